This design comes from an exercise in tuning for small area on the open sky130 flow, not from production work.
In this exercise RTL edits were held to simulation tests only and were not proved equivalent to the original.
The runs stand in the order in which they began. Some may have run side by side, so a run need not build on the results above it, and the first need not be the original design.
Not every run is shown, and edits may drop behaviour that the tests do not exercise.
No driver is modelled on the clock port, so clocking that relies on it looks cheaper here than on a real chip.
Power and IR drop assume default switching activity.

==> flow/constraint.sdc <==
create_clock -name core_clock -period 20.0 [get_ports {clk50mhz}]
set_input_delay 4.0000 -clock core_clock [delete_from_list [all_inputs] [get_ports {clk50mhz}]]
set_output_delay 4.0000 -clock core_clock [all_outputs]
set_load 0.01 [all_outputs]
==> flow/config.mk <==
export PLATFORM = sky130hd
export DESIGN_NAME = missile_predictor_fpga
export DESIGN_NICKNAME = missile_predictor_fpga
export VERILOG_FILES = /design/flow/design.v
export SDC_FILE = /design/flow/constraint.sdc
export NUM_CORES = 4
export LEC_CHECK = 0
export CAP_MARGIN = 20
export CORE_MARGIN = 2
export CORE_UTILIZATION = 40
export SLEW_MARGIN = 20
==> flow/design.v <==
module missile_predictor_fpga(
    input clk50mhz,
    input rst,
    input uart_rx,
    output reg servo_pwm_out_x,
    output reg servo_pwm_out_y,
    output uart_tx
);
    reg [10:0] rx_sh;
    reg [12:0] rx_baud;
    reg        rx_dv;
    wire       rx_idle = rx_sh[0];
    wire       rx_tick = (rx_baud == 13'd0);
    always @(posedge clk50mhz) begin
        if (rst) begin
            rx_sh[0] <= 1'b1;
            rx_dv <= 1'b0;
        end else begin
            rx_dv <= 1'b0;
            if (rx_idle) begin
                if (!uart_rx) begin
                    rx_sh <= 11'b100_0000_0000;
                    rx_baud <= 13'd2604;
                end
            end else if (rx_tick) begin
                rx_sh <= {uart_rx, rx_sh[10:1]};
                rx_baud <= 13'd5207;
                rx_dv <= rx_sh[1];
            end else begin
                rx_baud <= rx_baud - 13'd1;
            end
        end
    end
    wire [7:0] rx_byte = rx_sh[8:1];
    reg        byte_state;
    reg [7:0]  ux, uy, lx, ly, hx, hy, xpos, ypos;
    reg [4:0]  cnt;
    wire       window = (cnt == 5'd20);
    wire       differs = (ux != lx) || (uy != ly);
    wire [8:0] dx = {1'b0, lx} - {1'b0, hx};
    wire [8:0] dy = {1'b0, ly} - {1'b0, hy};
    wire [8:0] px = {1'b0, lx} + {dx[8], dx[8:2], 1'b0};
    wire [8:0] py = {1'b0, ly} + {dy[8], dy[8:2], 1'b0};
    wire [7:0] fx = px[8] ? 8'd0 : px[7:0];
    wire [7:0] fy = py[8] ? 8'd0 : py[7:0];
    wire [7:0] fvx = dx[8] ? 8'd0 : {2'b00, dx[7:2]};
    wire [7:0] fvy = dy[8] ? 8'd0 : {2'b00, dy[7:2]};
    always @(posedge clk50mhz) begin
        if (rst) begin
            byte_state <= 1'b0;
            uy <= 8'd128;
            lx <= 8'd128;
            ly <= 8'd128;
            xpos <= 8'd128;
            ypos <= 8'd128;
            cnt <= 5'd0;
        end else if (rx_dv) begin
            byte_state <= ~byte_state;
            if (!byte_state) begin
                ux <= rx_byte;
            end else begin
                uy <= rx_byte;
                if (differs) begin
                    lx <= ux;
                    ly <= uy;
                    if (cnt == 5'd14) begin
                        hx <= ux;
                        hy <= uy;
                    end
                    if (!window)
                        cnt <= cnt + 5'd1;
                end
                if (window) begin
                    xpos <= fx;
                    ypos <= fy;
                    cnt <= 5'd0;
                end
            end
        end
    end
    reg [8:0]  pr;
    reg [12:0] pq;
    wire       pr_wrap = (pr == 9'd293);
    wire       p_end = (pq == 13'd3316) && (pr == 9'd95);
    wire       pq_low = (pq[12:8] == 5'd0);
    wire       lt_x = pq[12] | (pq_low & (pq[7:0] < xpos));
    wire       lt_y = pq[12] | (pq_low & (pq[7:0] < ypos));
    always @(posedge clk50mhz) begin
        if (rst || p_end) begin
            pr <= 9'd284;
            pq <= -13'sd86;
        end else if (pr_wrap) begin
            pr <= 9'd0;
            pq <= pq + 13'd1;
        end else begin
            pr <= pr + 9'd1;
        end
    end
    always @(posedge clk50mhz) begin
        if (rst) begin
            servo_pwm_out_x <= 1'b0;
            servo_pwm_out_y <= 1'b0;
        end else begin
            servo_pwm_out_x <= window & lt_x;
            servo_pwm_out_y <= window & lt_y;
        end
    end
    reg [2:0]  tx_state;
    reg [10:0] tx_sh;
    reg [12:0] tx_baud;
    wire       tx_busy = |tx_sh[10:1];
    wire       tx_tick = (tx_baud == 13'd0);
    reg [7:0]  tx_byte;
    always @(*) begin
        case (tx_state[1:0])
            2'd0: tx_byte = fy;
            2'd1: tx_byte = fx;
            2'd2: tx_byte = fvy;
            default: tx_byte = fvx;
        endcase
    end
    assign uart_tx = tx_sh[0];
    always @(posedge clk50mhz) begin
        if (rst) begin
            tx_state <= 3'd0;
            tx_sh <= 11'd1;
        end else if (tx_busy) begin
            if (tx_tick) begin
                tx_sh <= {1'b0, tx_sh[10:1]};
                tx_baud <= 13'd5207;
            end else begin
                tx_baud <= tx_baud - 13'd1;
            end
        end else if (window) begin
            if (tx_state[2]) begin
                tx_state <= 3'd0;
            end else begin
                tx_sh <= {1'b1, tx_byte, 1'b0, 1'b1};
                tx_baud <= 13'd5208;
                tx_state <= tx_state + 3'd1;
            end
        end
    end
endmodule
==> flow/run.sh <==
#!/bin/bash
# synth_recipe.tcl (not shown) runs the flow's synth.tcl, then flattens the netlist and writes it again
# the make line also repeats each setting of config.mk as NAME=value (left out here)
make -C /OpenROAD-flow-scripts/flow DESIGN_CONFIG=/design/flow/config.mk WORK_HOME=/design/flow/orfs CLKGATE_MAP_FILE= SYNTH_SCRIPT=/design/flow/synth_recipe.tcl finish
==> results.sh, run 1 <==
export IMPL_outcome="no timing/DRC/antenna violations"
export IMPL_setup_viol=0
export IMPL_die_area_sq_um=20900
export IMPL_hold_buffers=0
export IMPL_maxCapViolCount=0
export IMPL_grt_pass1_wl_um=26400
export IMPL_cts_tree="done"
export IMPL_muxShareOfSynthArea_pct=2.15
export IMPL_clock_sinks=146
export IMPL_p_total_uw=652
export IMPL_worst_endpoint_required_ns=20.32
export IMPL_viasPerCell=5.13
export IMPL_h_tree_depth=4
export IMPL_io_buffers=5
export IMPL_synth_cells=814
export IMPL_place_ws_ns=14.12
export IMPL_synth_edff_count=60
export IMPL_finalCriticalPeriod_ns=5.38
export IMPL_synth_adder_area_share_pct=9.69
export IMPL_worstSetupPathType="in2reg"
export IMPL_core_area_sq_um=19400
export IMPL_hold_slack_ns=0.452
export IMPL_yosysSeqAreaShare_pct=44.6
export IMPL_clk_latency_ns=0.43
export IMPL_avgRoutedWirePerCell_um=14.3
export IMPL_synth_top_family_by_area="simple AND/OR/NAND/NOR gates"
export IMPL_finalWorstSetupSlack_ns=14.62
export IMPL_max_freq_ghz=0.186
export IMPL_cp_max_fo=53
export IMPL_area_delta_synth_final_pct=11.6
export IMPL_numCtsBuffers=17
export IMPL_drive_gt1_share_pct=7.11
export IMPL_worst_pin_slew_ns=1.07
export IMPL_cp_end_kind="flip-flop"
export IMPL_hpwl_um=11300
export IMPL_gp_congestion=0.805
export IMPL_drt_total_wl_um=15700
export IMPL_firstDrtPassIters=5
export IMPL_slew_violations=0
export IMPL_grt_max_degree=54
export IMPL_arrival_ns=5.70
export IMPL_p_leak_uw=0.00322
export IMPL_start_util_pct=40.7
export IMPL_fin_nets=880
export IMPL_root_buffer="clkbuf_16"
export IMPL_crit_path_start_kind="input port"
export IMPL_diodes=0
export IMPL_die_y_um=145
export IMPL_synth_compound_area_share_pct=12.7
export IMPL_ys_flop_type="dfxtp_1"
export IMPL_fp_row_count=51
export IMPL_relSlewSlack_pct=28.6
export IMPL_ys_async_sr_fraction_pct=0
export IMPL_clk_path_buf_depth=2
export IMPL_die_x_um=145
export IMPL_yosys_area_share_simple_pct=17.8
export IMPL_overflow=0
export IMPL_skew_ns=0.00676
export IMPL_fin_tns_setup_ns=0
export IMPL_drt_iter0_drc=297
export IMPL_path_clk_slew_ns=0.06
export IMPL_cts_setup_buffers=0
export IMPL_synth_area_sq_um=7900
export IMPL_synth_cell_type_count=71
export IMPL_rsz0062_at_grt="no"
export IMPL_io_pins=6
export IMPL_vias=5613
export IMPL_grt_pass1_vias=5404
export IMPL_syn_area_per_cell_sq_um=9.71
export IMPL_detail_route_antenna_nets=0
export IMPL_grt_use_total_pct=16.1
export IMPL_cts_resized=0
export IMPL_synth_xor_area_share_pct=8.53
export IMPL_ys_ff_latch=146
export IMPL_antenna_found_initial=0
export IMPL_n_fill_cell=1896
export IMPL_syn_nets=877
export IMPL_period_share_pct=26.9
export IMPL_drc_errors=0
export IMPL_fin_area_sq_um=8820
export IMPL_hold_violations=0
export IMPL_power_density_nw_per_um2=73.9
export IMPL_place_area_sq_um=8210
export IMPL_worst_ir_drop_vdd_v=0.0000592
export IMPL_hp_class="reg2reg"
export IMPL_ys_warn_count=1
-- through the flow --
stage / util (%) / std cells
after floorplan: - / 814
after global placement: 42.3 / 1063
after detailed placement: 42.3 / 1063
after CTS: 45.5 / 1095
after global routing: 45.5 / 1095
final: 45.5 / 1095
-- registers in the layout, indices dropped and copies added (netlist names) --
| register | cells |
|---|---|
| tx_sh | 11 |
| uy | 8 |
| ly | 8 |
| byte_state | 1 |
| tx_state | 3 |
| rx_sh | 11 |
| pr | 9 |
| ypos | 8 |
| pq | 13 |
| servo_pwm_out_y | 1 |
| rx_baud | 13 |
| tx_baud | 13 |
| hy | 8 |
| lx | 8 |
| cnt | 5 |
| servo_pwm_out_x | 1 |
| ux | 8 |
| rx_dv | 1 |
| xpos | 8 |
| hx | 8 |
-- worst max-delay path, cell delays in order --
cell      delay (ns)
buf_2           0.07
buf_4           0.47
inv_1           0.40
o21a_1          0.41
nand2b_1        0.25
nor2_1          0.07
-- cell families (layout without fill, tap and decap cells) --
logic type	count (synthesis)	in the layout
XOR/XNOR	74	74
multiplexers	17	17
AO/OA/AOI/OAI	155	155
AND/OR/NAND/NOR	273	273
adder cells (fa/ha/maj)	60	60
flip-flops	146	146
buffers and inverters	89	105
-- layout make-up --
class	count	area [sq um]	area share, %
Inverter	61	229	2.60
Timing Repair Buffer	12	97.6	1.11
Multi-Input combinational cell	579	4030	45.7
Tap cell	265	332	3.76
Clock buffer	24	514	5.83
Sequential cell	146	3520	39.9
Clock inverter	8	97.6	1.11
-- final timing paths --
kind                         from               endpoint  slack, ns  cells after the start
max                           rst       pr[5]$_SDFF_PP0_      14.62                      6
min          xpos[1]$_SDFFE_PP0P_   xpos[1]$_SDFFE_PP0P_       0.45                      2
max reg2reg    lx[2]$_SDFFE_PP0P_  tx_sh[3]$_SDFFE_PP0P_      16.10                     13
min reg2reg  xpos[1]$_SDFFE_PP0P_   xpos[1]$_SDFFE_PP0P_       0.45                      2
-- power by group --
| part | leakage (uW) | internal [uW] | switching, uW |
|---|---|---|---|
| combinational | 0.00169 | 3.94 | 6.44 |
| clock | 0.000304 | 205 | 121 |
| sequential | 0.00123 | 313 | 4.05 |
| total | 0.00322 | 521 | 131 |
-- cells in the mapped netlist, types with 4 or more instances --
cell | number | area, sq um
and2_1 | 7 | 43.8
buf_2 | 5 | 25.0
nor4_1 | 5 | 31.3
nand4_1 | 16 | 100
a211oi_1 | 8 | 60.1
o21a_1 | 6 | 45.0
and3_1 | 7 | 43.8
o31ai_1 | 7 | 52.6
o21bai_1 | 7 | 52.6
a32oi_1 | 5 | 43.8
nand3_1 | 35 | 175
inv_1 | 60 | 225
nor2b_1 | 12 | 75.1
dfxtp_1 | 86 | 1720
o211ai_1 | 4 | 30.0
edfxtp_1 | 60 | 1800
xor2_1 | 31 | 272
o21ai_0 | 18 | 90.1
clkbuf_1 | 18 | 67.6
a21oi_1 | 57 | 285
a31oi_1 | 9 | 56.3
nand2_1 | 68 | 255
mux2i_1 | 17 | 170
xnor2_1 | 41 | 359
nor2_1 | 65 | 244
nand2b_1 | 11 | 68.8
o221ai_1 | 5 | 43.8
nor3_1 | 11 | 55.1
ha_1 | 58 | 726
a21o_1 | 11 | 82.6
or3_1 | 6 | 37.5
nor3b_1 | 4 | 30.0
-- cell usage in the layout (no fill, tap or decap), drive strengths merged, types with 13 or more instances in the layout --
cell    count
nand3      35
clkbuf     24
edfxtp     60
xnor2      43
nand4      16
nor3       13
o21ai      21
nor2       66
inv        61
nand2      69
xor2       31
mux2i      17
dfxtp      86
ha         58
a21oi      58
-- routing by layer --
layer	wire length [um]	global-route usage, %	vias to the layer above
li1	-	-	2887
met1	7440	20.4	2622
met2	7510	27.1	83
met3	530	4.37	21
met4	218	4.29	0
met5	0	0	-
==> run 2, diff against run 1 <==
==> flow/design.v (replaced) <==
module missile_predictor_fpga(
    input clk50mhz,
    input rst,
    input uart_rx,
    output reg servo_pwm_out_x,
    output reg servo_pwm_out_y,
    output uart_tx
);
    reg [10:0] rx_sh;
    reg        rx_dv;
    wire       rx_idle = rx_sh[0];
    reg [2:0]  rx_c8;
    reg [1:0]  rx_c3;
    reg [2:0]  rx_c7;
    reg [4:0]  rx_c31;
    wire       rx_tick = (&rx_c8) & rx_c3[1] & ~|rx_c7[2:1] & ~|rx_c31[4:1];
    wire       rx_start = rx_idle & ~uart_rx;
    always @(posedge clk50mhz) begin
        if (rx_start) begin
            rx_c8 <= 3'd3;
            rx_c3 <= 2'b10;
            rx_c7 <= 3'b001;
            rx_c31 <= 5'b00001;
        end else begin
            rx_c8 <= rx_c8 + 3'd1;
            rx_c3 <= {rx_c3[0], ~|rx_c3};
            rx_c7 <= {rx_c7[1:0], rx_c7[2] ^ rx_c7[1]};
            rx_c31 <= {rx_c31[3:0], rx_c31[4] ^ rx_c31[2]};
        end
    end
    always @(posedge clk50mhz) begin
        if (rst) begin
            rx_sh[0] <= 1'b1;
            rx_dv <= 1'b0;
        end else begin
            rx_dv <= 1'b0;
            if (rx_idle) begin
                if (!uart_rx)
                    rx_sh <= 11'b100_0000_0000;
            end else if (rx_tick) begin
                rx_sh <= {uart_rx, rx_sh[10:1]};
                rx_dv <= rx_sh[1];
            end
        end
    end
    wire [7:0] rx_byte = rx_sh[8:1];
    reg        byte_state;
    reg [7:0]  ux, uy, lx, ly, hx, hy, xpos, ypos;
    reg [4:0]  cnt;
    wire       window = ~cnt[0] & cnt[1] & ~cnt[2];
    wire       cnt14 = ~cnt[0] & ~cnt[3] & ~cnt[4];
    wire       differs = (ux != lx) || (uy != ly);
    wire [8:0] dx = {1'b0, lx} - {1'b0, hx};
    wire [8:0] dy = {1'b0, ly} - {1'b0, hy};
    wire [8:0] px = {1'b0, lx} + {dx[8], dx[8:2], 1'b0};
    wire [8:0] py = {1'b0, ly} + {dy[8], dy[8:2], 1'b0};
    wire [7:0] fx = px[8] ? 8'd0 : px[7:0];
    wire [7:0] fy = py[8] ? 8'd0 : py[7:0];
    wire [7:0] fvx = dx[8] ? 8'd0 : {2'b00, dx[7:2]};
    wire [7:0] fvy = dy[8] ? 8'd0 : {2'b00, dy[7:2]};
    always @(posedge clk50mhz) begin
        if (rst) begin
            byte_state <= 1'b0;
            uy <= 8'd128;
            lx <= 8'd128;
            ly <= 8'd128;
            xpos <= 8'd128;
            ypos <= 8'd128;
            cnt <= 5'b00101;
        end else if (rx_dv) begin
            byte_state <= ~byte_state;
            if (!byte_state) begin
                ux <= rx_byte;
            end else begin
                uy <= rx_byte;
                if (differs) begin
                    lx <= ux;
                    ly <= uy;
                    if (cnt14) begin
                        hx <= ux;
                        hy <= uy;
                    end
                    if (!window)
                        cnt <= {cnt[3:0], cnt[4] ^ cnt[2]};
                end
                if (window) begin
                    xpos <= fx;
                    ypos <= fy;
                    cnt <= 5'b00101;
                end
            end
        end
    end
    reg [8:0]  pr;
    reg [7:0]  pq;
    reg [3:0]  pu;
    wire       pr_wrap = (pr[5:0] == 6'b000100);               
    wire       pr_95 = pr[8] & pr[7] & ~pr[6] & ~pr[5] & pr[3] & ~pr[2];
    wire       pu_pre = (pu[3:1] == 3'b000);
    wire       pu_mid = ~pu[3] & ~pu[2] & ~pu[0];
    wire       pu_last = pu[3] & ~pu[1] & ~pu[0];
    wire       p_end = pu_last & (pq == 8'd244) & pr_95;
    wire       lt_x = pu_pre | (pu_mid & (pq < xpos));
    wire       lt_y = pu_pre | (pu_mid & (pq < ypos));
    always @(posedge clk50mhz) begin
        if (rst || p_end) begin
            pr <= 9'b110101110;                                 
            pq <= 8'd170;
            pu <= 4'b0001;
        end else if (pr_wrap) begin
            pr <= 9'b001010101;                                 
            pq <= pq + 8'd1;
            if (&pq)
                pu <= {pu[2:0], pu[3] ^ pu[2]};
        end else begin
            pr <= {pr[7:0], pr[8] ^ pr[4]};
        end
    end
    always @(posedge clk50mhz) begin
        if (rst) begin
            servo_pwm_out_x <= 1'b0;
            servo_pwm_out_y <= 1'b0;
        end else begin
            servo_pwm_out_x <= window & lt_x;
            servo_pwm_out_y <= window & lt_y;
        end
    end
    reg [2:0]  tx_state;
    reg [11:0] tx_sh;
    wire       tx_busy = |tx_sh[11:1];
    reg [7:0]  tx_byte;
    reg [2:0]  tx_c8;
    reg [1:0]  tx_c3;
    reg [2:0]  tx_c7;
    reg [4:0]  tx_c31;
    wire       tx_tick = (&tx_c8) & tx_c3[1] & ~|tx_c7[2:1] & ~|tx_c31[4:1];
    wire       tx_load = ~tx_busy & window & ~tx_state[2];
    always @(posedge clk50mhz) begin
        if (tx_load) begin
            tx_c8 <= 3'd7;
            tx_c3 <= 2'b10;
            tx_c7 <= 3'b001;
            tx_c31 <= 5'b00001;
        end else begin
            tx_c8 <= tx_c8 + 3'd1;
            tx_c3 <= {tx_c3[0], ~|tx_c3};
            tx_c7 <= {tx_c7[1:0], tx_c7[2] ^ tx_c7[1]};
            tx_c31 <= {tx_c31[3:0], tx_c31[4] ^ tx_c31[2]};
        end
    end
    always @(*) begin
        case (tx_state[1:0])
            2'd0: tx_byte = fy;
            2'd1: tx_byte = fx;
            2'd2: tx_byte = fvy;
            default: tx_byte = fvx;
        endcase
    end
    assign uart_tx = tx_sh[0];
    always @(posedge clk50mhz) begin
        if (rst) begin
            tx_state <= 3'd0;
            tx_sh <= 12'd1;
        end else if (tx_busy) begin
            if (tx_tick)
                tx_sh <= {1'b0, tx_sh[11:1]};
        end else if (window) begin
            if (tx_state[2]) begin
                tx_state <= 3'd0;
            end else begin
                tx_sh <= {1'b1, tx_byte, 1'b0, 1'b1, 1'b1};
                tx_state <= tx_state + 3'd1;
            end
        end
    end
endmodule
==> run 2 against run 1 <==
Effect of this change:
- critical path type unchanged
- still clean
- utilization shrank 0.16 points
- largest power group unchanged
- worst setup slack lost 0.58 ns
- first-iteration DRC count shrank 7.7%
==> results.sh, run 2 <==
export IMPL_io_buffers=5
export IMPL_syn_area_per_cell_sq_um=9.57
export IMPL_fin_nets=814
export IMPL_path_clk_slew_ns=0.06
export IMPL_power_density_nw_per_um2=86.5
export IMPL_relSlewSlack_pct=23.8
export IMPL_finalCriticalPeriod_ns=5.96
export IMPL_clk_latency_ns=0.42
export IMPL_core_area_sq_um=17800
export IMPL_overflow=0
export IMPL_area_delta_synth_final_pct=12.0
export IMPL_r2r_slack_ns=16.11
export IMPL_power_switching_uw=144
export IMPL_crit_path_start_kind="input port"
export IMPL_grt_pass1_wl_um=25200
export IMPL_arrival_ns=6.09
export IMPL_synth_cells=752
export IMPL_cp_max_fo=58
export IMPL_intPower_uw=553
export IMPL_cts_resized=0
export IMPL_comb_power_share_pct=4.1
export IMPL_crit_top_cell="buf_4"
export IMPL_firstDrtPassIters=5
export IMPL_setup_viol=0
export IMPL_worstSetupPathType="in2reg"
export IMPL_yosysMostFrequentCell="dfxtp_1"
export IMPL_synth_area_sq_um=7190
export IMPL_worst_ir_drop_vdd_v=0.0000572
export IMPL_muxShareOfSynthArea_pct=0.557
export IMPL_start_util_pct=40.5
export IMPL_hold_slack_ns=0.387
export IMPL_h_tree_depth=4
export IMPL_worst_endpoint_required_ns=20.13
export IMPL_critPathBufInv=4
export IMPL_n_fill_cell=1665
export IMPL_ys_flop_type="dfxtp_1"
export IMPL_top_register="tx_sh"
export IMPL_synth_top_family_by_area="simple AND/OR/NAND/NOR gates"
export IMPL_yosysSeqAreaShare_pct=45.4
export IMPL_yosys_area_share_simple_pct=18.1
export IMPL_drive_gt1_share_pct=7.84
export IMPL_gp_congestion=0.839
export IMPL_fin_tns_setup_ns=0
export IMPL_largest_reg_flops=12
export IMPL_clkPwrFrac_pct=48.5
export IMPL_cp_top_family="buffers and inverters"
export IMPL_synth_top_area_cell="dfxtp_1"
export IMPL_synth_commonest_cells="dfxtp_1 (112), nand2_1 (92), a21oi_1 (63), ha_1 (57), inv_1 (48)"
export IMPL_yosys_top_cells_area="dfxtp_1 (31%), edfxtp_1 (14%), ha_1 (9.9%)"
export IMPL_die_x_um=138
export IMPL_ys_warn_count=1
export IMPL_top_regs="tx_sh (12), rx_sh (11), pr (9)"
export IMPL_period_share_pct=29.8
export IMPL_drc_errors=0
export IMPL_clock_sinks=146
export IMPL_hold_violations=0
export IMPL_cp_startpoint="rst"
export IMPL_rsz0062_at_grt="no"
export IMPL_mostFrequentLayoutCells="dfxtp_1 (112), nand2_1 (92), a21oi_1 (63)"
export IMPL_synth_top_area_share_pct=31.2
export IMPL_hpwl_um=11200
export IMPL_drt_total_wl_um=15200
export IMPL_crit_chain="buf_2 -> buf_4 -> inv_1 -> nand4b_1 -> nor4_2 -> buf_4"
export IMPL_hold_buffers=0
export IMPL_p_leak_uw=0.00302
export IMPL_regArea_sq_um=3260
export IMPL_antenna_found_initial=0
export IMPL_slew_violations=0
export IMPL_grt_max_degree=59
export IMPL_root_buffer="clkbuf_16"
export IMPL_io_pins=6
export IMPL_syn_nets=814
export IMPL_post_route_util_pct=45.3
export IMPL_die_y_um=138
export IMPL_ys_async_sr_fraction_pct=0
export IMPL_numCtsBuffers=17
export IMPL_hp_class="reg2reg"
export IMPL_maxCapViolCount=0
export IMPL_cts_setup_buffers=0
export IMPL_vias=5242
export IMPL_max_freq_ghz=0.168
export IMPL_slowest_stage="nor4_2"
export IMPL_worst_pin_slew_ns=1.14
export IMPL_grt_use_total_pct=16.3
export IMPL_multi_input_area_sq_um=3620
export IMPL_seq_power_share_pct=47.4
export IMPL_synth_edff_count=34
export IMPL_avgRoutedWirePerCell_um=15.3
export IMPL_viasPerCell=5.27
export IMPL_synth_xor_area_share_pct=6.07
export IMPL_synth_adder_area_share_pct=10.5
export IMPL_ys_ff_latch=146
export IMPL_diodes=0
export IMPL_die_area_sq_um=19100
export IMPL_fp_row_count=49
export IMPL_drt_iter0_drc=274
export IMPL_worstHoldStart="tx_c8[0]$_SDFF_PP1_"
export IMPL_cp_slowest_stage_delay_ns=0.73
export IMPL_skew_ns=0.00562
export IMPL_clk_path_buf_depth=2
export IMPL_cts_tree="done"
export IMPL_final_common_cell="dfxtp_1"
export IMPL_detail_route_antenna_nets=0
export IMPL_outcome="no timing/DRC/antenna violations"
export IMPL_timing_rr_start="ly[2]$_SDFFE_PP0P_"
export IMPL_grt_pass1_vias=5270
export IMPL_synth_cell_type_count=72
export IMPL_switching_share_pct=20.7
export IMPL_cp_end_kind="flip-flop"
export IMPL_synth_compound_area_share_pct=15.1
run 2: cell count changes in the layout (fill, tap and decap cells not counted), sizes merged, moves of 7 or more:
| cell | delta |
|---|---|
| inv | -11 |
| nand2 | +23 |
| xor2 | -18 |
| o21ai | -7 |
| edfxtp | -26 |
| nand3 | -12 |
| mux2i | -13 |
| xnor2 | -7 |
| dfxtp | +26 |
| nor2 | -20 |
run 2: worst register-to-register path: cells and delay by family (launching register included):
family / cells / cell delay (ns)
compound gates: 7 / 1.66
xor+xnor: 2 / 1.04
fa+ha+maj: 2 / 0.60
flops: 1 / 0.46
simple gates: 1 / 0.06
run 2: worst paths after layout:
kind | end | cells after the start
max | hy[6]$_DFFE_PP_ | 6
min | tx_c8[0]$_SDFF_PP1_ | 1
max reg2reg | tx_sh[4]$_SDFFE_PP0P_ | 12
min reg2reg | tx_c8[0]$_SDFF_PP1_ | 1
run 2: final cells by class:
cell class              instances  share of cell area [%]
clock buffers                  20                    5.67
flip-flops and latches        146                    40.5
clock inverters                12                    2.22
well taps                     229                    3.56
inverters                      49                    2.28
multi-input cells             530                    44.9
repair buffers                  8                   0.839
run 2: cell families (layout without fill, tap and decap cells):
logic type	after synthesis	after routing
mux	4	4
compound gates	157	157
flops	146	146
simple gates	261	261
buf+inv	76	89
fa+ha+maj	59	59
xor+xnor	49	49
run 2: stage by stage:
step           worst slack [ns]  cell area [sq um]  instances  total power [uW]
2_1_floorplan             13.81               7190        752               357
3_3_place_gp              13.66               7420        962               363
3_5_place_dp              13.61               7420        962               366
4_1_cts                   14.03               8060        994               704
5_1_grt                   13.86               8060        994               726
6_report                  14.04               8060        994               697
run 2: power groups by stage:
stage,combinational (uW),sequential (uW),clock [uW]
after floorplan,23.7,334,0
after global placement,27.3,336,0
after detailed placement,29.7,336,0
after CTS,29.9,331,343
after global routing,35.2,332,358
final,28.9,330,338
run 2: layer usage:
| metal | wire [um] | global-route usage, % | vias to the layer above |
|---|---|---|---|
| met1 | 6820 | 19.8 | 2486 |
| li1 | - | - | 2638 |
| met2 | 7540 | 28.2 | 89 |
| met3 | 509 | 3.78 | 29 |
| met4 | 291 | 5.91 | 0 |
| met5 | 0 | 0 | - |
==> run 3, diff against run 2 <==
==> flow/flow/run.sh (new file) <==
#!/bin/bash
# The standard layout (standard.sh: standard synthesis, floorplan,
# placement, CTS, routing, finish), with one change to clock tree synthesis:
# no dummy loads, and small leaf buffers (clkbuf_4) under a clkbuf_8 root.
set -euo pipefail
export CTS_ARGS="-sink_clustering_enable -repair_clock_nets -dont_use_dummy_load -root_buf sky130_fd_sc_hd__clkbuf_8 -buf_list sky130_fd_sc_hd__clkbuf_4"
bash standard.sh > standard_flow.log 2>&1
==> flow/standard.sh (new file) <==
#!/bin/bash
# synth_recipe.tcl (not shown) runs the flow's synth.tcl, then flattens the netlist and writes it again
# the make line also repeats each setting of config.mk as NAME=value (left out here)
make -C /OpenROAD-flow-scripts/flow DESIGN_CONFIG=/design/flow/config.mk WORK_HOME=/design/flow/orfs CLKGATE_MAP_FILE= SYNTH_SCRIPT=/design/flow/synth_recipe.tcl "${@:-finish}"
removed: flow/run.sh
==> run 3 against run 2 <==
Effect of this change:
- critical endpoint is now hy[5]$_DFFE_PP_
- cell count decreased by 1.5%
- worst setup slack better by 0.0085 ns
- critical path depth is the same
- largest cell class unchanged
- hold slack got worse by 0.00090 ns
- utilization is 2.8 points lower
- flip-flop and latch count stayed put
- design area shrank 6.2%
==> results.sh, run 3 <==
export IMPL_fin_tns_setup_ns=0
export IMPL_timing_rr_start="ly[2]$_SDFFE_PP0P_"
export IMPL_power_density_nw_per_um2=64.3
export IMPL_hpwl_um=11200
export IMPL_r2r_cells=12
export IMPL_finalCriticalPeriod_ns=5.96
export IMPL_final_common_cell="dfxtp_1"
export IMPL_cp_end_kind="flip-flop"
export IMPL_area_delta_synth_final_pct=5.03
export IMPL_r2r_slack_ns=16.11
export IMPL_h_tree_depth=4
export IMPL_vias=5183
export IMPL_hold_violations=0
export IMPL_clock_sinks=146
export IMPL_drt_total_wl_um=15000
export IMPL_multi_input_area_sq_um=3620
export IMPL_place_area_sq_um=7420
export IMPL_avgRoutedWirePerCell_um=15.3
export IMPL_hold_buffers=0
export IMPL_relSlewSlack_pct=25.2
export IMPL_cts_resized=0
export IMPL_worst_ir_drop_vdd_v=0.0000541
export IMPL_worstHoldStart="rx_c3[1]$_SDFF_PP1_"
export IMPL_n_fill_cell=1723
export IMPL_yosys_top_cells_area="dfxtp_1 (31%), edfxtp_1 (14%), ha_1 (9.9%)"
export IMPL_root_buffer="clkbuf_8"
export IMPL_routed_top_layer="met4"
export IMPL_io_buffers=5
export IMPL_yosysSeqAreaShare_pct=45.4
export IMPL_maxCapViolCount=0
export IMPL_cp_max_fo=58
export IMPL_skew_ns=0.0355
export IMPL_grt_use_total_pct=16.1
export IMPL_wl_met2_um=7400
export IMPL_clk_path_buf_depth=2
export IMPL_gp_congestion=0.839
export IMPL_synth_cell_type_count=72
export IMPL_detail_route_antenna_nets=0
export IMPL_hold_slack_ns=0.386
export IMPL_regToRegEndpoint="tx_sh[4]$_SDFFE_PP0P_"
export IMPL_outcome="no timing/DRC/antenna violations"
export IMPL_drt_iter0_drc=287
export IMPL_ys_warn_count=1
export IMPL_top_regs="tx_sh (12), rx_sh (11), pr (9)"
export IMPL_cp_slowest_stage_delay_ns=0.74
export IMPL_fin_nets=814
export IMPL_die_area_sq_um=19100
export IMPL_die_x_um=138
export IMPL_syn_area_per_cell_sq_um=9.57
export IMPL_crit_path_start_kind="input port"
export IMPL_worst_pin_slew_ns=1.12
export IMPL_synth_top_area_cell="dfxtp_1"
export IMPL_clk_latency_ns=0.43
export IMPL_crit_chain="buf_2 -> buf_4 -> inv_1 -> nand4b_1 -> nor4_2 -> buf_4"
export IMPL_met3_length_um=385
export IMPL_drive_gt1_share_pct=6.13
export IMPL_worstSetupPathType="in2reg"
export IMPL_grt_pass1_wl_um=25000
export IMPL_numCtsBuffers=17
export IMPL_setup_viol=0
export IMPL_post_route_util_pct=42.5
export IMPL_worst_endpoint_required_ns=20.12
export IMPL_p_leak_uw=0.00280
export IMPL_path_clk_slew_ns=0.11
export IMPL_synth_edff_count=34
export IMPL_hp_class="reg2reg"
export IMPL_wl_met1_um=6920
export IMPL_synth_commonest_cells="dfxtp_1 (112), nand2_1 (92), a21oi_1 (63), ha_1 (57), inv_1 (48)"
export IMPL_syn_nets=814
export IMPL_cts_setup_buffers=0
export IMPL_start_util_pct=40.5
export IMPL_ys_flop_type="dfxtp_1"
export IMPL_antenna_found_initial=0
export IMPL_synth_cells=752
export IMPL_cts_tree="done"
export IMPL_drc_errors=0
export IMPL_slowest_stage="nor4_2"
export IMPL_viasPerCell=5.29
export IMPL_ys_async_sr_fraction_pct=0
export IMPL_io_pins=6
export IMPL_core_area_sq_um=17800
export IMPL_largest_reg_flops=12
export IMPL_crit_top_cell="buf_4"
export IMPL_synth_area_sq_um=7190
export IMPL_mostFrequentLayoutCells="dfxtp_1 (112), nand2_1 (92), a21oi_1 (63)"
export IMPL_firstDrtPassIters=4
export IMPL_yosysMostFrequentCell="dfxtp_1"
export IMPL_fin_area_sq_um=7560
export IMPL_final_cells=979
export IMPL_die_y_um=138
export IMPL_fp_row_count=49
export IMPL_grt_max_degree=59
export IMPL_ys_ff_latch=146
export IMPL_worstHoldEndpoint="rx_c3[0]$_SDFF_PP0_"
export IMPL_regArea_sq_um=3260
export IMPL_top_register="tx_sh"
export IMPL_hold_depth=1
export IMPL_overflow=0
export IMPL_slew_violations=0
export IMPL_rsz0062_at_grt="no"
export IMPL_max_freq_ghz=0.168
export IMPL_arrival_ns=6.07
export IMPL_period_share_pct=29.8
export IMPL_diodes=0
export IMPL_dp_cells=962
export IMPL_grt_pass1_vias=5212
export IMPL_synth_top_area_share_pct=31.2
==> run 3: cell types whose count changed in the layout (fill, tap and decap cells not counted), sizes merged <==
cell / delta
clkbuf: -3
bufinv: -4
clkinv: -3
inv: -2
clkinvlp: -3
==> run 3: logic make-up after synthesis <==
kind of cell             after synthesis  synth area share [%]
adder cells (fa/ha/maj)               59                  10.5
flip-flops                           146                  45.4
XOR/XNOR                              49                  6.07
buffers and inverters                 76                  4.40
AND/OR/NAND/NOR                      261                  18.1
multiplexers                           4                 0.557
AO/OA/AOI/OAI                        157                  15.1
==> run 3: worst max path at each step <==
stage / start / endpoint / slack [ns]
after detailed placement: rst / hy[2]$_DFFE_PP_ / 13.61
after CTS: rst / hy[5]$_DFFE_PP_ / 14.03
after global placement: rst / hy[0]$_DFFE_PP_ / 13.66
after floorplan: rst / hx[0]$_DFFE_PP_ / 13.81
final: rst / hy[5]$_DFFE_PP_ / 14.04
after global routing: rst / hy[4]$_DFFE_PP_ / 13.86
==> run 3: layout make-up <==
cell class | instances | share of cell area [%]
clock buffers | 17 | 1.77
well taps | 229 | 3.79
flip-flops and latches | 146 | 43.2
repair buffers | 8 | 0.894
multi-input cells | 530 | 47.9
inverters | 49 | 2.43
==> run 3: where the power goes <==
group          switching, uW  internal [uW]  leakage [uW]
Clock                   85.7           41.7     0.0000808
Combinational           13.6           15.3       0.00150
Sequential              8.80            321       0.00122
Total                    108            378       0.00280
==> run 3: metal layers <==
metal	vias up	GRT usage [%]
li1	2622	-
met1	2480	19.8
met2	60	27.9
met3	21	3.57
met4	0	5.53
met5	-	0
==> run 3: worst max-delay path, delay by kind of cell <==
family        cells  cell delay [ns]
buf+inv           4             1.14
simple gates      2             0.91
==> run 3: through the flow <==
step	power [uW]	setup WS, ns
after CTS	493	14.03
after detailed placement	366	13.61
after floorplan	357	13.81
after global routing	514	13.86
after global placement	363	13.66
final	486	14.04
==> run 4, diff against run 3 <==
--- a/flow/design.v
+++ b/flow/design.v
@@ -50,14 +50,39 @@
     wire       window = ~cnt[0] & cnt[1] & ~cnt[2];
     wire       cnt14 = ~cnt[0] & ~cnt[3] & ~cnt[4];
     wire       differs = (ux != lx) || (uy != ly);
-    wire [8:0] dx = {1'b0, lx} - {1'b0, hx};
-    wire [8:0] dy = {1'b0, ly} - {1'b0, hy};
-    wire [8:0] px = {1'b0, lx} + {dx[8], dx[8:2], 1'b0};
-    wire [8:0] py = {1'b0, ly} + {dy[8], dy[8:2], 1'b0};
-    wire [7:0] fx = px[8] ? 8'd0 : px[7:0];
-    wire [7:0] fy = py[8] ? 8'd0 : py[7:0];
-    wire [7:0] fvx = dx[8] ? 8'd0 : {2'b00, dx[7:2]};
-    wire [7:0] fvy = dy[8] ? 8'd0 : {2'b00, dy[7:2]};
+    wire [8:0] bx, by;                   
+    wire [7:0] dx, dy;                   
+    wire [7:0] cx, cy;                   
+    wire [7:0] sx, sy;                   
+    assign bx[0] = 1'b0;
+    assign by[0] = 1'b0;
+    assign cx[0] = 1'b0;
+    assign cy[0] = 1'b0;
+    genvar gi;
+    generate
+        for (gi = 0; gi < 8; gi = gi + 1) begin : g_sub
+            assign dx[gi] = lx[gi] ^ hx[gi] ^ bx[gi];
+            assign bx[gi+1] = (~lx[gi] & hx[gi]) | (~lx[gi] & bx[gi]) | (hx[gi] & bx[gi]);
+            assign dy[gi] = ly[gi] ^ hy[gi] ^ by[gi];
+            assign by[gi+1] = (~ly[gi] & hy[gi]) | (~ly[gi] & by[gi]) | (hy[gi] & by[gi]);
+        end
+    endgenerate
+    wire [6:0] vx = {bx[8], dx[7:2]};
+    wire [6:0] vy = {by[8], dy[7:2]};
+    generate
+        for (gi = 0; gi < 7; gi = gi + 1) begin : g_add
+            assign sx[gi] = lx[gi+1] ^ vx[gi] ^ cx[gi];
+            assign sy[gi] = ly[gi+1] ^ vy[gi] ^ cy[gi];
+            assign cx[gi+1] = (lx[gi+1] & vx[gi]) | (lx[gi+1] & cx[gi]) | (vx[gi] & cx[gi]);
+            assign cy[gi+1] = (ly[gi+1] & vy[gi]) | (ly[gi+1] & cy[gi]) | (vy[gi] & cy[gi]);
+        end
+    endgenerate
+    assign sx[7] = vx[6] ^ cx[7];
+    assign sy[7] = vy[6] ^ cy[7];
+    wire [7:0] fx = sx[7] ? 8'd0 : {sx[6:0], lx[0]};
+    wire [7:0] fy = sy[7] ? 8'd0 : {sy[6:0], ly[0]};
+    wire [7:0] fvx = vx[6] ? 8'd0 : {2'b00, vx[5:0]};
+    wire [7:0] fvy = vy[6] ? 8'd0 : {2'b00, vy[5:0]};
     always @(posedge clk50mhz) begin
         if (rst) begin
             byte_state <= 1'b0;
@@ -94,17 +119,16 @@
     reg [8:0]  pr;
     reg [7:0]  pq;
     reg [3:0]  pu;
+    reg        lt_x, lt_y;
     wire       pr_wrap = (pr[5:0] == 6'b000100);               
-    wire       pr_95 = pr[8] & pr[7] & ~pr[6] & ~pr[5] & pr[3] & ~pr[2];
+    wire       pr_96 = ~pr[7] & ~pr[6] & (pr[3:0] == 4'b0000);
     wire       pu_pre = (pu[3:1] == 3'b000);
     wire       pu_mid = ~pu[3] & ~pu[2] & ~pu[0];
     wire       pu_last = pu[3] & ~pu[1] & ~pu[0];
-    wire       p_end = pu_last & (pq == 8'd244) & pr_95;
-    wire       lt_x = pu_pre | (pu_mid & (pq < xpos));
-    wire       lt_y = pu_pre | (pu_mid & (pq < ypos));
+    wire       p_end = pu_last & (pq == 8'd244) & pr_96;       
     always @(posedge clk50mhz) begin
         if (rst || p_end) begin
-            pr <= 9'b110101110;                                 
+            pr <= 9'b101011101;                                 
             pq <= 8'd170;
             pu <= 4'b0001;
         end else if (pr_wrap) begin
@@ -115,6 +139,10 @@
         end else begin
             pr <= {pr[7:0], pr[8] ^ pr[4]};
         end
+    end
+    always @(posedge clk50mhz) begin
+        lt_x <= pu_pre | p_end | (lt_x & ~(pu_mid & (pq == xpos)));
+        lt_y <= pu_pre | p_end | (lt_y & ~(pu_mid & (pq == ypos)));
     end
     always @(posedge clk50mhz) begin
         if (rst) begin
==> flow/flow/run.sh (replaced) <==
#!/bin/bash
# The standard layout (standard.sh: standard synthesis, floorplan,
# placement, CTS, routing, finish), with one change to clock tree synthesis:
# no dummy loads, and clkbuf_8 buffers throughout the tree.
set -euo pipefail
export CTS_ARGS="-sink_clustering_enable -repair_clock_nets -dont_use_dummy_load -root_buf sky130_fd_sc_hd__clkbuf_8 -buf_list sky130_fd_sc_hd__clkbuf_8"
bash standard.sh > standard_flow.log 2>&1
==> run 4 against run 3 <==
Effect of this change:
- global-route usage fell by 0.71 points
- wire length fell by 14%
- combinational power fell by 47%
- critical path depth rose by 9
- clock-buffer cell count did not move
- worst setup slack improved by 0.020 ns
- cell count fell by 11%
- clock skew fell by 0.0084 ns
==> results.sh, run 4 <==
export IMPL_syn_nets=696
export IMPL_grt_use_total_pct=15.4
export IMPL_die_x_um=133
export IMPL_synth_cells=653
export IMPL_power_switching_uw=104
export IMPL_gp_congestion=0.863
export IMPL_start_util_pct=40.6
export IMPL_hpwl_um=9610
export IMPL_synth_compound_area_share_pct=6.69
export IMPL_synth_top_family_by_area="simple AND/OR/NAND/NOR gates"
export IMPL_largest_reg_flops=12
export IMPL_dp_cells=853
export IMPL_setup_viol=0
export IMPL_top_register="tx_sh"
export IMPL_grt_pass1_wl_um=21300
export IMPL_yosysMostFrequentCell="dfxtp_1"
export IMPL_finalWorstSetupSlack_ns=14.06
export IMPL_relSlewSlack_pct=35.4
export IMPL_place_ws_ns=13.98
export IMPL_fin_area_sq_um=7130
export IMPL_yosys_area_share_simple_pct=20.9
export IMPL_cp_max_fo=13
export IMPL_fin_nets=695
export IMPL_synth_area_sq_um=6660
export IMPL_worst_ir_drop_vdd_v=0.0000476
export IMPL_power_density_nw_per_um2=70.0
export IMPL_mostFrequentLayoutCells="dfxtp_1 (114), nand2_1 (92), a21oi_1 (41)"
export IMPL_path_clk_slew_ns=0.06
export IMPL_intPower_uw=395
export IMPL_seq_power_share_pct=63.5
export IMPL_syn_area_per_cell_sq_um=10.2
export IMPL_antenna_found_initial=0
export IMPL_place_area_sq_um=6890
export IMPL_detail_route_antenna_nets=0
export IMPL_cts_setup_buffers=0
export IMPL_area_delta_synth_final_pct=6.99
export IMPL_die_area_sq_um=17700
export IMPL_muxShareOfSynthArea_pct=2.86
export IMPL_io_pins=6
export IMPL_vias=4422
export IMPL_fin_tns_setup_ns=0
export IMPL_synth_commonest_cells="dfxtp_1 (114), nand2_1 (92), a21oi_1 (41), edfxtp_1 (34), nand3_1 (34)"
export IMPL_grt_pass1_vias=4375
export IMPL_synth_edff_count=34
export IMPL_crit_path_start_kind="flip-flop"
export IMPL_clkPwrFrac_pct=33.4
export IMPL_hp_class="reg2reg"
export IMPL_ys_flop_type="dfxtp_1"
export IMPL_skew_ns=0.0271
export IMPL_switching_share_pct=20.9
export IMPL_h_tree_depth=4
export IMPL_synth_top_area_cell="dfxtp_1"
export IMPL_ys_async_sr_fraction_pct=0
export IMPL_drt_iter0_drc=240
export IMPL_rsz0062_at_grt="no"
export IMPL_core_area_sq_um=16400
export IMPL_finalCriticalPeriod_ns=5.94
export IMPL_hold_violations=0
export IMPL_die_y_um=133
export IMPL_synth_cell_type_count=56
export IMPL_clk_latency_ns=0.45
export IMPL_root_buffer="clkbuf_8"
export IMPL_synth_top_area_share_pct=34.3
export IMPL_cp_end_kind="flip-flop"
export IMPL_cts_tree="done"
export IMPL_synth_adder_area_share_pct=10.5
export IMPL_arrival_ns=6.27
export IMPL_slew_violations=0
export IMPL_clk_path_buf_depth=2
export IMPL_firstDrtPassIters=5
export IMPL_fp_row_count=47
export IMPL_period_share_pct=29.7
export IMPL_synth_xor_area_share_pct=5.92
export IMPL_final_common_cell="dfxtp_1"
export IMPL_top_regs="tx_sh (12), rx_sh (11), pr (9)"
export IMPL_worstSetupPathType="reg2reg"
export IMPL_numCtsBuffers=17
export IMPL_yosysSeqAreaShare_pct=49.6
export IMPL_hold_buffers=0
export IMPL_p_leak_uw=0.00255
export IMPL_overflow=0
export IMPL_outcome="no timing/DRC/antenna violations"
export IMPL_grt_max_degree=49
export IMPL_final_cells=870
export IMPL_max_freq_ghz=0.168
export IMPL_drt_total_wl_um=12900
export IMPL_cts_resized=0
export IMPL_yosys_top_cells_area="dfxtp_1 (34%), edfxtp_1 (15%), fa_1 (7.2%)"
export IMPL_ys_ff_latch=148
export IMPL_viasPerCell=5.08
export IMPL_diodes=0
export IMPL_comb_power_share_pct=3.1
export IMPL_maxCapViolCount=0
export IMPL_avgRoutedWirePerCell_um=14.9
export IMPL_io_buffers=5
export IMPL_worst_pin_slew_ns=0.962
export IMPL_ys_warn_count=1
export IMPL_clock_sinks=148
export IMPL_worst_endpoint_required_ns=20.34
export IMPL_drive_gt1_share_pct=5.38
export IMPL_drc_errors=0
run 4: area by class of cell:
class                           count  area, sq um
Clock buffer                       17          234
Tap cell                          220          275
Timing Repair Buffer                8         67.6
Multi-Input combinational cell    446         3130
Fill cell                        1581         9280
Sequential cell                   148         3300
Inverter                           31          116
run 4: power by group through the flow:
| stage | Sequential, uW | Clock (uW) | Combinational (uW) |
|---|---|---|---|
| floorplan | 322 | 0 | 12.6 |
| global route | 317 | 185 | 17.9 |
| detailed placement | 324 | 0 | 15.5 |
| finish | 317 | 167 | 15.3 |
| CTS | 317 | 173 | 15.8 |
| global placement | 323 | 0 | 14.5 |
run 4: worst max-delay path, cell delays in order, from the launching register on:
cell and delay, ns:
dfxtp_1 0.38, nand2b_1 0.18, maj3_1 0.38, fa_1 0.39, fa_1 0.39, fa_1 0.40, fa_1 0.49, fa_1 0.44
fa_1 0.39, fa_1 0.40, fa_1 0.45, xnor2_1 0.78, nand3_1 0.19, a21oi_1 0.27, a2111oi_0 0.12, nor3_1 0.20
run 4: final timing paths:
path / cells after the start / slack (ns) / endpoint / startpoint
max: 15 / 14.06 / tx_sh[5]$_SDFFE_PP0P_ / ly[0]$_SDFFE_PP0P_
min: 1 / 0.39 / tx_c8[0]$_SDFF_PP1_ / tx_c8[0]$_SDFF_PP1_
max reg2reg: 15 / 14.06 / tx_sh[5]$_SDFFE_PP0P_ / ly[0]$_SDFFE_PP0P_
min reg2reg: 1 / 0.39 / tx_c8[0]$_SDFF_PP1_ / tx_c8[0]$_SDFF_PP1_
run 4: layer usage:
layer / GRT usage, % / wire length (um) / part of all wire (%)
met1: 18.4 / 5820 / 45
met2: 26.9 / 6600 / 51
met3: 4.21 / 383 / 3.0
met4: 4.78 / 136 / 1.1
met5: 0 / 0 / 0
run 4: cell families after synthesis:
group	after synthesis
simple gates	269
flops	148
compound gates	71
buf+inv	59
xor+xnor	45
fa+ha+maj	42
mux	19
run 4: per-stage QoR:
stage	util [%]	hold WS (ns)	total power (uW)
after floorplan	-	0.362	335
after global placement	42.0	0.370	338
after detailed placement	42.0	0.376	339
after CTS	43.4	0.391	506
after global routing	43.4	0.414	520
final	43.4	0.391	499
==> run 5, diff against run 4 <==
--- a/flow/design.v
+++ b/flow/design.v
@@ -2,8 +2,8 @@
     input clk50mhz,
     input rst,
     input uart_rx,
-    output reg servo_pwm_out_x,
-    output reg servo_pwm_out_y,
+    output servo_pwm_out_x,
+    output servo_pwm_out_y,
     output uart_tx
 );
     reg [10:0] rx_sh;
@@ -119,16 +119,15 @@
     reg [8:0]  pr;
     reg [7:0]  pq;
     reg [3:0]  pu;
-    reg        lt_x, lt_y;
+    reg        lt_x, lt_y, win_d;
     wire       pr_wrap = (pr[5:0] == 6'b000100);               
-    wire       pr_96 = ~pr[7] & ~pr[6] & (pr[3:0] == 4'b0000);
+    wire       pr_95 = pr[8] & pr[7] & ~pr[6] & ~pr[5] & pr[3] & ~pr[2];
     wire       pu_pre = (pu[3:1] == 3'b000);
-    wire       pu_mid = ~pu[3] & ~pu[2] & ~pu[0];
     wire       pu_last = pu[3] & ~pu[1] & ~pu[0];
-    wire       p_end = pu_last & (pq == 8'd244) & pr_96;       
+    wire       p_end = pu_last & (&pq[7:4]) & pq[2] & pr_95;   
     always @(posedge clk50mhz) begin
         if (rst || p_end) begin
-            pr <= 9'b101011101;                                 
+            pr <= 9'b110101110;                                 
             pq <= 8'd170;
             pu <= 4'b0001;
         end else if (pr_wrap) begin
@@ -141,32 +140,26 @@
         end
     end
     always @(posedge clk50mhz) begin
-        lt_x <= pu_pre | p_end | (lt_x & ~(pu_mid & (pq == xpos)));
-        lt_y <= pu_pre | p_end | (lt_y & ~(pu_mid & (pq == ypos)));
+        lt_x <= pu_pre | (lt_x & ~(pq == xpos));
+        lt_y <= pu_pre | (lt_y & ~(pq == ypos));
+        win_d <= ~rst & window;
     end
-    always @(posedge clk50mhz) begin
-        if (rst) begin
-            servo_pwm_out_x <= 1'b0;
-            servo_pwm_out_y <= 1'b0;
-        end else begin
-            servo_pwm_out_x <= window & lt_x;
-            servo_pwm_out_y <= window & lt_y;
-        end
-    end
+    assign servo_pwm_out_x = win_d & lt_x;
+    assign servo_pwm_out_y = win_d & lt_y;
     reg [2:0]  tx_state;
-    reg [11:0] tx_sh;
-    wire       tx_busy = |tx_sh[11:1];
+    reg [10:0] tx_sh;
+    wire       tx_busy = |tx_sh[10:1];
     reg [7:0]  tx_byte;
     reg [2:0]  tx_c8;
     reg [1:0]  tx_c3;
     reg [2:0]  tx_c7;
     reg [4:0]  tx_c31;
-    wire       tx_tick = (&tx_c8) & tx_c3[1] & ~|tx_c7[2:1] & ~|tx_c31[4:1];
+    wire       tx_tick = (&tx_c8) & ~tx_c3[1] & tx_c3[0] & ~|tx_c7[2:1] & ~|tx_c31[4:1];
     wire       tx_load = ~tx_busy & window & ~tx_state[2];
     always @(posedge clk50mhz) begin
         if (tx_load) begin
             tx_c8 <= 3'd7;
-            tx_c3 <= 2'b10;
+            tx_c3 <= 2'b11;
             tx_c7 <= 3'b001;
             tx_c31 <= 5'b00001;
         end else begin
@@ -188,15 +181,15 @@
     always @(posedge clk50mhz) begin
         if (rst) begin
             tx_state <= 3'd0;
-            tx_sh <= 12'd1;
+            tx_sh <= 11'd1;
         end else if (tx_busy) begin
             if (tx_tick)
-                tx_sh <= {1'b0, tx_sh[11:1]};
+                tx_sh <= {1'b0, tx_sh[10:1]};
         end else if (window) begin
             if (tx_state[2]) begin
                 tx_state <= 3'd0;
             end else begin
-                tx_sh <= {1'b1, tx_byte, 1'b0, 1'b1, 1'b1};
+                tx_sh <= {1'b1, tx_byte, 1'b0, 1'b1};
                 tx_state <= tx_state + 3'd1;
             end
         end
==> flow/flow/run.sh (replaced) <==
#!/bin/bash
# The standard layout (standard.sh) with two changes:
#  - synthesis: flow/synth.tcl, the standard synthesis with an area-oriented
#    ABC mapping script (flow/area.abc);
#  - clock tree synthesis: no dummy loads, clkbuf_8 buffers throughout.
set -euo pipefail
here=$(pwd)
export CTS_ARGS="-sink_clustering_enable -repair_clock_nets -dont_use_dummy_load -root_buf sky130_fd_sc_hd__clkbuf_8 -buf_list sky130_fd_sc_hd__clkbuf_8"
bash standard.sh SYNTH_SCRIPT="$here/flow/synth.tcl" finish > standard_flow.log 2>&1
==> flow/flow/area.abc (new file) <==
&get -n
&st
&dch
&nf -a
&put
==> flow/flow/synth.tcl (new file) <==
# The standard synthesis script (synth_recipe.tcl), with one change: ABC
# maps the logic with an area-oriented script (flow/area.abc) in place of
# ORFS's delay-oriented one. Everything before ABC, the flip-flop mapping
# included, is unchanged, so the registers are the standard synthesis's.
set area_abc [file join [file dirname [file normalize [info script]]] area.abc]
proc synth {args} { yosys synth -nofsm -noshare {*}$args }
proc abc {args} {
  set i [lsearch -exact $args -script]
  if {$i >= 0} { set args [lreplace $args [expr {$i + 1}] [expr {$i + 1}] $::area_abc] }
  yosys abc {*}$args
}
source $::env(SCRIPTS_DIR)/synth.tcl
# left out here: clear keep_hierarchy, flatten, clean up, hide names made inside functions, write 1_2_yosys.v
==> run 5 against run 4 <==
Effect of this change:
- power up 3.7%
- combinational power up 68%
- clock skew down 0.0039 ns
- via count down 4.6%
- global-route usage up 0.23 points
- area after synthesis down 7.4%
- die area down 7.2%
- sequential power up 4%
- wire length down 8.8%
- design area down 5.5%
- largest cell class unchanged
==> results.sh, run 5 <==
export IMPL_power_density_nw_per_um2=76.8
export IMPL_synth_commonest_cells="dfxtp_1 (112), a21oi_1 (55), o21ai_0 (55), nor2_1 (51), clkinv_1 (44)"
export IMPL_crit_end="hx[4]$_DFFE_PP_"
export IMPL_clk_path_buf_depth=2
export IMPL_die_y_um=128
export IMPL_synth_top_area_share_pct=36.4
export IMPL_cp_slowest_stage_delay_ns=0.84
export IMPL_seq_power_share_pct=63.6
export IMPL_drt_total_wl_um=11800
export IMPL_die_x_um=128
export IMPL_syn_nets=631
export IMPL_synth_area_sq_um=6170
export IMPL_regArea_sq_um=3260
export IMPL_fin_tns_setup_ns=0
export IMPL_grt_pass1_wl_um=20000
export IMPL_yosysMostFrequentCell="dfxtp_1"
export IMPL_use_met1_pct=19.9
export IMPL_ys_async_sr_fraction_pct=0
export IMPL_synth_cells=590
export IMPL_fin_nets=659
export IMPL_slew_violations=0
export IMPL_finalCriticalPeriod_ns=6.21
export IMPL_root_buffer="clkbuf_8"
export IMPL_yosysSeqAreaShare_pct=52.9
export IMPL_numCtsBuffers=17
export IMPL_outcome="no timing/DRC/antenna violations"
export IMPL_hp_class="reg2reg"
export IMPL_hold_buffers=0
export IMPL_synth_edff_count=34
export IMPL_area_delta_synth_final_pct=9.17
export IMPL_cts_tree="done"
export IMPL_worst_path_stages=4
export IMPL_dp_cells=787
export IMPL_viasPerCell=5.25
export IMPL_gp_congestion=0.891
export IMPL_crit_path_start_kind="input port"
export IMPL_yosys_top_cells_area="dfxtp_1 (36%), edfxtp_1 (17%), fa_1 (7.8%)"
export IMPL_cp_top_family="buffers and inverters"
export IMPL_synth_top_area_cell="dfxtp_1"
export IMPL_die_area_sq_um=16400
export IMPL_period_share_pct=31.1
export IMPL_hold_violations=0
export IMPL_ys_flop_type="dfxtp_1"
export IMPL_p_leak_uw=0.00246
export IMPL_regToRegEndpoint="tx_sh[2]$_SDFFE_PP0P_"
export IMPL_worstSetupPathType="in2reg"
export IMPL_n_fill_cell=1426
export IMPL_arrival_ns=6.30
export IMPL_final_cells=804
export IMPL_hpwl_um=8550
export IMPL_synth_adder_area_share_pct=11.0
export IMPL_max_freq_ghz=0.161
export IMPL_core_area_sq_um=15100
export IMPL_final_common_cell="dfxtp_1"
export IMPL_firstDrtPassIters=6
export IMPL_cp_startpoint="rst"
export IMPL_diodes=0
export IMPL_synth_top_family_by_area="simple AND/OR/NAND/NOR gates"
export IMPL_maxCapViolCount=0
export IMPL_slowest_stage="clkinv_1"
export IMPL_syn_area_per_cell_sq_um=10.5
export IMPL_worst_ir_drop_vdd_v=0.0000506
export IMPL_cts_resized=0
export IMPL_worst_pin_slew_ns=1.05
export IMPL_skew_ns=0.0232
export IMPL_cp_max_fo=40
export IMPL_r2r_slack_ns=14.16
export IMPL_r2r_cells=16
export IMPL_ys_ff_latch=146
export IMPL_switching_share_pct=21.1
export IMPL_grt_pass1_vias=4174
export IMPL_synth_xor_area_share_pct=6.11
export IMPL_detail_route_antenna_nets=0
export IMPL_h_tree_depth=4
export IMPL_critPathBufInv=3
export IMPL_clk_latency_ns=0.44
export IMPL_start_util_pct=40.7
export IMPL_rsz0062_at_grt="no"
export IMPL_antenna_found_initial=0
export IMPL_power_switching_uw=109
export IMPL_multi_input_area_sq_um=2750
export IMPL_ys_warn_count=1
export IMPL_timing_rr_start="lx[0]$_SDFFE_PP0P_"
export IMPL_relSlewSlack_pct=29.2
export IMPL_io_buffers=5
export IMPL_setup_viol=0
export IMPL_grtUsageMet2_pct=24.3
export IMPL_muxShareOfSynthArea_pct=0.487
export IMPL_avgRoutedWirePerCell_um=14.7
export IMPL_clock_sinks=146
export IMPL_cts_setup_buffers=0
export IMPL_fp_row_count=45
export IMPL_mostFrequentLayoutCells="dfxtp_1 (112), o21ai_0 (55), a21oi_1 (54)"
export IMPL_io_pins=6
export IMPL_top_regs="rx_sh (11), tx_sh (11), pr (9)"
export IMPL_drc_errors=0
export IMPL_comb_power_share_pct=5.0
export IMPL_busiest_layer="met2"
export IMPL_synth_compound_area_share_pct=12.3
export IMPL_clkPwrFrac_pct=31.5
export IMPL_cp_end_kind="flip-flop"
export IMPL_path_clk_slew_ns=0.07
export IMPL_intPower_uw=408
export IMPL_yosys_area_share_simple_pct=14.6
export IMPL_vias=4219
export IMPL_drive_gt1_share_pct=3.90
export IMPL_grt_use_met3_pct=4.17
export IMPL_grt_max_degree=41
export IMPL_crit_chain="clkdlybuf4s50_1 -> buf_4 -> clkinv_1 -> and3_1"
export IMPL_drt_iter0_drc=220
export IMPL_synth_cell_type_count=37
export IMPL_worst_endpoint_required_ns=20.09
export IMPL_overflow=0
export IMPL_grt_use_total_pct=15.6
## run 5: cell count changes after synthesis, moves of 9 or more
| cell | delta |
|---|---|
| a21oi_1 | +14 |
| nand2_1 | -62 |
| inv_1 | -30 |
| o21ai_0 | +48 |
| and2_1 | -18 |
| mux2i_1 | -16 |
| clkinv_1 | +43 |
| nand3_1 | -20 |
| nor2_1 | +18 |
| xor2_1 | -9 |
| clkbuf_1 | -20 |
| and2_0 | +13 |
## run 5: how the worst min path moves through the flow
stage	start	endpoint	slack [ns]	cells after the start
after floorplan	rx_c8[0]$_SDFF_PP1_	rx_c8[0]$_SDFF_PP1_	0.36	1
after global placement	rx_c8[0]$_SDFF_PP1_	rx_c8[0]$_SDFF_PP1_	0.37	1
after detailed placement	rx_c8[0]$_SDFF_PP1_	rx_c8[0]$_SDFF_PP1_	0.37	1
after CTS	rx_c8[0]$_SDFF_PP1_	rx_c8[0]$_SDFF_PP1_	0.39	1
after global routing	rx_c8[0]$_SDFF_PP1_	rx_c8[0]$_SDFF_PP1_	0.40	1
final	rx_c8[0]$_SDFF_PP1_	rx_c8[0]$_SDFF_PP1_	0.39	1
## run 5: per-stage QoR
stage / utilization [%] / hold slack (ns) / worst slack (ns) / area (sq um) / total power, uW
floorplan: - / 0.362 / 14.69 / 6170 / 352
finish: 44.4 / 0.386 / 13.79 / 6730 / 517
CTS: 44.4 / 0.392 / 13.83 / 6720 / 526
detailed placement: 42.8 / 0.374 / 13.36 / 6480 / 362
global placement: 42.8 / 0.369 / 13.40 / 6480 / 359
global route: 44.4 / 0.403 / 13.65 / 6730 / 542
## run 5: logic make-up (layout without fill, tap and decap cells)
kind of cell	count (synthesis)	count (layout)
flops	146	146
simple gates	179	179
compound gates	135	135
fa+ha+maj	40	40
xor+xnor	43	43
buf+inv	44	70
mux	3	3
## run 5: per-layer routing
layer | wire (um) | share of wire, % | vias up
li1 | - | - | 2094
met1 | 5610 | 48 | 2015
met2 | 5490 | 47 | 86
met3 | 375 | 3.2 | 24
met4 | 324 | 2.7 | 0
met5 | 0 | 0 | -
## run 5: final cells by class
cell class              instances  area share [%]
well taps                     188            3.49
multi-input cells             400            40.9
clock buffers                  17            3.48
inverters                      44            2.45
flip-flops and latches        146            48.5
repair buffers                  9            1.19
## run 5: power groups by stage
stage	combinational (uW)	sequential (uW)	clock (uW)
floorplan	20.1	332	0
global placement	24.7	334	0
global route	30.2	331	181
finish	25.7	329	163
detailed placement	26.6	335	0
CTS	26.6	329	171
## run 5: worst reg2reg max path: stages (launching register included)
cell       delay (ns)
dfxtp_1          0.38
nand2b_1         0.18
maj3_1           0.36
fa_1             0.41
fa_1             0.39
fa_1             0.40
fa_1             0.39
fa_1             0.39
fa_1             0.55
fa_1             0.19
clkinv_1         0.07
fa_1             0.39
xnor2_1          0.85
a32oi_1          0.22
a21oi_1          0.28
a2111oi_0        0.13
nor3_1           0.17
==> run 6, diff against run 5 <==
==> flow/flow/run.sh (replaced) <==
#!/bin/bash
# The standard layout (standard.sh) with three changes:
#  - synthesis: flow/synth.tcl, the standard synthesis with an area-oriented
#    ABC mapping script (flow/area.abc);
#  - clock tree synthesis: no dummy loads, clkbuf_8 buffers throughout;
#  - after CTS, flow/resize_clk.tcl swaps a clkbuf_8 for a clkbuf_4 where
#    the estimated slew at the clock pins stays under 100 ps.
set -euo pipefail
here=$(pwd)
export CTS_ARGS="-sink_clustering_enable -repair_clock_nets -dont_use_dummy_load -root_buf sky130_fd_sc_hd__clkbuf_8 -buf_list sky130_fd_sc_hd__clkbuf_8"
bash standard.sh SYNTH_SCRIPT="$here/flow/synth.tcl" cts > standard_flow_1.log 2>&1
RESULTS_DIR="$here/orfs/results/sky130hd/missile_predictor_fpga/base" PLATFORM_DIR="$FLOW_HOME/platforms/sky130hd" CLK_SLEW_LIMIT_PS=100 \
  openroad -no_init -exit "$here/flow/resize_clk.tcl" > resize_clk.log 2>&1
bash standard.sh SYNTH_SCRIPT="$here/flow/synth.tcl" finish > standard_flow_2.log 2>&1
==> flow/flow/resize_clk.tcl (new file) <==
# Downsize clock tree buffers (clkbuf_8 -> clkbuf_4) where the estimated
# slew at the flip-flop clock pins they drive stays under a limit.
set results $::env(RESULTS_DIR)
set plat $::env(PLATFORM_DIR)
read_liberty $plat/lib/sky130_fd_sc_hd__tt_025C_1v80.lib
read_db $results/4_cts.odb
read_sdc $results/4_cts.sdc
source $plat/setRC.tcl
set_propagated_clock [all_clocks]
estimate_parasitics -placement
set limit [expr {[info exists ::env(CLK_SLEW_LIMIT_PS)] ? $::env(CLK_SLEW_LIMIT_PS) : 90.0}]
proc sink_slew {inst} {
  set worst 0
  foreach pin [get_pins -of_objects [get_nets -of_objects [get_pins [get_full_name $inst]/X]]] {
    if {[get_property $pin direction] ne "input"} continue
    foreach e {rise fall} {
      set s [get_property $pin slew_max_$e]
      set ps [expr {[sta::time_ui_sta $s] * 1e12}]
      if {$ps > $worst} { set worst $ps }
    }
  }
  return $worst
}
set block [ord::get_db_block]
foreach inst [get_cells *] {
  set m [get_property $inst ref_name]
  if {$m ne "sky130_fd_sc_hd__clkbuf_8"} continue
  set before [sink_slew $inst]
  replace_cell $inst sky130_fd_sc_hd__clkbuf_4
  estimate_parasitics -placement
  set after [sink_slew $inst]
  # the root also sets the slew at every leaf buffer's input
  set worst_all 0
  foreach p [get_pins -hierarchical */CLK] { foreach e {rise fall} { set s [expr {[sta::time_ui_sta [get_property $p slew_max_$e]] * 1e12}]; if {$s > $worst_all} { set worst_all $s } } }
  if {$after > $limit || $worst_all > $limit} {
    replace_cell $inst sky130_fd_sc_hd__clkbuf_8
    estimate_parasitics -placement
    puts "keep [get_full_name $inst]: $before -> $after ps (worst $worst_all)"
  } else {
    puts "down [get_full_name $inst]: $before -> $after ps (worst $worst_all)"
  }
}
detailed_placement
check_placement
write_db [expr {[info exists ::env(OUT_ODB)] ? $::env(OUT_ODB) : "$results/4_cts.odb"}]
==> run 6 against run 5 <==
Effect of this change:
- wire length about the same
- utilization decreased by 0.37 points
- synthesized cell count unchanged
- critical endpoint is now hy[5]$_DFFE_PP_
- clock power fell by 12%
- hold slack hardly changed
- via count fell by 0.14%
- first-iteration DRC count down 7.3%
- non-clock buffer count unchanged
- flip-flop and latch count unchanged
- die area is the same
- global-route usage about the same
- clock-buffer cell count stayed put
==> results.sh, run 6 <==
export IMPL_outcome="no timing/DRC/antenna violations"
export IMPL_cts_setup_buffers=0
export IMPL_synth_top_area_share_pct=36.4
export IMPL_worst_ir_drop_vdd_v=0.0000505
export IMPL_worstHoldStart="rx_c8[0]$_SDFF_PP1_"
export IMPL_start_util_pct=40.7
export IMPL_ys_async_sr_fraction_pct=0
export IMPL_relSlewSlack_pct=29.4
export IMPL_viasPerCell=5.24
export IMPL_crit_chain="clkdlybuf4s50_1 -> buf_4 -> clkinv_1 -> and3_1"
export IMPL_grt_pass1_wl_um=20000
export IMPL_hp_class="reg2reg"
export IMPL_period_share_pct=31.0
export IMPL_mostFrequentLayoutCells="dfxtp_1 (112), o21ai_0 (55), a21oi_1 (54)"
export IMPL_rsz0062_at_grt="no"
export IMPL_yosysSeqAreaShare_pct=52.9
export IMPL_h_tree_depth=4
export IMPL_hold_depth=1
export IMPL_worstHoldEndpoint="rx_c8[0]$_SDFF_PP1_"
export IMPL_overflow=0
export IMPL_post_route_util_pct=44.1
export IMPL_synth_cell_type_count=37
export IMPL_comb_power_share_pct=5.2
export IMPL_firstDrtPassIters=5
export IMPL_skew_ns=0.0300
export IMPL_root_buffer="clkbuf_8"
export IMPL_final_cells=804
export IMPL_diodes=0
export IMPL_slew_violations=0
export IMPL_maxCapViolCount=0
export IMPL_fin_tns_setup_ns=0
export IMPL_clk_path_buf_depth=2
export IMPL_cp_slowest_stage_delay_ns=0.83
export IMPL_final_common_cell="dfxtp_1"
export IMPL_ys_flop_type="dfxtp_1"
export IMPL_cp_max_fo=40
export IMPL_clock_sinks=146
export IMPL_cp_top_family="buffers and inverters"
export IMPL_critPathBufInv=3
export IMPL_cp_end_kind="flip-flop"
export IMPL_drc_errors=0
export IMPL_power_density_nw_per_um2=74.4
export IMPL_synth_compound_area_share_pct=12.3
export IMPL_io_buffers=5
export IMPL_dp_cells=787
export IMPL_die_area_sq_um=16400
export IMPL_fp_row_count=45
export IMPL_synth_commonest_cells="dfxtp_1 (112), a21oi_1 (55), o21ai_0 (55), nor2_1 (51), clkinv_1 (44)"
export IMPL_cts_tree="done"
export IMPL_io_pins=6
export IMPL_worstSetupPathType="in2reg"
export IMPL_cts_resized=0
export IMPL_synth_edff_count=34
export IMPL_drt_total_wl_um=11800
export IMPL_drt_iter0_drc=204
export IMPL_synth_top_area_cell="dfxtp_1"
export IMPL_r2r_cells=16
export IMPL_clkPwrFrac_pct=28.7
export IMPL_r2r_slack_ns=14.20
export IMPL_numCtsBuffers=17
export IMPL_hpwl_um=8550
export IMPL_worst_pin_slew_ns=1.05
export IMPL_arrival_ns=6.28
export IMPL_vias=4213
export IMPL_slowest_stage="clkinv_1"
export IMPL_p_leak_uw=0.00244
export IMPL_avgRoutedWirePerCell_um=14.7
export IMPL_fin_nets=659
export IMPL_top_regs="rx_sh (11), tx_sh (11), pr (9)"
export IMPL_synth_area_sq_um=6170
export IMPL_die_y_um=128
export IMPL_ys_ff_latch=146
export IMPL_gp_congestion=0.891
export IMPL_synth_xor_area_share_pct=6.11
export IMPL_core_area_sq_um=15100
export IMPL_crit_path_start_kind="input port"
export IMPL_path_clk_slew_ns=0.07
export IMPL_regToRegEndpoint="tx_sh[2]$_SDFFE_PP0P_"
export IMPL_die_x_um=128
export IMPL_worst_endpoint_required_ns=20.08
export IMPL_seq_power_share_pct=66.1
export IMPL_area_delta_synth_final_pct=8.26
export IMPL_hold_buffers=0
export IMPL_switching_share_pct=21.6
export IMPL_hold_violations=0
export IMPL_synth_top_family_by_area="simple AND/OR/NAND/NOR gates"
export IMPL_power_switching_uw=107
export IMPL_finalCriticalPeriod_ns=6.20
export IMPL_timing_rr_start="lx[0]$_SDFFE_PP0P_"
export IMPL_yosys_area_share_simple_pct=14.6
export IMPL_grt_use_total_pct=15.6
export IMPL_yosys_top_cells_area="dfxtp_1 (36%), edfxtp_1 (17%), fa_1 (7.8%)"
export IMPL_synth_adder_area_share_pct=11.0
export IMPL_max_freq_ghz=0.161
export IMPL_detail_route_antenna_nets=0
export IMPL_syn_area_per_cell_sq_um=10.5
export IMPL_syn_nets=631
export IMPL_intPower_uw=389
export IMPL_drive_gt1_share_pct=3.90
export IMPL_muxShareOfSynthArea_pct=0.487
export IMPL_yosysMostFrequentCell="dfxtp_1"
export IMPL_antenna_found_initial=0
export IMPL_setup_viol=0
export IMPL_ys_warn_count=1
export IMPL_grt_max_degree=41
export IMPL_clk_latency_ns=0.44
export IMPL_synth_cells=590
export IMPL_grt_pass1_vias=4175
[run 6: cell count changes in the layout (fill, tap and decap cells not counted)]
cell	change
clkbuf_4	+9
clkbuf_8	-9
[run 6: kinds of logic (layout without fill, tap and decap cells)]
logic type,count (synthesis),after routing
AO/OA/AOI/OAI,135,135
XOR/XNOR,43,43
adder cells (fa/ha/maj),40,40
buffers and inverters,44,70
flip-flops,146,146
multiplexers,3,3
AND/OR/NAND/NOR,179,179
[run 6: power groups by stage]
stage	logic (uW)	registers, uW	clock network [uW]
2_1_floorplan	20.1	332	0
3_3_place_gp	24.7	334	0
3_5_place_dp	26.6	335	0
4_1_cts	26.6	329	171
5_1_grt	30.2	331	160
6_report	25.7	328	143
[run 6: routing by layer]
layer / wire length (um) / GRT usage (%) / share of wire, % / up-vias
li1: - / - / - / 2093
met1: 5600 / 19.9 / 47 / 2012
met2: 5430 / 24.3 / 46 / 79
met3: 400 / 4.30 / 3.4 / 29
met4: 378 / 8.40 / 3.2 / 0
met5: 0 / 0 / 0 / -
[run 6: how the worst max path moves through the flow]
stage / slack [ns] / end / from / depth (start not counted)
6_report: 13.80 / hy[5]$_DFFE_PP_ / rst / 4
5_1_grt: 13.64 / hy[4]$_DFFE_PP_ / rst / 4
4_1_cts: 13.83 / hx[4]$_DFFE_PP_ / rst / 4
3_5_place_dp: 13.36 / hy[1]$_DFFE_PP_ / rst / 4
3_3_place_gp: 13.40 / hy[0]$_DFFE_PP_ / rst / 4
2_1_floorplan: 14.69 / tx_sh[4]$_SDFFE_PP0P_ / ly[0]$_SDFFE_PP0P_ / 15
[run 6: metrics by stage]
step / hold slack, ns / worst slack, ns / instance area, sq um / total power [uW]
5_1_grt: 0.403 / 13.64 / 6680 / 521
6_report: 0.386 / 13.80 / 6680 / 497
3_5_place_dp: 0.374 / 13.36 / 6480 / 362
3_3_place_gp: 0.369 / 13.40 / 6480 / 359
2_1_floorplan: 0.362 / 14.69 / 6170 / 352
4_1_cts: 0.392 / 13.83 / 6720 / 526
[run 6: area by class of cell]
type | instances | area (sq um)
clock buffer | 17 | 178
timing repair buffer | 9 | 80.1
fill | 1439 | 8470
multi-input combinational | 400 | 2750
sequential | 146 | 3260
inverter | 44 | 165
tap | 188 | 235
==> run 7, diff against run 6 <==
==> flow/flow/area.abc (replaced) <==
strash
dch
amap
==> run 7 against run 6 <==
Effect of this change:
- still clean on timing, DRC and antenna
- cell count is 1.9% higher
- area after synthesis is 0.39% lower
- critical path type is now reg2reg
- highest routed layer unchanged
- non-clock buffer count is 2 higher
==> results.sh, run 7 <==
export IMPL_outcome="no timing/DRC/antenna violations"
export IMPL_critPathBufInv=2
export IMPL_die_x_um=128
export IMPL_syn_nets=644
export IMPL_drc_errors=0
export IMPL_skew_ns=0.0244
export IMPL_final_common_cell="dfxtp_1"
export IMPL_rsz0062_at_grt="no"
export IMPL_crit_path_start_kind="flip-flop"
export IMPL_grt_max_degree=54
export IMPL_crit_chain="clkinv_1 -> or2_0 -> a32oi_1 -> fa_1 -> fa_1 -> fa_1 -> fa_1 -> fa_1 -> fa_1 -> fa_1 -> clkinv_1 -> fa_1 -> nor2_1 -> a21oi_1 -> nor2b_1 -> a222oi_1 -> o21ai_0 -> a22oi_1 -> nor2_1"
export IMPL_core_area_sq_um=15100
export IMPL_p_leak_uw=0.00236
export IMPL_comb_power_share_pct=5.8
export IMPL_slowest_stage="a222oi_1"
export IMPL_yosysMostFrequentCell="dfxtp_1"
export IMPL_start_util_pct=40.7
export IMPL_clkPwrFrac_pct=28.7
export IMPL_worst_endpoint_required_ns=20.31
export IMPL_fin_nets=674
export IMPL_switching_share_pct=22.7
export IMPL_crit_top_cell="fa_1"
export IMPL_synth_top_area_share_pct=36.5
export IMPL_clk_path_buf_depth=2
export IMPL_final_cells=819
export IMPL_r2r_cells=19
export IMPL_syn_area_per_cell_sq_um=10.2
export IMPL_cts_tree="done"
export IMPL_antenna_found_initial=0
export IMPL_yosys_top_cells_area="dfxtp_1 (37%), edfxtp_1 (17%), fa_1 (7.8%)"
export IMPL_overflow=0
export IMPL_numCtsBuffers=17
export IMPL_cp_startpoint="lx[1]$_SDFFE_PP0P_"
export IMPL_period_share_pct=28.2
export IMPL_die_area_sq_um=16400
export IMPL_ys_async_sr_fraction_pct=0
export IMPL_power_density_nw_per_um2=75.4
export IMPL_hold_violations=0
export IMPL_finalCriticalPeriod_ns=5.63
export IMPL_mostFrequentLayoutCells="dfxtp_1 (112), nor2_1 (92), clkinv_1 (78)"
export IMPL_worst_pin_slew_ns=1.06
export IMPL_top_regs="rx_sh (11), tx_sh (11), pr (9)"
export IMPL_setup_viol=0
export IMPL_firstDrtPassIters=7
export IMPL_yosysSeqAreaShare_pct=53.1
export IMPL_hp_class="reg2reg"
export IMPL_cts_resized=0
export IMPL_relSlewSlack_pct=29.5
export IMPL_n_fill_cell=1424
export IMPL_cp_max_fo=8
export IMPL_synth_cells=603
export IMPL_avgRoutedWirePerCell_um=14.9
export IMPL_clk_latency_ns=0.44
export IMPL_maxCapViolCount=0
export IMPL_gp_congestion=0.789
export IMPL_worstSetupPathType="reg2reg"
export IMPL_grt_use_total_pct=16.1
export IMPL_crit_end="tx_sh[4]$_SDFFE_PP0P_"
export IMPL_r2r_slack_ns=14.37
export IMPL_viasPerCell=5.30
export IMPL_slew_violations=0
export IMPL_synth_edff_count=34
export IMPL_max_freq_ghz=0.177
export IMPL_timing_rr_start="lx[1]$_SDFFE_PP0P_"
export IMPL_drive_gt1_share_pct=3.96
export IMPL_multi_input_area_sq_um=2600
export IMPL_cp_end_kind="flip-flop"
export IMPL_drt_total_wl_um=12200
export IMPL_ys_warn_count=1
export IMPL_vias=4340
export IMPL_fin_area_sq_um=6650
export IMPL_synth_cell_type_count=37
export IMPL_detail_route_antenna_nets=0
export IMPL_hpwl_um=8950
export IMPL_fp_row_count=45
export IMPL_worst_ir_drop_vdd_v=0.0000629
export IMPL_drt_iter0_drc=395
export IMPL_io_buffers=5
export IMPL_hold_buffers=0
export IMPL_io_pins=6
export IMPL_worst_path_stages=19
export IMPL_cp_top_family="adder cells"
export IMPL_cp_slowest_stage_delay_ns=0.52
export IMPL_grt_pass1_vias=4206
export IMPL_synth_top_area_cell="dfxtp_1"
export IMPL_place_area_sq_um=6470
export IMPL_seq_power_share_pct=65.5
export IMPL_grt_pass1_wl_um=20600
export IMPL_root_buffer="clkbuf_8"
export IMPL_area_delta_synth_final_pct=8.27
export IMPL_synth_area_sq_um=6140
export IMPL_diodes=0
export IMPL_arrival_ns=5.95
export IMPL_cts_setup_buffers=0
export IMPL_die_y_um=128
export IMPL_dp_cells=802
export IMPL_h_tree_depth=4
export IMPL_clock_sinks=146
export IMPL_synth_commonest_cells="dfxtp_1 (112), nor2_1 (92), clkinv_1 (78), a22oi_1 (41), edfxtp_1 (34)"
export IMPL_fin_tns_setup_ns=0
export IMPL_path_clk_slew_ns=0.09
export IMPL_regArea_sq_um=3260
export IMPL_power_switching_uw=114
export IMPL_ys_ff_latch=146
export IMPL_ys_flop_type="dfxtp_1"
export IMPL_intPower_uw=388
export IMPL_regToRegEndpoint="tx_sh[4]$_SDFFE_PP0P_"
[run 7: cell types whose count changed in the layout (fill, tap and decap cells not counted), moves of 8 or more]
cell | before | now
a22oi_1 | 0 | 41
nor2_1 | 51 | 92
clkinv_1 | 44 | 78
xnor2_1 | 34 | 1
o21ai_0 | 55 | 31
a21oi_1 | 54 | 31
nor2b_1 | 11 | 28
and2_0 | 15 | 0
nand2b_1 | 13 | 0
nand3_1 | 14 | 2
or2_0 | 2 | 14
o221ai_1 | 0 | 8
[run 7: area by class of cell]
cell class	instances	share of cell area (%)
clock buffer	17	2.58
inverter	78	4.40
multi-input combinational	379	39.1
sequential	146	49.1
tap	188	3.54
timing repair buffer	11	1.35
[run 7: power groups by stage]
stage	clock network [uW]	registers (uW)	logic (uW)
2_1_floorplan	0	333	21.2
3_3_place_gp	0	334	26.7
3_5_place_dp	0	335	29.5
4_1_cts	173	329	29.5
5_1_grt	162	331	34.2
6_report	144	329	28.9
[run 7: how the worst min path moves through the flow]
stage | from | end | slack (ns) | cells past startpoint
global placement | tx_c8[0]$_SDFF_PP1_ | tx_c8[0]$_SDFF_PP1_ | 0.37 | 1
global route | tx_c8[0]$_SDFF_PP1_ | tx_c8[0]$_SDFF_PP1_ | 0.43 | 1
floorplan | tx_c8[0]$_SDFF_PP1_ | tx_c8[0]$_SDFF_PP1_ | 0.36 | 1
finish | tx_c8[0]$_SDFF_PP1_ | tx_c8[0]$_SDFF_PP1_ | 0.39 | 1
CTS | tx_c8[0]$_SDFF_PP1_ | tx_c8[0]$_SDFF_PP1_ | 0.40 | 1
detailed placement | tx_c8[0]$_SDFF_PP1_ | tx_c8[0]$_SDFF_PP1_ | 0.38 | 1
[run 7: cells by family (layout without fill, tap and decap cells)]
group,count (synthesis),count (layout),share of synthesized area [%]
DFF,146,146,53.1
xor gates and xnor gates,3,3,0.428
buffers and inverters,78,106,4.77
AOI/OAI and AO/OA,151,151,16.8
adders and majority gates,38,38,10.7
and+or+nand+nor,187,187,14.2
[run 7: per-layer routing]
metal  global-route usage [%]  vias up  part of all wire (%)
met5                        0        -                     0
li1                         -     2190                     -
met2                     25.3       97                    46
met1                     20.9     2027                    48
met4                     7.05        0                   2.6
met3                     4.63       26                   3.8
[run 7: per-stage QoR]
stage,power (uW),hold slack (ns),utilization (%),setup WS [ns]
finish,501,0.394,44.1,14.37
global route,527,0.430,44.1,13.94
floorplan,354,0.362,-,14.40
CTS,531,0.400,44.4,14.38
global placement,361,0.372,42.9,14.14
detailed placement,365,0.383,42.9,14.05
==> run 8, diff against run 7 <==
==> flow/flow/run.sh (replaced) <==
#!/bin/bash
# The standard layout (standard.sh) with three changes:
#  - synthesis: flow/synth.tcl, the standard synthesis with an area-oriented
#    ABC mapping script (flow/area.abc: a 30 s &deepsyn run, then
#    &dch and area-mode &nf);
#  - clock tree synthesis: no dummy loads, clkbuf_8 buffers throughout;
#  - after CTS, flow/resize_clk.tcl swaps a clkbuf_8 for a clkbuf_4 where
#    the estimated slew at the clock pins stays under 110 ps.
set -euo pipefail
here=$(pwd)
export CTS_ARGS="-sink_clustering_enable -repair_clock_nets -dont_use_dummy_load -root_buf sky130_fd_sc_hd__clkbuf_8 -buf_list sky130_fd_sc_hd__clkbuf_8"
bash standard.sh SYNTH_SCRIPT="$here/flow/synth.tcl" cts > standard_flow_1.log 2>&1
RESULTS_DIR="$here/orfs/results/sky130hd/missile_predictor_fpga/base" PLATFORM_DIR="$FLOW_HOME/platforms/sky130hd" CLK_SLEW_LIMIT_PS=110 \
  openroad -no_init -exit "$here/flow/resize_clk.tcl" > resize_clk.log 2>&1
bash standard.sh SYNTH_SCRIPT="$here/flow/synth.tcl" finish > standard_flow_2.log 2>&1
==> flow/flow/area.abc (replaced) <==
strash
&get -n
&deepsyn -T 30
&st
&dch
&nf -a
&put
==> run 8 against run 7 <==
Effect of this change:
- combinational power fell by 51%
- area after synthesis fell by 2.2%
- non-clock buffer count fell by 4
- worst setup slack got worse by 0.42 ns
- via count fell by 11%
- sequential share of layout area rose by 1.2 points
- first-iteration DRC count fell by 14%
- global-route usage fell by 0.060 points
- hold slack got worse by 0.0027 ns
- synthesized cell count fell by 14%
==> results.sh, run 8 <==
export IMPL_outcome="no timing/DRC/antenna violations"
export IMPL_synth_cell_type_count=47
export IMPL_root_buffer="clkbuf_8"
export IMPL_rsz0062_at_grt="no"
export IMPL_hold_buffers=0
export IMPL_drc_errors=0
export IMPL_skew_ns=0.0309
export IMPL_power_density_nw_per_um2=71.9
export IMPL_viasPerCell=5.34
export IMPL_hp_class="reg2reg"
export IMPL_max_freq_ghz=0.165
export IMPL_gp_congestion=0.880
export IMPL_final_common_cell="dfxtp_1"
export IMPL_drt_iter0_drc=338
export IMPL_arrival_ns=6.15
export IMPL_timing_rr_start="ly[0]$_SDFFE_PP0P_"
export IMPL_multi_input_area_sq_um=2590
export IMPL_cp_end_kind="flip-flop"
export IMPL_relSlewSlack_pct=33.4
export IMPL_worst_pin_slew_ns=0.985
export IMPL_regArea_sq_um=3260
export IMPL_n_fill_cell=1370
export IMPL_grt_pass1_wl_um=20100
export IMPL_finalCriticalPeriod_ns=6.06
export IMPL_die_x_um=127
export IMPL_place_area_sq_um=6310
export IMPL_start_util_pct=41.2
export IMPL_overflow=0
export IMPL_cts_tree="done"
export IMPL_top_regs="rx_sh (11), tx_sh (11), pr (9)"
export IMPL_fin_tns_setup_ns=0
export IMPL_avgRoutedWirePerCell_um=16.5
export IMPL_yosys_top_cells_area="dfxtp_1 (37%), edfxtp_1 (17%), fa_1 (8.0%)"
export IMPL_mostFrequentLayoutCells="dfxtp_1 (112), clkinv_1 (46), a22o_1 (39)"
export IMPL_vias=3883
export IMPL_hold_violations=0
export IMPL_ys_ff_latch=146
export IMPL_die_y_um=127
export IMPL_synth_top_area_share_pct=37.3
export IMPL_worstSetupPathType="in2reg"
export IMPL_grt_use_total_pct=16.1
export IMPL_drt_total_wl_um=12000
export IMPL_ys_flop_type="dfxtp_1"
export IMPL_cp_startpoint="rst"
export IMPL_synth_top_area_cell="dfxtp_1"
export IMPL_path_clk_slew_ns=0.07
export IMPL_worst_endpoint_required_ns=20.10
export IMPL_syn_area_per_cell_sq_um=11.6
export IMPL_synth_cells=519
export IMPL_slew_violations=0
export IMPL_core_area_sq_um=14600
export IMPL_synth_area_sq_um=6000
export IMPL_firstDrtPassIters=5
export IMPL_worst_ir_drop_vdd_v=0.0000455
export IMPL_grt_pass1_vias=4049
export IMPL_die_area_sq_um=16000
export IMPL_drive_gt1_share_pct=4.24
export IMPL_cts_setup_buffers=0
export IMPL_clock_sinks=146
export IMPL_setup_viol=0
export IMPL_detail_route_antenna_nets=0
export IMPL_crit_path_start_kind="input port"
export IMPL_area_delta_synth_final_pct=8.02
export IMPL_period_share_pct=30.3
export IMPL_numCtsBuffers=17
export IMPL_r2r_cells=14
export IMPL_p_leak_uw=0.00240
export IMPL_h_tree_depth=4
export IMPL_fin_area_sq_um=6490
export IMPL_synth_edff_count=34
export IMPL_fp_row_count=44
export IMPL_diodes=0
export IMPL_io_pins=6
export IMPL_hpwl_um=9040
export IMPL_worstHoldStart="rx_c8[0]$_SDFF_PP1_"
export IMPL_ys_warn_count=1
export IMPL_syn_nets=560
export IMPL_yosysMostFrequentCell="dfxtp_1"
export IMPL_hold_depth=1
export IMPL_synth_commonest_cells="dfxtp_1 (112), clkinv_1 (46), a22o_1 (39), edfxtp_1 (34)"
export IMPL_maxCapViolCount=0
export IMPL_antenna_found_initial=0
export IMPL_clk_path_buf_depth=2
export IMPL_clk_latency_ns=0.43
export IMPL_fin_nets=586
export IMPL_cts_resized=0
export IMPL_io_buffers=5
export IMPL_yosysSeqAreaShare_pct=54.3
export IMPL_ys_async_sr_fraction_pct=0
export IMPL_grt_max_degree=24
export IMPL_cp_max_fo=23
## run 8: worst paths after layout
| kind | end | slack, ns |
|---|---|---|
| worst max register to register | tx_sh[2]$_SDFFE_PP0P_ | 14.44 |
| worst min register to register | rx_c8[0]$_SDFF_PP1_ | 0.39 |
| worst max-delay path | hy[6]$_DFFE_PP_ | 13.94 |
| worst min-delay path | rx_c8[0]$_SDFF_PP1_ | 0.39 |
## run 8: cell families after synthesis
group,Yosys count,share of synthesized area (%)
xor+xnor,21,3.06
compound gates,121,15.3
fa+ha+maj,39,11.1
simple gates,145,13.2
mux,1,0.188
buf+inv,46,2.88
flops,146,54.3
## run 8: worst max-delay path: stages
cell and delay [ns]:
clkdlybuf4s50_1 0.74, or2_0 0.44, a31oi_1 0.18, buf_4 0.28
nor4b_2 0.23, buf_4 0.27
## run 8: final cells by class
cell class                      instances  share of cell area, %
Clock buffer                           17                   2.55
Inverter                               46                   2.66
Multi-Input combinational cell        327                   39.9
Sequential cell                       146                   50.3
Tap cell                              184                   3.55
Timing Repair Buffer                    7                   1.00
## run 8: where the power goes
group	internal, uW	switching (uW)
logic	6.63	7.71
registers	309	4.02
clock network	52.2	87.1
total	368	98.9
## run 8: metal layers
layer,GRT usage [%],vias to the layer above,routed length (um)
li1,-,1915,-
met1,20.3,1884,5610
met2,25.9,68,5640
met3,4.09,16,498
met4,7.76,0,225
met5,0,-,0
## run 8: through the flow
step | total power, uW | std cells | utilization, % | setup slack, ns | hold WS, ns
after floorplan | 329 | 519 | - | 12.57 | 0.362
after global placement | 333 | 710 | 43.2 | 13.46 | 0.369
after detailed placement | 334 | 710 | 43.3 | 13.33 | 0.374
after CTS | 500 | 727 | 44.9 | 13.80 | 0.394
after global routing | 488 | 727 | 44.5 | 13.80 | 0.401
final | 467 | 727 | 44.5 | 13.94 | 0.391
==> run 9, diff against run 8 <==
--- a/flow/config.mk
+++ b/flow/config.mk
@@ -7,5 +7,5 @@
 export LEC_CHECK = 0
 export CAP_MARGIN = 20
 export CORE_MARGIN = 2
-export CORE_UTILIZATION = 40
+export CORE_UTILIZATION = 65
 export SLEW_MARGIN = 20
==> run 9 against run 8 <==
Effect of this change:
- critical endpoint is now ypos[5]$_SDFFE_PP0P_
- worst setup slack lost 0.057 ns
- clock skew is essentially flat
- via count grew 2.2%
- largest cell class unchanged
- sequential power is essentially flat
- still clean on timing, DRC and antenna
- non-clock buffer count grew 1
- sequential share of layout area grew 0.81 points
- design area shrank 1.6%
- highest routed layer unchanged
==> results.sh, run 9 <==
export IMPL_outcome="no timing/DRC/antenna violations"
export IMPL_overflow=0
export IMPL_clk_path_buf_depth=2
export IMPL_synth_edff_count=34
export IMPL_period_share_pct=30.6
export IMPL_fin_nets=587
export IMPL_finalCriticalPeriod_ns=6.12
export IMPL_worstSetupPathType="in2reg"
export IMPL_mostFrequentLayoutCells="dfxtp_1 (112), clkinv_1 (46), a22o_1 (39)"
export IMPL_rsz0062_at_grt="no"
export IMPL_top_regs="rx_sh (11), tx_sh (11), pr (9)"
export IMPL_drc_errors=0
export IMPL_maxCapViolCount=0
export IMPL_ys_warn_count=1
export IMPL_clock_sinks=146
export IMPL_hp_class="reg2reg"
export IMPL_cp_max_fo=15
export IMPL_worst_pin_slew_ns=1.10
export IMPL_n_fill_cell=717
export IMPL_switching_share_pct=21.2
export IMPL_yosysMostFrequentCell="dfxtp_1"
export IMPL_hold_violations=0
export IMPL_cp_top_family="simple AND/OR/NAND/NOR gates"
export IMPL_ys_ff_latch=146
export IMPL_vias=3968
export IMPL_die_x_um=100
export IMPL_cp_slowest_stage_delay_ns=0.79
export IMPL_cts_setup_buffers=0
export IMPL_synth_cell_type_count=47
export IMPL_p_leak_uw=0.00240
export IMPL_synth_adder_area_share_pct=11.1
export IMPL_grt_pass1_vias=3796
export IMPL_multi_input_area_sq_um=2580
export IMPL_setup_viol=0
export IMPL_numCtsBuffers=17
export IMPL_clkPwrFrac_pct=29.1
export IMPL_synth_compound_area_share_pct=15.3
export IMPL_relSlewSlack_pct=25.6
export IMPL_detail_route_antenna_nets=0
export IMPL_yosys_top_cells_area="dfxtp_1 (37%), edfxtp_1 (17%), fa_1 (8.0%)"
export IMPL_avgRoutedWirePerCell_um=17.7
export IMPL_io_pins=6
export IMPL_cts_tree="done"
export IMPL_critPathBufInv=1
export IMPL_power_switching_uw=97.8
export IMPL_fin_tns_setup_ns=0
export IMPL_fp_row_count=35
export IMPL_synth_top_area_share_pct=37.3
export IMPL_syn_area_per_cell_sq_um=11.6
export IMPL_regToRegEndpoint="tx_sh[2]$_SDFFE_PP0P_"
export IMPL_area_delta_synth_final_pct=6.31
export IMPL_root_buffer="clkbuf_8"
export IMPL_grt_max_degree=24
export IMPL_ys_flop_type="dfxtp_1"
export IMPL_timing_rr_start="ly[0]$_SDFFE_PP0P_"
export IMPL_die_y_um=100
export IMPL_power_density_nw_per_um2=72.3
export IMPL_h_tree_depth=4
export IMPL_synth_top_area_cell="dfxtp_1"
export IMPL_drive_gt1_share_pct=4.23
export IMPL_clk_latency_ns=0.41
export IMPL_hold_slack_ns=0.398
export IMPL_cp_end_kind="flip-flop"
export IMPL_worst_ir_drop_vdd_v=0.0000456
export IMPL_start_util_pct=65.9
export IMPL_comb_power_share_pct=3.1
export IMPL_intPower_uw=364
export IMPL_hold_depth=1
export IMPL_synth_top_family_by_area="compound AO/OA/AOI/OAI gates"
export IMPL_seq_power_share_pct=67.8
export IMPL_path_clk_slew_ns=0.09
export IMPL_muxShareOfSynthArea_pct=0.188
export IMPL_worstHoldEndpoint="tx_c8[0]$_SDFF_PP1_"
export IMPL_hold_buffers=0
export IMPL_regArea_sq_um=3260
export IMPL_syn_nets=560
export IMPL_hpwl_um=8780
export IMPL_core_area_sq_um=9110
export IMPL_drt_iter0_drc=232
export IMPL_grt_use_total_pct=24.7
export IMPL_skew_ns=0.0312
export IMPL_die_area_sq_um=10000
export IMPL_viasPerCell=6.06
export IMPL_io_buffers=5
export IMPL_antenna_found_initial=0
export IMPL_yosysSeqAreaShare_pct=54.3
export IMPL_synth_xor_area_share_pct=3.06
export IMPL_worstHoldStart="tx_c8[0]$_SDFF_PP1_"
export IMPL_synth_area_sq_um=6000
export IMPL_crit_path_start_kind="input port"
export IMPL_firstDrtPassIters=5
export IMPL_slew_violations=0
export IMPL_synth_cells=519
export IMPL_gp_congestion=0.946
export IMPL_yosys_area_share_simple_pct=13.2
export IMPL_synth_commonest_cells="dfxtp_1 (112), clkinv_1 (46), a22o_1 (39), edfxtp_1 (34)"
export IMPL_arrival_ns=6.43
export IMPL_grt_pass1_wl_um=18800
export IMPL_final_common_cell="dfxtp_1"
export IMPL_cts_resized=0
export IMPL_drt_total_wl_um=11600
export IMPL_r2r_cells=14
export IMPL_ys_async_sr_fraction_pct=0
export IMPL_r2r_slack_ns=14.42
export IMPL_worst_endpoint_required_ns=20.32
export IMPL_slowest_stage="clkdlybuf4s50_1"
export IMPL_crit_chain="clkdlybuf4s50_1 -> nor2_1 -> nand2_1 -> nor2_1 -> nand2_1 -> o21ai_0"
export IMPL_max_freq_ghz=0.164
export IMPL_diodes=0
==> run 9: cell counts after synthesis <==
No cell type changed its count.
==> run 9: layout make-up <==
class	count	area share [%]
tap	111	2.18
multi-input combinational	327	40.5
sequential	146	51.1
timing repair buffer	8	1.14
clock buffer	17	2.39
inverter	46	2.70
==> run 9: layer usage <==
metal	wire length (um)	part of all wire, %	GRT usage (%)
met5	0	0	0
met4	244	2.1	9.27
met3	520	4.5	6.69
met2	5400	47	38.5
met1	5430	47	33.5
==> run 9: metrics by stage <==
stage	setup slack [ns]	total power, uW	cells	utilization (%)	instance area, sq um
floorplan	12.57	329	519	-	6000
global placement	13.37	333	638	68.3	6220
detailed placement	13.31	334	638	68.3	6220
CTS	13.78	496	655	70.9	6460
global route	13.67	480	655	70.1	6380
finish	13.88	461	655	70.1	6380
==> run 9: logic make-up (layout without fill, tap and decap cells) <==
logic type | count (synthesis) | in the layout
XOR/XNOR | 21 | 21
AO/OA/AOI/OAI | 121 | 121
AND/OR/NAND/NOR | 145 | 145
flip-flops | 146 | 146
buffers and inverters | 46 | 71
multiplexers | 1 | 1
adder cells (fa/ha/maj) | 39 | 39
==> run 9: power by group through the flow <==
| stage | Combinational [uW] | Clock [uW] | Sequential, uW |
|---|---|---|---|
| after floorplan | 10.9 | 0 | 318 |
| after global placement | 13.9 | 0 | 319 |
| after detailed placement | 14.5 | 0 | 320 |
| after CTS | 14.7 | 168 | 313 |
| after global routing | 16.9 | 149 | 314 |
| final | 14.5 | 134 | 313 |
==> run 9: worst register-to-register path: stages, from the launching register on <==
cell,delay [ns]
dfxtp_1,0.38
nand2b_1,0.17
maj3_1,0.36
fa_1,0.39
fa_1,0.50
fa_1,0.45
fa_1,0.39
fa_1,0.39
fa_1,0.39
fa_1,0.39
fa_1,0.38
xor2_1,0.19
nor4b_2,0.63
a221oi_1,0.30
o22ai_1,0.21
==> run 9: how the worst max path moves through the flow <==
stage               from                   end  slack [ns]  cells past startpoint
finish               rst  ypos[5]$_SDFFE_PP0P_       13.88                      6
global route         rst       hx[3]$_DFFE_PP_       13.67                      6
CTS                  rst    lx[6]$_SDFFE_PP0P_       13.78                      6
detailed placement   rst   cnt[4]$_SDFFE_PP0P_       13.31                      6
global placement     rst   cnt[1]$_SDFFE_PP0P_       13.37                      6
floorplan            rst       hx[0]$_DFFE_PP_       12.57                      3
==> run 10, diff against run 9 <==
--- a/flow/flow/run.sh
+++ b/flow/flow/run.sh
@@ -2,7 +2,7 @@
 # The standard layout (standard.sh) with three changes:
 #  - synthesis: flow/synth.tcl, the standard synthesis with an area-oriented
 #    ABC mapping script (flow/area.abc: a 30 s &deepsyn run, then
-#    &dch and area-mode &nf);
+#    &dch and area-mode &nf with the delay constraint relaxed);
 #  - clock tree synthesis: no dummy loads, clkbuf_8 buffers throughout;
 #  - after CTS, flow/resize_clk.tcl swaps a clkbuf_8 for a clkbuf_4 where
 #    the estimated slew at the clock pins stays under 110 ps.
==> flow/flow/area.abc (replaced) <==
strash
&get -n
&deepsyn -T 30
&st
&dch
&nf -a -R 1000 -p -F 8 -A 8 -C 32
&put
==> run 10 against run 9 <==
Effect of this change:
- combinational power grew 97%
- first-iteration DRC count increased by 28%
- wire length shrank 1.7%
- utilization grew 1.9 points
- largest cell class unchanged
- global-route usage rose by 0.70 points
==> results.sh, run 10 <==
export IMPL_yosys_top_cells_area="dfxtp_1 (38%), edfxtp_1 (17%), fa_1 (8.1%)"
export IMPL_top_regs="rx_sh (11), tx_sh (11), pr (9)"
export IMPL_drc_errors=0
export IMPL_outcome="no timing/DRC/antenna violations"
export IMPL_cts_setup_buffers=0
export IMPL_cp_max_fo=23
export IMPL_fin_tns_setup_ns=0
export IMPL_ys_warn_count=1
export IMPL_place_ws_ns=13.21
export IMPL_clk_latency_ns=0.42
export IMPL_viasPerCell=6.18
export IMPL_worst_endpoint_required_ns=20.27
export IMPL_cp_end_kind="flip-flop"
export IMPL_synth_top_area_share_pct=37.6
export IMPL_fin_nets=574
export IMPL_synth_edff_count=34
export IMPL_start_util_pct=67.7
export IMPL_synth_cells=506
export IMPL_io_buffers=5
export IMPL_die_y_um=99.8
export IMPL_max_freq_ghz=0.157
export IMPL_clock_sinks=146
export IMPL_grt_pass1_vias=3952
export IMPL_hpwl_um=8550
export IMPL_ys_flop_type="dfxtp_1"
export IMPL_drive_gt1_share_pct=4.14
export IMPL_io_pins=6
export IMPL_overflow=0
export IMPL_power_density_nw_per_um2=77.4
export IMPL_hold_violations=0
export IMPL_hold_buffers=0
export IMPL_vias=3949
export IMPL_hp_class="reg2reg"
export IMPL_area_delta_synth_final_pct=6.25
export IMPL_clk_path_buf_depth=2
export IMPL_die_x_um=99.8
export IMPL_cts_resized=0
export IMPL_firstDrtPassIters=5
export IMPL_final_common_cell="dfxtp_1"
export IMPL_drt_iter0_drc=297
export IMPL_root_buffer="clkbuf_8"
export IMPL_cts_tree="done"
export IMPL_drt_total_wl_um=11400
export IMPL_die_area_sq_um=9960
export IMPL_diodes=0
export IMPL_gp_congestion=0.846
export IMPL_yosysMostFrequentCell="dfxtp_1"
export IMPL_grt_use_total_pct=25.4
export IMPL_ys_ff_latch=146
export IMPL_worst_ir_drop_vdd_v=0.0000534
export IMPL_post_route_util_pct=72.0
export IMPL_ys_async_sr_fraction_pct=0
export IMPL_period_share_pct=31.8
export IMPL_fp_row_count=34
export IMPL_syn_area_per_cell_sq_um=11.8
export IMPL_syn_nets=547
export IMPL_grt_pass1_wl_um=19500
export IMPL_skew_ns=0.0321
export IMPL_antenna_found_initial=0
export IMPL_p_leak_uw=0.00241
export IMPL_synth_area_sq_um=5960
export IMPL_rsz0062_at_grt="no"
export IMPL_slew_violations=0
export IMPL_fin_area_sq_um=6340
export IMPL_crit_path_start_kind="input port"
export IMPL_avgRoutedWirePerCell_um=17.8
export IMPL_yosysSeqAreaShare_pct=54.7
export IMPL_grt_max_degree=24
export IMPL_synth_cell_type_count=45
export IMPL_relSlewSlack_pct=30.4
export IMPL_setup_viol=0
export IMPL_place_area_sq_um=6180
export IMPL_arrival_ns=6.64
export IMPL_detail_route_antenna_nets=0
export IMPL_core_area_sq_um=8810
export IMPL_worst_pin_slew_ns=1.04
export IMPL_h_tree_depth=4
export IMPL_finalWorstSetupSlack_ns=13.64
export IMPL_synth_commonest_cells="dfxtp_1 (112), a22o_1 (52), clkinv_1 (46), nor2_1 (36), edfxtp_1 (34)"
export IMPL_mostFrequentLayoutCells="dfxtp_1 (112), a22o_1 (52), clkinv_1 (46)"
export IMPL_maxCapViolCount=0
export IMPL_path_clk_slew_ns=0.09
export IMPL_worstSetupPathType="in2reg"
export IMPL_synth_top_area_cell="dfxtp_1"
export IMPL_finalCriticalPeriod_ns=6.36
export IMPL_numCtsBuffers=17
## run 10: path summary, 6_finish.rpt
path                            start               endpoint  slack (ns)  cells after the start
hold reg to reg   tx_c8[0]$_SDFF_PP1_    tx_c8[0]$_SDFF_PP1_        0.40                      1
setup reg to reg   lx[0]$_SDFFE_PP0P_  tx_sh[2]$_SDFFE_PP0P_       14.33                     17
setup / recovery                  rst    cnt[0]$_SDFFE_PP1P_       13.64                      8
hold / removal    tx_c8[0]$_SDFF_PP1_    tx_c8[0]$_SDFF_PP1_        0.40                      1
## run 10: kinds of logic after synthesis
family	share of synthesized area [%]
xor+xnor	2.64
simple gates	11.8
mux	0.189
buf+inv	2.89
fa+ha+maj	11.3
compound gates	16.5
flops	54.7
## run 10: area by class of cell
class                      instances  area, sq um
multi-input combinational        314         2540
tap                              108          135
sequential                       146         3260
fill                             658         2470
timing repair buffer               8         72.6
inverter                          46          173
clock buffer                      17          153
## run 10: stage by stage
step           cells  hold WS [ns]  power [uW]
2_1_floorplan    506         0.362         356
3_3_place_gp     622         0.369         363
3_5_place_dp     622         0.383         365
4_1_cts          639         0.393         525
5_1_grt          639         0.417         514
6_report         639         0.399         490
## run 10: worst max-delay path: stages
cell and delay [ns]:
clkdlybuf4s50_1 0.83, or2_0 0.27, a41oi_1 0.06, buf_4 0.24, nor2_1 0.80, nand2_1 0.20, nor2_1 0.15, a31oi_1 0.05
## run 10: routing by layer
layer / track usage (%) / wire, um
met3: 6.96 / 665
met4: 9.59 / 262
met1: 34.2 / 5140
met5: 0 / 0
met2: 39.9 / 5330
## run 10: report_power, final
group / switching, uW / leakage, uW / total [uW] / internal [uW]
logic: 13.7 / 0.00110 / 28.6 / 14.9
clock network: 83.3 / 0.0000886 / 131 / 48.1
registers: 9.26 / 0.00123 / 330 / 321
==> run 11, diff against run 10 <==
--- a/flow/flow/run.sh
+++ b/flow/flow/run.sh
@@ -1,13 +1,15 @@
 #!/bin/bash
-# The standard layout (standard.sh) with three changes:
+# The standard layout (standard.sh) with four changes:
 #  - synthesis: flow/synth.tcl, the standard synthesis with an area-oriented
 #    ABC mapping script (flow/area.abc: a 30 s &deepsyn run, then
 #    &dch and area-mode &nf with the delay constraint relaxed);
+#  - port buffers: buf_1 (the smallest buffer) in place of clkdlybuf4s50_1;
 #  - clock tree synthesis: no dummy loads, clkbuf_8 buffers throughout;
 #  - after CTS, flow/resize_clk.tcl swaps a clkbuf_8 for a clkbuf_4 where
 #    the estimated slew at the clock pins stays under 110 ps.
 set -euo pipefail
 here=$(pwd)
+export BUFFER_PORTS_ARGS="-buffer_cell sky130_fd_sc_hd__buf_1"
 export CTS_ARGS="-sink_clustering_enable -repair_clock_nets -dont_use_dummy_load -root_buf sky130_fd_sc_hd__clkbuf_8 -buf_list sky130_fd_sc_hd__clkbuf_8"
 bash standard.sh SYNTH_SCRIPT="$here/flow/synth.tcl" cts > standard_flow_1.log 2>&1
 RESULTS_DIR="$here/orfs/results/sky130hd/missile_predictor_fpga/base" PLATFORM_DIR="$FLOW_HOME/platforms/sky130hd" CLK_SLEW_LIMIT_PS=110 \
==> run 11 against run 10 <==
Effect of this change:
- first-iteration DRC count did not move
- sequential share of layout area rose by 0.23 points
- clock power barely moved
- combinational power fell by 3%
- largest cell class unchanged
- via count fell by 1.7%
- hold slack got worse by 0.0045 ns
- global-route usage fell by 0.45 points
- non-clock buffer count did not move
- area after synthesis did not move
- clock skew fell by 0.0074 ns
- register-to-register slack improved by 0.09 ns
==> results.sh, run 11 <==
export IMPL_slew_violations=0
export IMPL_avgRoutedWirePerCell_um=17.6
export IMPL_worst_pin_slew_ns=1.03
export IMPL_p_leak_uw=0.00240
export IMPL_syn_area_per_cell_sq_um=11.8
export IMPL_die_area_sq_um=9960
export IMPL_finalCriticalPeriod_ns=5.99
export IMPL_numCtsBuffers=17
export IMPL_clock_sinks=146
export IMPL_synth_area_sq_um=5960
export IMPL_core_area_sq_um=8810
export IMPL_ys_async_sr_fraction_pct=0
export IMPL_setup_viol=0
export IMPL_synth_top_family_by_area="compound AO/OA/AOI/OAI gates"
export IMPL_hp_class="reg2reg"
export IMPL_cp_slowest_stage_delay_ns=0.79
export IMPL_synth_top_area_cell="dfxtp_1"
export IMPL_io_pins=6
export IMPL_diodes=0
export IMPL_grt_pass1_vias=3822
export IMPL_overflow=0
export IMPL_fin_nets=574
export IMPL_worst_ir_drop_vdd_v=0.0000606
export IMPL_maxCapViolCount=0
export IMPL_outcome="no timing/DRC/antenna violations"
export IMPL_grt_max_degree=24
export IMPL_detail_route_antenna_nets=0
export IMPL_viasPerCell=6.07
export IMPL_top_regs="rx_sh (11), tx_sh (11), pr (9)"
export IMPL_ys_warn_count=1
export IMPL_yosysMostFrequentCell="dfxtp_1"
export IMPL_synth_top_area_share_pct=37.6
export IMPL_clk_path_buf_depth=2
export IMPL_gp_congestion=0.859
export IMPL_grt_pass1_wl_um=19100
export IMPL_ys_flop_type="dfxtp_1"
export IMPL_cts_tree="done"
export IMPL_final_common_cell="dfxtp_1"
export IMPL_drive_gt1_share_pct=4.33
export IMPL_fin_area_sq_um=6310
export IMPL_skew_ns=0.0247
export IMPL_cts_setup_buffers=0
export IMPL_clk_latency_ns=0.40
export IMPL_n_fill_cell=663
export IMPL_crit_path_start_kind="input port"
export IMPL_power_density_nw_per_um2=77.4
export IMPL_yosysSeqAreaShare_pct=54.7
export IMPL_post_route_util_pct=71.6
export IMPL_crit_top_cell="nor2_1"
export IMPL_cp_top_family="simple AND/OR/NAND/NOR gates"
export IMPL_die_x_um=99.8
export IMPL_path_clk_slew_ns=0.09
export IMPL_vias=3881
export IMPL_worstSetupPathType="in2reg"
export IMPL_worst_endpoint_required_ns=20.28
export IMPL_yosys_area_share_simple_pct=11.8
export IMPL_mostFrequentLayoutCells="dfxtp_1 (112), a22o_1 (52), clkinv_1 (46)"
export IMPL_grt_use_total_pct=25.0
export IMPL_arrival_ns=6.27
export IMPL_drc_errors=0
export IMPL_crit_chain="buf_1 -> or2_0 -> a41oi_1 -> buf_4 -> nor2_1 -> nand2_1 -> nor2_1 -> a21oi_1"
export IMPL_area_delta_synth_final_pct=5.77
export IMPL_drt_iter0_drc=297
export IMPL_start_util_pct=67.7
export IMPL_drt_total_wl_um=11300
export IMPL_place_area_sq_um=6150
export IMPL_hpwl_um=8620
export IMPL_yosys_top_cells_area="dfxtp_1 (38%), edfxtp_1 (17%), fa_1 (8.1%)"
export IMPL_fin_tns_setup_ns=0
export IMPL_max_freq_ghz=0.167
export IMPL_dp_cells=622
export IMPL_h_tree_depth=4
export IMPL_cp_end_kind="flip-flop"
export IMPL_relSlewSlack_pct=31.3
export IMPL_root_buffer="clkbuf_8"
export IMPL_antenna_found_initial=0
export IMPL_synth_cells=506
export IMPL_fp_row_count=34
export IMPL_hold_buffers=0
export IMPL_syn_nets=547
export IMPL_ys_ff_latch=146
export IMPL_critPathBufInv=2
export IMPL_muxShareOfSynthArea_pct=0.189
export IMPL_synth_xor_area_share_pct=2.64
export IMPL_cp_max_fo=23
export IMPL_hold_violations=0
export IMPL_hold_slack_ns=0.394
export IMPL_die_y_um=99.8
export IMPL_final_cells=639
export IMPL_synth_adder_area_share_pct=11.3
export IMPL_synth_compound_area_share_pct=16.5
export IMPL_io_buffers=5
export IMPL_rsz0062_at_grt="no"
export IMPL_synth_cell_type_count=45
export IMPL_slowest_stage="nor2_1"
export IMPL_cts_resized=0
export IMPL_synth_commonest_cells="dfxtp_1 (112), a22o_1 (52), clkinv_1 (46), nor2_1 (36), edfxtp_1 (34)"
export IMPL_firstDrtPassIters=5
export IMPL_period_share_pct=30.0
export IMPL_synth_edff_count=34
==> run 11: changes by cell type in the layout (fill, tap and decap cells not counted) <==
cell,before,now
nor2_1,36,35
clkdlybuf4s50_1,5,0
buf_1,0,5
nor2_2,0,1
==> run 11: power breakdown <==
group,leakage [uW],internal (uW),switching (uW)
clock,0.0000886,48.1,82.5
sequential,0.00123,321,9.23
combinational,0.00108,14.3,13.3
==> run 11: path summary, 6_finish.rpt <==
path                                               to  slack, ns                start  cells after the start
worst min-delay path              tx_c8[0]$_SDFF_PP1_       0.39  tx_c8[0]$_SDFF_PP1_                      1
worst max register to register  tx_sh[2]$_SDFFE_PP0P_      14.42   lx[0]$_SDFFE_PP0P_                     17
worst max-delay path              cnt[2]$_SDFFE_PP1P_      14.01                  rst                      8
worst min register to register    tx_c8[0]$_SDFF_PP1_       0.39  tx_c8[0]$_SDFF_PP1_                      1
==> run 11: metrics by stage <==
step                total power (uW)  setup slack [ns]
floorplan                        356             12.55
global placement                 363             13.71
detailed placement               365             13.60
CTS                              526             14.05
global route                     512             13.78
finish                           489             14.01
==> run 11: layout make-up <==
class	instances	area, sq um	area share (%)
multi-input combinational	314	2540	40.3
clock buffer	17	153	2.42
inverter	46	173	2.74
tap	108	135	2.14
sequential	146	3260	51.7
timing repair buffer	8	41.3	0.655
==> run 11: cells by family (layout without fill, tap and decap cells) <==
family,after synthesis,count (layout)
muxes,1,1
xor gates and xnor gates,18,18
and+or+nand+nor,133,133
AOI/OAI and AO/OA,122,122
buffers and inverters,46,71
DFF,146,146
adders and majority gates,40,40
==> run 11: worst reg2reg max path, delay by kind of cell, from the launching register on <==
family	cells	cell delay (ns)
AOI/OAI and AO/OA	3	0.81
xor gates and xnor gates	1	0.27
adders and majority gates	9	3.42
buffers and inverters	2	0.26
DFF	1	0.42
and+or+nand+nor	2	0.29
==> run 11: layer usage <==
layer | wire [um] | track usage (%)
met1 | 5280 | 34.9
met2 | 5350 | 39.2
met3 | 551 | 5.50
met4 | 81 | 8.54
met5 | 0 | 0

==> what the ideal ports hide <==
In the flow no input, the clock included, has a driving cell. The finished layouts below were timed again as built, in two steps. Step 1 (the two cells are an assumption about what drives the block):
set clk [get_ports {clk50mhz}]
set_driving_cell -lib_cell sky130_fd_sc_hd__clkbuf_16 $clk
set_driving_cell -lib_cell sky130_fd_sc_hd__buf_2 [delete_from_list [all_inputs] $clk]
Step 2, shift: input delay + t, output delay - t, t = (earliest + latest rising clock arrival at the registers) / 2. This alone moves slack from input paths to output paths. Three values: ideal ports, drivers, drivers and shift; two values: the first two.
| run | shift t [ns] | slack for setup (ns) | hold WS [ns] | cell pins on the clock port's net |
|---|---|---|---|---|
| run 1 | 0.465 | 14.620 / 14.628 / 14.179 | 0.452 / 0.452 / 0.452 | 1 |
| run 2 | 0.459 | 14.036 / 14.059 / 13.600 | 0.387 / 0.387 / 0.387 | 1 |
| run 3 | 0.449 | 14.044 / 14.063 / 13.614 | 0.386 / 0.386 / 0.386 | 1 |
| run 4 | 0.469 | 14.064 / 14.064 / 13.942 | 0.391 / 0.391 / 0.391 | 1 |
| run 5 | 0.467 | 13.787 / 13.802 / 13.335 | 0.386 / 0.386 / 0.386 | 1 |
| run 6 | 0.459 | 13.799 / 13.813 / 13.354 | 0.386 / 0.386 / 0.386 | 1 |
| run 7 | 0.466 | 14.365 / 14.365 / 14.060 | 0.394 / 0.394 / 0.394 | 1 |
| run 8 | 0.449 | 13.941 / 13.956 / 13.507 | 0.391 / 0.391 / 0.391 | 1 |
| run 9 | 0.426 | 13.884 / 13.898 / 13.471 | 0.398 / 0.398 / 0.398 | 1 |
| run 10 | 0.431 | 13.636 / 13.647 / 13.216 | 0.399 / 0.399 / 0.399 | 1 |
| run 11 | 0.419 | 14.006 / 14.010 / 13.590 | 0.394 / 0.394 / 0.394 | 1 |
After both steps every run listed still meets setup and hold. The setup slack of run 5, which loses most, moves by +0.015 ns with the drivers and by -0.452 ns with both steps.
